From an optimization exercise on the open Yosys and OpenROAD flow, aimed at small area and a short achievable clock period; shortcuts taken in it are not production practice.
Function was checked by simulation only, so behaviour that the tests miss may differ from the original.
The runs stand in the order in which they began. Some may have run side by side, so a run need not build on the results above it, and the first need not be the original design.
The series may have gaps, and a smaller design here may also do less where the tests do not look.

==> flow/design.v <==
`timescale 1ns/10ps
module alu #(
    parameter WIDTH = 64  
)(
    input [WIDTH-1:0] operand_a,
    input [WIDTH-1:0] operand_b,
    input [4:0] operation,
    input clear_lsb,
    output wire [WIDTH-1:0] result,
    output wire error  
);
    reg [WIDTH-1:0] result_reg;
    reg error_reg;
    assign result = result_reg;
    assign error = error_reg;
    localparam ALU_ADD  = 5'b00000;
    localparam ALU_SUB  = 5'b00001;
    localparam ALU_AND  = 5'b00010;
    localparam ALU_OR   = 5'b00011;
    localparam ALU_XOR  = 5'b00100;
    localparam ALU_SLT  = 5'b00101;
    localparam ALU_SLTU = 5'b00110;
    localparam ALU_SLL  = 5'b00111;
    localparam ALU_SRL  = 5'b01000;
    localparam ALU_SRA  = 5'b01001;
    localparam ALU_MUL  = 5'b01010;
    localparam ALU_MULH = 5'b01011;
    localparam ALU_MULHSU = 5'b01100;
    localparam ALU_MULHU = 5'b01101;
    localparam ALU_DIV  = 5'b01110;
    localparam ALU_DIVU = 5'b01111;
    localparam ALU_REM  = 5'b10000;
    localparam ALU_REMU = 5'b10001;
    function integer clog2;
    	input integer value;
    	integer temp_value;
    	begin
        	clog2 = 0;
        	temp_value = value - 1;
        	while (temp_value > 0) begin
            		clog2 = clog2 + 1;
            		temp_value = temp_value >> 1;
        	end
    	end
    endfunction
    localparam CLOG2_WIDTH = clog2(WIDTH);
    reg [(2*WIDTH)-1:0] temp;
    always @(*) begin
	result_reg = {WIDTH{1'b0}};
    	error_reg = 1'b0;
	temp = {(2*WIDTH){1'b0}};
	case (operation)
            ALU_ADD:    begin
	    		    	result_reg = clear_lsb ? (operand_a + operand_b) & ~1 : (operand_a + operand_b);
			    	error_reg = 1'b0;
			end
            ALU_SUB:    begin
	    		    	result_reg = operand_a - operand_b;
			    	error_reg = 1'b0;
			end
            ALU_AND:    begin
	    		    	result_reg = operand_a & operand_b;
			    	error_reg = 1'b0;
	    		end
            ALU_OR:     begin
	    		    	result_reg = operand_a | operand_b;
				error_reg = 1'b0;
			end
            ALU_XOR:    begin
	    		    	result_reg = operand_a ^ operand_b;
				error_reg = 1'b0;
			end
            ALU_SLT:    begin
	    		    	result_reg = ($signed(operand_a) < $signed(operand_b)) ? {{(WIDTH-1){1'b0}}, 1'b1} : {WIDTH{1'b0}};
				error_reg = 1'b0;
			end
            ALU_SLTU:   begin
	                    	result_reg = (operand_a < operand_b) ? {{(WIDTH-1){1'b0}}, 1'b1} : {WIDTH{1'b0}};
				error_reg = 1'b0;
			end
            ALU_SLL:    begin
	    			result_reg = operand_a << operand_b[CLOG2_WIDTH-1:0];
				error_reg = 1'b0;
			end
            ALU_SRL:    begin
	    			result_reg = operand_a >> operand_b[CLOG2_WIDTH-1:0];
				error_reg = 1'b0;
			end
            ALU_SRA:    begin
	    			result_reg = $signed(operand_a) >>> operand_b[CLOG2_WIDTH-1:0];
				error_reg = 1'b0;
			end
            ALU_MUL:    begin
	    			result_reg = $signed(operand_a) * $signed(operand_b);
				error_reg = 1'b0;
			end
            ALU_MULH:   begin
			    	temp = $signed(operand_a) * $signed(operand_b);
                            	result_reg = temp[(2*WIDTH)-1:WIDTH];
				error_reg = 1'b0;
                        end
            ALU_MULHSU: begin
			    	temp = $signed(operand_a) * operand_b;
                            	result_reg = temp[(2*WIDTH)-1:WIDTH];
				error_reg = 1'b0;
                        end 
            ALU_MULHU:  begin
			    	temp = operand_a * operand_b;
                            	result_reg = temp[(2*WIDTH)-1:WIDTH];
				error_reg = 1'b0;
                        end
            ALU_DIV:    begin
	    			result_reg = (operand_b != {WIDTH{1'b0}}) ? ($signed(operand_a) / $signed(operand_b)) : {WIDTH{1'b0}};
				error_reg = 1'b0;
			end
            ALU_DIVU:   begin
	    			result_reg = (operand_b != {WIDTH{1'b0}}) ? (operand_a / operand_b) : {WIDTH{1'b0}};
				error_reg = 1'b0;
			end
            ALU_REM:    begin
	    			result_reg = (operand_b != {WIDTH{1'b0}}) ? ($signed(operand_a) % $signed(operand_b)) : {WIDTH{1'b0}};
				error_reg = 1'b0;
			end
            ALU_REMU:   begin
	    			result_reg = (operand_b != {WIDTH{1'b0}}) ? (operand_a % operand_b) : {WIDTH{1'b0}};
				error_reg = 1'b0;
			end
            default: 	begin
				result_reg = {WIDTH{1'b0}};
                		error_reg = 1'b1;  
            		end
        endcase
    end
endmodule
`timescale 1ns/10ps
module alu_top (
    input             clk,
    input      [31:0] operand_a,
    input      [31:0] operand_b,
    input      [4:0]  operation,
    input             clear_lsb,
    output reg [31:0] result,
    output reg        error
);
    reg [31:0] a_q;
    reg [31:0] b_q;
    reg [4:0]  op_q;
    reg        cl_q;
    wire [31:0] alu_result;
    wire        alu_error;
    always @(posedge clk) begin
        a_q    <= operand_a;
        b_q    <= operand_b;
        op_q   <= operation;
        cl_q   <= clear_lsb;
        result <= alu_result;
        error  <= alu_error;
    end
    alu #(.WIDTH(32)) alu_0 (
        .operand_a(a_q),
        .operand_b(b_q),
        .operation(op_q),
        .clear_lsb(cl_q),
        .result(alu_result),
        .error(alu_error)
    );
endmodule
==> flow/run.sh <==
#!/bin/bash
# synth_recipe.tcl (not shown) runs the flow's synth.tcl, then flattens the netlist and writes it again
# the make line also repeats each setting of config.mk as NAME=value (left out here)
make -C /OpenROAD-flow-scripts/flow DESIGN_CONFIG=/design/flow/config.mk WORK_HOME=/design/flow/orfs CLKGATE_MAP_FILE= SYNTH_SCRIPT=/design/flow/synth_recipe.tcl finish
==> flow/config.mk <==
export PLATFORM = sky130hd
export DESIGN_NAME = alu_top
export DESIGN_NICKNAME = alu_top
export VERILOG_FILES = /design/flow/design.v
export SDC_FILE = /design/flow/constraint.sdc
export NUM_CORES = 4
export LEC_CHECK = 0
export CAP_MARGIN = 20
export CORE_MARGIN = 2
export CORE_UTILIZATION = 40
export SLEW_MARGIN = 20
==> flow/constraint.sdc <==
create_clock -name core_clock -period 75.0 [get_ports {clk}]
set_input_delay 15.0000 -clock core_clock [delete_from_list [all_inputs] [get_ports {clk}]]
set_output_delay 15.0000 -clock core_clock [all_outputs]
set_load 0.01 [all_outputs]
==> results.py, run 1 <==
metrics = {
    "synth": {
        "synth_top_area_share_pct": 33.0,
        "syn-mean-instance-area_um2": 8.10,
        "netlist_top_cells_area": "fa_1 (33%), ha_1 (14%), inv_1 (7.2%), nand2_1 (5.5%), nor2_1 (4.0%)",
        "async_reset_ff_share_pct": 0,
        "synth_top_cell_by_area": "fa_1",
        "synth_nets": 13606,
        "seq_area_frac_synth_pct": 2.30,
        "ys_ff_latch": 103,
        "synth.distinct_cells": 104,
        "ys_warn_count": 2,
        "synth_ff_type": "dfxtp_1",
        "synth-edff-count": 0,
        "syn-cell-area_um2": 89500,
        "synthCells": 11047,
    },
    "route": {
        "wirelength_mm": 458,
        "drt-initial-drc-count": 10837,
        "dr.pass1.iters": 6,
        "vias_per_cell": 6.12,
        "wl_per_cell_um": 31.2,
        "ant_nets": 0,
        "drc": 0,
        "vias": 90039,
    },
    "finish": {
        "fin_util_pct": 45.6,
        "mostFrequentLayoutCell": "inv_1",
        "area_delta_synth_final_pct": 13.1,
        "mostFrequentLayoutCells": "inv_1 (1697), fa_1 (1473), nand2_1 (1298), ha_1 (1014), buf_4 (976)",
        "finalNonFillerCells": 14701,
        "layout.nets": 14239,
        "fill_cells": 22184,
        "drive_gt1_share_pct": 12.4,
    },
    "sta": {
        "slew_viol_final": 0,
        "relSlewSlack_pct": 17.7,
        "fin_crit_ns": 71.83,
        "finalSetupViolations": 0,
        "min_period_over_period_pct": 95.8,
        "fin_skew_ns": 0.0261,
        "fmax_ghz": 0.0139,
        "holdWs_ns": 0.777,
        "hold_violations": 0,
        "worst_pin_slew_ns": 1.23,
        "rsz0062_at_grt": "true",
    },
    "critical_path": {
        "regToRegSetupSlack_ns": 3.17,
        "worstRegToRegCells": 307,
        "cp-start-kind": "flop",
        "crit_start": "b_q[9]$_DFF_P_",
        "critPathMaxFanout": 20,
        "critPathCapture": "result[30]$_DFF_P_",
        "r2r_end": "result[30]$_DFF_P_",
        "max_stage_delay_ns": 0.52,
        "required_ns": 75.30,
        "cp_num_cells": 307,
        "cp_top_family": "compound AO/OA/AOI/OAI gates",
        "cp_slowest_cell": "nor4_1",
        "path_common_cell": "buf_4",
        "criticalPathCategory": "reg2reg",
        "critical_path_arrival_ns": 72.13,
        "reg2reg_from": "b_q[9]$_DFF_P_",
        "crit_buf_inv": 46,
        "end_kind": "flop",
    },
    "global_route": {
        "grt_start_max_net_pins": 81,
        "gr-total-overflow": 0,
        "grt_pass1_wl_mm": 654,
        "grt_pass1_vias": 91629,
        "grt_use_total_pct": 39.7,
        "grt_antenna_before_repair": 58,
    },
    "placed_design": {
        "hpwl_mm": 373,
        "place.gp.congestion": 1.11,
        "port_buffers": 103,
        "placedCellCount": 14626,
    },
    "floorplanning": {
        "start_util_pct": 40.3,
        "die_w_um": 477,
        "core_region_area_um2": 222000,
        "num_io_pins": 104,
        "die-area_um2": 228000,
        "fp.dieH_um": 477,
        "num_rows": 173,
    },
    "clocking": {
        "clkSinkCount": 103,
        "cts_buffers": 9,
        "clock_latency_ns": 0.48,
        "cts-root-buf": "clkbuf_16",
        "cts_hold_buf": 0,
        "cts_tree": "yes",
        "cts.path.max_buffers": 2,
        "cts_max_level": 3,
        "cts.clk_slew.worst_paths_ns": 0.11,
    },
    "min_path": {
        "hold_path_class": "reg2reg",
    },
    "outcome": {
        "status": "no timing/DRC/antenna violations",
    },
    "run": {
        "maxCapViolCount": 0,
    },
}
## repair_timing
action	in CTS	in global routing
resized for setup	21	132
buffers inserted	1	17
gates cloned	0	0
setup endpoints to repair	32	32
pin swaps	1	9
## cell usage after synthesis (57+ instances only)
| cell | n |
|---|---|
| o21bai_1 | 63 |
| nor2b_1 | 59 |
| a21oi_1 | 603 |
| fa_1 | 1474 |
| nor3_1 | 196 |
| mux2_2 | 61 |
| mux2i_1 | 82 |
| nand3_1 | 167 |
| clkbuf_1 | 351 |
| or2_2 | 60 |
| inv_1 | 1714 |
| a211oi_1 | 96 |
| and3_1 | 75 |
| xor2_1 | 166 |
| o21ai_0 | 403 |
| a31oi_1 | 100 |
| ha_1 | 1014 |
| nand4_1 | 62 |
| xnor2_1 | 293 |
| or3_1 | 85 |
| a21o_1 | 213 |
| o21a_1 | 151 |
| buf_1 | 103 |
| nor2_1 | 952 |
| a221oi_1 | 61 |
| nand2_1 | 1307 |
| o211ai_1 | 95 |
| o31ai_1 | 57 |
| dfxtp_1 | 103 |
| nand2b_1 | 72 |
## metrics by stage
stage	cell area (um^2)	TNS (ns)	setup slack, ns
6_report	101000	0	3.17
5_1_grt	101000	-1.62	-0.200
4_1_cts	100000	0	0.00205
3_5_place_dp	100000	-35.06	-1.62
3_3_place_gp	100000	-21.23	-1.19
2_1_floorplan	89500	0	5.11
## worst reg2reg max path: cells and delay by family (launching register included)
| kind | cells | cell delay (ns) |
|---|---|---|
| buffers and inverters | 46 | 8.12 |
| adder cells (fa/ha/maj) | 31 | 9.66 |
| AND/OR/NAND/NOR | 66 | 14.76 |
| multiplexers | 7 | 2.50 |
| AO/OA/AOI/OAI | 157 | 36.11 |
| flip-flops | 1 | 0.47 |
## how the worst min path moves through the flow
stage | to | from | slack [ns] | cells after the start
2_1_floorplan | error$_DFF_P_ | op_q[4]$_DFF_P_ | 0.65 | 2
3_3_place_gp | error$_DFF_P_ | op_q[4]$_DFF_P_ | 0.75 | 1
3_5_place_dp | error$_DFF_P_ | op_q[4]$_DFF_P_ | 0.74 | 1
4_1_cts | error$_DFF_P_ | op_q[4]$_DFF_P_ | 0.76 | 1
5_1_grt | error$_DFF_P_ | op_q[4]$_DFF_P_ | 0.82 | 1
6_report | error$_DFF_P_ | op_q[4]$_DFF_P_ | 0.78 | 1
## per-layer routing
layer	track usage, %	part of all wire (%)	up-vias
li1	-	-	38276
met1	49.9	39	44805
met2	58.6	41	5432
met3	11.2	11	1476
met4	27.8	8.6	50
met5	0.945	0.16	-
## area by class of cell
cell class | instances | area (um^2) | share of cell area (%)
sequential | 103 | 2130 | 2.10
clock inverter | 7 | 66.3 | 0.0655
tap | 2975 | 3720 | 3.68
antenna | 41 | 103 | 0.101
timing repair buffer | 1091 | 8560 | 8.45
clock buffer | 9 | 225 | 0.222
inverter | 1730 | 6500 | 6.42
multi-input combinational | 8745 | 80000 | 79.0
## cell families after synthesis
logic type / synth area share (%)
DFF: 2.30
buffers and inverters: 9.25
xor gates and xnor gates: 4.49
and+or+nand+nor: 16.0
AOI/OAI and AO/OA: 17.8
muxes: 3.01
adders and majority gates: 47.1
Power of run 1 is left out: the tool's default activity adds up to more than one toggle a clock period on the data nets, which glitch-free logic cannot reach.
==> run 2: too many edits to list; what changed since run 1 <==
flow/design.v: 167 -> 9869 lines; modules unchanged: 1
  alu: edited, 133 -> 160 lines
  alu_mul: new, 2363 lines, not shown
  alu_div: new, 7312 lines, shown in part
==> module alu as of run 2 <==
module alu #(
    parameter WIDTH = 32
)(
    input  [31:0] operand_a,
    input  [31:0] operand_b,
    input  [4:0]  operation,
    input         clear_lsb,
    output [31:0] result,
    output        error
);
    wire [4:0] op = operation;
    wire op_add = (op == 5'd0);
    wire op_sub = (op == 5'd1);
    wire op_and = (op == 5'd2);
    wire op_or = (op == 5'd3);
    wire op_xor = (op == 5'd4);
    wire op_slt = (op == 5'd5);
    wire op_sltu = (op == 5'd6);
    wire op_sll = (op == 5'd7);
    wire op_srl = (op == 5'd8);
    wire op_sra = (op == 5'd9);
    wire op_mul = (op == 5'd10);
    wire op_mulh = (op == 5'd11);
    wire op_mulhsu = (op == 5'd12);
    wire op_mulhu = (op == 5'd13);
    wire op_div = (op == 5'd14);
    wire op_divu = (op == 5'd15);
    wire op_rem = (op == 5'd16);
    wire op_remu = (op == 5'd17);
    assign error = (op > 5'd17);
    wire do_sub = op_sub | op_slt | op_sltu;
    wire bx1 = operand_b[0] ^ do_sub;
    wire bx2 = operand_b[1] ^ do_sub;
    wire bx3 = operand_b[2] ^ do_sub;
    wire bx4 = operand_b[3] ^ do_sub;
    wire bx5 = operand_b[4] ^ do_sub;
    wire bx6 = operand_b[5] ^ do_sub;
    wire bx7 = operand_b[6] ^ do_sub;
    wire bx8 = operand_b[7] ^ do_sub;
    wire bx9 = operand_b[8] ^ do_sub;
    wire bx10 = operand_b[9] ^ do_sub;
    wire bx11 = operand_b[10] ^ do_sub;
    wire bx12 = operand_b[11] ^ do_sub;
    wire bx13 = operand_b[12] ^ do_sub;
    wire bx14 = operand_b[13] ^ do_sub;
    wire bx15 = operand_b[14] ^ do_sub;
    wire bx16 = operand_b[15] ^ do_sub;
    wire bx17 = operand_b[16] ^ do_sub;
    wire bx18 = operand_b[17] ^ do_sub;
    wire bx19 = operand_b[18] ^ do_sub;
    wire bx20 = operand_b[19] ^ do_sub;
    wire bx21 = operand_b[20] ^ do_sub;
    wire bx22 = operand_b[21] ^ do_sub;
    wire bx23 = operand_b[22] ^ do_sub;
    wire bx24 = operand_b[23] ^ do_sub;
    wire bx25 = operand_b[24] ^ do_sub;
    wire bx26 = operand_b[25] ^ do_sub;
    wire bx27 = operand_b[26] ^ do_sub;
    wire bx28 = operand_b[27] ^ do_sub;
    wire bx29 = operand_b[28] ^ do_sub;
    wire bx30 = operand_b[29] ^ do_sub;
    wire bx31 = operand_b[30] ^ do_sub;
    wire bx32 = operand_b[31] ^ do_sub;
    wire s33 = operand_a[0] ^ bx1 ^ do_sub;
    wire c34 = (operand_a[0] & bx1) | (operand_a[0] & do_sub) | (bx1 & do_sub);
    wire s35 = operand_a[1] ^ bx2 ^ c34;
    wire c36 = (operand_a[1] & bx2) | (operand_a[1] & c34) | (bx2 & c34);
    wire s37 = operand_a[2] ^ bx3 ^ c36;
    wire c38 = (operand_a[2] & bx3) | (operand_a[2] & c36) | (bx3 & c36);
    wire s39 = operand_a[3] ^ bx4 ^ c38;
    wire c40 = (operand_a[3] & bx4) | (operand_a[3] & c38) | (bx4 & c38);
    wire s41 = operand_a[4] ^ bx5 ^ c40;
    wire c42 = (operand_a[4] & bx5) | (operand_a[4] & c40) | (bx5 & c40);
    wire s43 = operand_a[5] ^ bx6 ^ c42;
    wire c44 = (operand_a[5] & bx6) | (operand_a[5] & c42) | (bx6 & c42);
    wire s45 = operand_a[6] ^ bx7 ^ c44;
    wire c46 = (operand_a[6] & bx7) | (operand_a[6] & c44) | (bx7 & c44);
    wire s47 = operand_a[7] ^ bx8 ^ c46;
    wire c48 = (operand_a[7] & bx8) | (operand_a[7] & c46) | (bx8 & c46);
    wire s49 = operand_a[8] ^ bx9 ^ c48;
    wire c50 = (operand_a[8] & bx9) | (operand_a[8] & c48) | (bx9 & c48);
    wire s51 = operand_a[9] ^ bx10 ^ c50;
    wire c52 = (operand_a[9] & bx10) | (operand_a[9] & c50) | (bx10 & c50);
    wire s53 = operand_a[10] ^ bx11 ^ c52;
    wire c54 = (operand_a[10] & bx11) | (operand_a[10] & c52) | (bx11 & c52);
    wire s55 = operand_a[11] ^ bx12 ^ c54;
    wire c56 = (operand_a[11] & bx12) | (operand_a[11] & c54) | (bx12 & c54);
    wire s57 = operand_a[12] ^ bx13 ^ c56;
    wire c58 = (operand_a[12] & bx13) | (operand_a[12] & c56) | (bx13 & c56);
    wire s59 = operand_a[13] ^ bx14 ^ c58;
    wire c60 = (operand_a[13] & bx14) | (operand_a[13] & c58) | (bx14 & c58);
    wire s61 = operand_a[14] ^ bx15 ^ c60;
    wire c62 = (operand_a[14] & bx15) | (operand_a[14] & c60) | (bx15 & c60);
    wire s63 = operand_a[15] ^ bx16 ^ c62;
    wire c64 = (operand_a[15] & bx16) | (operand_a[15] & c62) | (bx16 & c62);
    wire s65 = operand_a[16] ^ bx17 ^ c64;
    wire c66 = (operand_a[16] & bx17) | (operand_a[16] & c64) | (bx17 & c64);
    wire s67 = operand_a[17] ^ bx18 ^ c66;
    wire c68 = (operand_a[17] & bx18) | (operand_a[17] & c66) | (bx18 & c66);
    wire s69 = operand_a[18] ^ bx19 ^ c68;
    wire c70 = (operand_a[18] & bx19) | (operand_a[18] & c68) | (bx19 & c68);
    wire s71 = operand_a[19] ^ bx20 ^ c70;
    wire c72 = (operand_a[19] & bx20) | (operand_a[19] & c70) | (bx20 & c70);
    wire s73 = operand_a[20] ^ bx21 ^ c72;
    wire c74 = (operand_a[20] & bx21) | (operand_a[20] & c72) | (bx21 & c72);
    wire s75 = operand_a[21] ^ bx22 ^ c74;
    wire c76 = (operand_a[21] & bx22) | (operand_a[21] & c74) | (bx22 & c74);
    wire s77 = operand_a[22] ^ bx23 ^ c76;
    wire c78 = (operand_a[22] & bx23) | (operand_a[22] & c76) | (bx23 & c76);
    wire s79 = operand_a[23] ^ bx24 ^ c78;
    wire c80 = (operand_a[23] & bx24) | (operand_a[23] & c78) | (bx24 & c78);
    wire s81 = operand_a[24] ^ bx25 ^ c80;
    wire c82 = (operand_a[24] & bx25) | (operand_a[24] & c80) | (bx25 & c80);
    wire s83 = operand_a[25] ^ bx26 ^ c82;
    wire c84 = (operand_a[25] & bx26) | (operand_a[25] & c82) | (bx26 & c82);
    wire s85 = operand_a[26] ^ bx27 ^ c84;
    wire c86 = (operand_a[26] & bx27) | (operand_a[26] & c84) | (bx27 & c84);
    wire s87 = operand_a[27] ^ bx28 ^ c86;
    wire c88 = (operand_a[27] & bx28) | (operand_a[27] & c86) | (bx28 & c86);
    wire s89 = operand_a[28] ^ bx29 ^ c88;
    wire c90 = (operand_a[28] & bx29) | (operand_a[28] & c88) | (bx29 & c88);
    wire s91 = operand_a[29] ^ bx30 ^ c90;
    wire c92 = (operand_a[29] & bx30) | (operand_a[29] & c90) | (bx30 & c90);
    wire s93 = operand_a[30] ^ bx31 ^ c92;
    wire c94 = (operand_a[30] & bx31) | (operand_a[30] & c92) | (bx31 & c92);
    wire s95 = operand_a[31] ^ bx32 ^ c94;
    wire c96 = (operand_a[31] & bx32) | (operand_a[31] & c94) | (bx32 & c94);
    wire [31:0] sum = {s95, s93, s91, s89, s87, s85, s83, s81, s79, s77, s75, s73, s71, s69, s67, s65, s63, s61, s59, s57, s55, s53, s51, s49, s47, s45, s43, s41, s39, s37, s35, s33};
    wire sum_cout = c96;
    wire ltu = ~sum_cout;
    wire lts = (operand_a[31] ^ operand_b[31]) ? operand_a[31] : ~sum_cout;
    wire [4:0] shamt = operand_b[4:0];
    wire is_shift = op_sll | op_srl | op_sra;
    wire [4:0] sexp = op_sll ? shamt : (5'd0 - shamt);
    wire [31:0] sdec = 32'd1 << sexp;
    wire [31:0] mb = is_shift ? sdec : operand_b;
    wire msa = operand_a[31] & (op_mulh | op_sra);
    wire msb = operand_b[31] & op_mulh;
    wire [63:0] prod;
    wire [31:0] quo, rem;
    wire bz;
    alu_mul u_mul (.operand_a(operand_a), .mb(mb), .msa(msa), .msb(msb), .prod(prod));
    alu_div u_div (.operand_a(operand_a), .operand_b(operand_b), .quo(quo), .rem(rem), .bz(bz));
    wire shz = (shamt == 5'd0);
    wire sel_sum = op_add | op_sub;
    wire sel_lo = op_mul | op_sll | ((op_srl | op_sra) & shz);
    wire sel_hi = op_mulh | op_mulhsu | op_mulhu | ((op_srl | op_sra) & ~shz);
    wire sel_q = (op_div | op_divu) & ~bz;
    wire sel_r = (op_rem | op_remu) & ~bz;
    wire [31:0] sumc = {sum[31:1], sum[0] & ~(op_add & clear_lsb)};
    assign result = ({32{sel_sum}} & sumc)
                  | ({32{op_and}} & (operand_a & operand_b))
                  | ({32{op_or}} & (operand_a | operand_b))
                  | ({32{op_xor}} & (operand_a ^ operand_b))
                  | {31'd0, (op_slt & lts) | (op_sltu & ltu)}
                  | ({32{sel_lo}} & prod[31:0])
                  | ({32{sel_hi}} & prod[63:32])
                  | ({32{sel_q}} & quo)
                  | ({32{sel_r}} & rem);
endmodule
==> module alu_div as of run 2, first 54 of 7312 lines <==
module alu_div (
    input  [31:0] operand_a,
    input  [31:0] operand_b,
    output [31:0] quo,
    output [31:0] rem,
    output        bz
);
    assign bz = ~|operand_b;
    wire nb2449 = ~operand_b[0];
    wire nb2450 = ~operand_b[1];
    wire nb2451 = ~operand_b[2];
    wire nb2452 = ~operand_b[3];
    wire nb2453 = ~operand_b[4];
    wire nb2454 = ~operand_b[5];
    wire nb2455 = ~operand_b[6];
    wire nb2456 = ~operand_b[7];
    wire nb2457 = ~operand_b[8];
    wire nb2458 = ~operand_b[9];
    wire nb2459 = ~operand_b[10];
    wire nb2460 = ~operand_b[11];
    wire nb2461 = ~operand_b[12];
    wire nb2462 = ~operand_b[13];
    wire nb2463 = ~operand_b[14];
    wire nb2464 = ~operand_b[15];
    wire nb2465 = ~operand_b[16];
    wire nb2466 = ~operand_b[17];
    wire nb2467 = ~operand_b[18];
    wire nb2468 = ~operand_b[19];
    wire nb2469 = ~operand_b[20];
    wire nb2470 = ~operand_b[21];
    wire nb2471 = ~operand_b[22];
    wire nb2472 = ~operand_b[23];
    wire nb2473 = ~operand_b[24];
    wire nb2474 = ~operand_b[25];
    wire nb2475 = ~operand_b[26];
    wire nb2476 = ~operand_b[27];
    wire nb2477 = ~operand_b[28];
    wire nb2478 = ~operand_b[29];
    wire nb2479 = ~operand_b[30];
    wire nb2480 = ~operand_b[31];
    wire hz2481 = ~|operand_b[31:31];
    wire hz2482 = ~|operand_b[31:30];
    wire hz2483 = ~|operand_b[31:29];
    wire hz2484 = ~|operand_b[31:28];
    wire hz2485 = ~|operand_b[31:27];
    wire hz2486 = ~|operand_b[31:26];
    wire hz2487 = ~|operand_b[31:25];
    wire hz2488 = ~|operand_b[31:24];
    wire hz2489 = ~|operand_b[31:23];
    wire hz2490 = ~|operand_b[31:22];
    wire hz2491 = ~|operand_b[31:21];
    wire hz2492 = ~|operand_b[31:20];
    wire hz2493 = ~|operand_b[31:19];
    wire hz2494 = ~|operand_b[31:18];
--- a/flow/config.mk
+++ b/flow/config.mk
@@ -5,6 +5,7 @@
 export SDC_FILE = /design/flow/constraint.sdc
 export NUM_CORES = 4
 export LEC_CHECK = 0
+export ABC_AREA = 1
 export CAP_MARGIN = 20
 export CORE_MARGIN = 2
 export CORE_UTILIZATION = 40
==> run 2 against run 1 <==
Effect of this change: via count fell by 3.6%; flip-flop and latch count stayed put; still clean on timing, DRC and antenna; synthesized cell count is 14% higher; fmax up 110%; highest routed layer unchanged; utilization down 3.9 points; register-to-register slack gained 37 ns; area after synthesis fell by 9.8%; worst setup slack better by 37 ns.
==> results.py, run 2 <==
metrics = {
    "outcome": {
        "status": "no timing/DRC/antenna violations",
    },
    "global_route": {
        "grt_start_max_net_pins": 47,
        "grt_antenna_before_repair": 13,
        "grt_pass1_wl_mm": 536,
        "grt_use_total_pct": 34.8,
        "gr-total-overflow": 0,
        "grt_pass1_vias": 80428,
    },
    "critical_path": {
        "path_common_cell": "nand2_2",
        "end_kind": "flop",
        "critical_path_arrival_ns": 35.40,
        "cp_slowest_cell": "a21oi_4",
        "criticalPathCategory": "reg2reg",
        "worstRegToRegCells": 232,
        "required_ns": 75.40,
        "cp-start-kind": "flop",
        "critPathMaxFanout": 38,
        "max_stage_delay_ns": 0.92,
    },
    "sta": {
        "finalSetupViolations": 0,
        "hold_violations": 0,
        "worst_pin_slew_ns": 1.16,
        "fin_crit_ns": 35.01,
        "finalSetupTns_ns": 0,
        "relSlewSlack_pct": 22.5,
        "fmax_ghz": 0.0286,
        "rsz0062_at_grt": "false",
        "fin_skew_ns": 0.0246,
        "slew_viol_final": 0,
        "min_period_over_period_pct": 46.7,
    },
    "floorplanning": {
        "num_rows": 164,
        "die-area_um2": 206000,
        "start_util_pct": 40.3,
        "fp.dieH_um": 453,
        "die_w_um": 453,
        "num_io_pins": 104,
        "core_region_area_um2": 200000,
    },
    "synth": {
        "syn-mean-instance-area_um2": 6.39,
        "ys_ff_latch": 103,
        "seq_area_frac_synth_pct": 2.55,
        "synth_ff_type": "dfxtp_1",
        "synth_most_common_cell": "nand2_1",
        "netlist_top_cells_area": "fa_1 (14%), nand2_1 (14%), xor2_1 (8.7%), inv_1 (8.2%), o22ai_1 (4.7%)",
        "syn-cell-area_um2": 80800,
        "synth.distinct_cells": 120,
        "synth_top_cell_by_area": "fa_1",
        "synth_top_area_share_pct": 13.9,
        "ys_warn_count": 1,
        "netlist_top_cells_count": "nand2_1 (2969), inv_1 (1758), xor2_1 (806)",
        "synthCells": 12637,
        "synth-edff-count": 0,
        "synth_nets": 13466,
        "async_reset_ff_share_pct": 0,
    },
    "route": {
        "drc": 0,
        "wirelength_mm": 367,
        "drt-initial-drc-count": 10797,
        "vias": 86842,
        "wl_per_cell_um": 24.3,
        "vias_per_cell": 5.74,
        "ant_nets": 0,
        "dr.pass1.iters": 7,
    },
    "finish": {
        "mostFrequentLayoutCells": "nand2_1 (2967), inv_1 (1742), xor2_1 (805), nor2_1 (795), o22ai_1 (604)",
        "biggestRegsByFlops": "a_q (32), b_q (32), result (32)",
        "design_area_um2": 83500,
        "area_delta_synth_final_pct": 3.33,
        "drive_gt1_share_pct": 16.2,
        "finalNonFillerCells": 15142,
        "mostFrequentLayoutCell": "nand2_1",
        "layout.nets": 13301,
    },
    "clocking": {
        "cts.path.max_buffers": 2,
        "cts_resized": 0,
        "postCtsSetupBuffers": 0,
        "cts_tree": "yes",
        "cts_buffers": 9,
        "cts-root-buf": "clkbuf_16",
        "cts_max_level": 3,
        "cts_hold_buf": 0,
        "cts.clk_slew.worst_paths_ns": 0.09,
        "clkSinkCount": 103,
        "clock_latency_ns": 0.46,
    },
    "placed_design": {
        "hpwl_mm": 278,
        "place.gp.congestion": 1.03,
        "port_buffers": 103,
        "placedCellCount": 15116,
        "placed_cell_area_um2": 83100,
    },
    "min_path": {
        "hold_path_class": "reg2reg",
        "whs_path_depth": 5,
    },
    "run": {
        "maxCapViolCount": 0,
    },
}
==> run 2: cell types whose count changed in the layout (fill, tap and decap cells not counted), moves of 130 or more <==
cell	delta
inv_2	+268
nor2_1	-143
o22ai_1	+567
fa_1	-918
nor3_1	-130
nand2_1	+1669
a21o_1	-212
nand3_2	+221
ha_1	-819
xor2_1	+639
nand3_1	+382
nand2_2	+549
buf_4	-748
==> run 2: per-layer routing <==
layer | up-vias | wire [um] | track usage [%]
li1 | 40154 | - | -
met1 | 40519 | 146000 | 45.1
met2 | 5014 | 150000 | 51.6
met3 | 1141 | 40800 | 7.36
met4 | 14 | 30600 | 23.8
met5 | - | 92 | 0
==> run 2: through the flow <==
stage / setup WS [ns] / utilization, % / hold slack (ns)
2_1_floorplan: 48.53 / - / 0.523
3_3_place_gp: 41.08 / 41.5 / 0.996
3_5_place_dp: 40.81 / 41.5 / 1.00
4_1_cts: 40.72 / 41.7 / 1.01
5_1_grt: 37.47 / 41.7 / 1.05
6_report: 39.99 / 41.7 / 1.09
==> run 2: worst max-delay path: cells and delay by family, from the launching register on <==
kind | cells | cell delay [ns]
compound gates | 44 | 8.85
xor+xnor | 3 | 0.52
fa+ha+maj | 3 | 1.28
buf+inv | 25 | 5.46
flops | 1 | 0.32
simple gates | 157 | 18.24
==> run 2: worst paths after layout <==
kind	slack [ns]	startpoint	to
hold reg to reg	1.09	a_q[0]$_DFF_P_	result[0]$_DFF_P_
setup reg to reg	39.99	b_q[1]$_DFF_P_	result[24]$_DFF_P_
hold / removal	1.09	a_q[0]$_DFF_P_	result[0]$_DFF_P_
setup / recovery	39.99	b_q[1]$_DFF_P_	result[24]$_DFF_P_
==> run 2: kinds of logic (layout without fill, tap and decap cells) <==
kind of cell	Yosys count	count (layout)	synth area share (%)
compound gates	2170	2170	17.2
xor+xnor	1085	1085	11.8
fa+ha+maj	769	769	17.1
buf+inv	2685	2525	15.4
flops	103	103	2.55
mux	4	4	0.0496
other cells	0	9	0
simple gates	5821	5821	35.9
==> run 2: cell type report <==
type | instances | area (um^2)
well taps | 2656 | 3320
diodes | 9 | 22.5
inverters | 2176 | 8430
clock inverters | 7 | 97.6
multi-input cells | 9849 | 66500
flip-flops and latches | 103 | 2070
fillers | 21873 | 117000
clock buffers | 9 | 225
repair buffers | 333 | 2760
Power of run 2 is not shown: the default activity estimate is doubtful for this run.
--- run 3: outline of the changes from run 2 ---
flow/design.v: 9869 -> 9968 lines; modules unchanged: 2
  alu_mul: edited, 2363 -> 2422 lines
  alu_div: edited, 7312 -> 7352 lines, shown in part
==> module alu_mul, changes in run 3 <==
@@ -2139,225 +2139,284 @@
     wire g2226 = g2191 | (p2192 & g2164);
     wire g2227 = g2193 | (p2194 & g2164);
     wire g2228 = g2195 | (p2196 & g2164);
-    wire gq2229 = g1846 | (t1782 & g1845);
-    wire tq2230 = t1782 & t1781;
-    wire gx2231 = gq2229 | (tq2230 & g1844);
-    wire gq2232 = g1848 | (t1784 & g1847);
-    wire tq2233 = t1784 & t1783;
-    wire gx2234 = gq2232 | (tq2233 & gx2231);
-    wire gq2235 = g1850 | (t1786 & g1849);
-    wire tq2236 = t1786 & t1785;
-    wire gx2237 = gq2235 | (tq2236 & gx2234);
-    wire gq2238 = g1852 | (t1788 & g1851);
-    wire tq2239 = t1788 & t1787;
-    wire gx2240 = gq2238 | (tq2239 & gx2237);
-    wire gq2241 = g1854 | (t1790 & g1853);
-    wire tq2242 = t1790 & t1789;
-    wire gx2243 = gq2241 | (tq2242 & gx2240);
-    wire gq2244 = g1856 | (t1792 & g1855);
-    wire tq2245 = t1792 & t1791;
-    wire gx2246 = gq2244 | (tq2245 & gx2243);
-    wire gq2247 = g1858 | (t1794 & g1857);
-    wire tq2248 = t1794 & t1793;
-    wire gx2249 = gq2247 | (tq2248 & gx2246);
-    wire gq2250 = g1860 | (t1796 & g1859);
-    wire tq2251 = t1796 & t1795;
-    wire gx2252 = gq2250 | (tq2251 & gx2249);
-    wire gq2253 = g1862 | (t1798 & g1861);
-    wire tq2254 = t1798 & t1797;
-    wire gx2255 = gq2253 | (tq2254 & gx2252);
-    wire gq2256 = g1864 | (t1800 & g1863);
-    wire tq2257 = t1800 & t1799;
-    wire gx2258 = gq2256 | (tq2257 & gx2255);
-    wire gq2259 = g1866 | (t1802 & g1865);
-    wire tq2260 = t1802 & t1801;
-    wire gx2261 = gq2259 | (tq2260 & gx2258);
-    wire gq2262 = g1868 | (t1804 & g1867);
-    wire tq2263 = t1804 & t1803;
-    wire gx2264 = gq2262 | (tq2263 & gx2261);
-    wire gq2265 = g1870 | (t1806 & g1869);
-    wire tq2266 = t1806 & t1805;
-    wire gx2267 = gq2265 | (tq2266 & gx2264);
-    wire gq2268 = g1872 | (t1808 & g1871);
-    wire tq2269 = t1808 & t1807;
-    wire gx2270 = gq2268 | (tq2269 & gx2267);
-    wire gq2271 = g1874 | (t1810 & g1873);
-    wire tq2272 = t1810 & t1809;
-    wire gx2273 = gq2271 | (tq2272 & gx2270);
-    wire gq2274 = g1876 | (t1812 & g1875);
-    wire tq2275 = t1812 & t1811;
-    wire gx2276 = gq2274 | (tq2275 & gx2273);
-    wire gq2277 = g1878 | (t1814 & g1877);
-    wire tq2278 = t1814 & t1813;
-    wire gx2279 = gq2277 | (tq2278 & gx2276);
-    wire gq2280 = g1880 | (t1816 & g1879);
-    wire tq2281 = t1816 & t1815;
-    wire gx2282 = gq2280 | (tq2281 & gx2279);
-    wire gq2283 = g1882 | (t1818 & g1881);
-    wire tq2284 = t1818 & t1817;
-    wire gx2285 = gq2283 | (tq2284 & gx2282);
-    wire gq2286 = g1884 | (t1820 & g1883);
-    wire tq2287 = t1820 & t1819;
-    wire gx2288 = gq2286 | (tq2287 & gx2285);
-    wire gq2289 = g1886 | (t1822 & g1885);
-    wire tq2290 = t1822 & t1821;
-    wire gx2291 = gq2289 | (tq2290 & gx2288);
-    wire gq2292 = g1888 | (t1824 & g1887);
-    wire tq2293 = t1824 & t1823;
-    wire gx2294 = gq2292 | (tq2293 & gx2291);
-    wire gq2295 = g1890 | (t1826 & g1889);
-    wire tq2296 = t1826 & t1825;
-    wire gx2297 = gq2295 | (tq2296 & gx2294);
-    wire gq2298 = g1892 | (t1828 & g1891);
-    wire tq2299 = t1828 & t1827;
-    wire gx2300 = gq2298 | (tq2299 & gx2297);
-    wire gq2301 = g1894 | (t1830 & g1893);
-    wire tq2302 = t1830 & t1829;
-    wire gx2303 = gq2301 | (tq2302 & gx2300);
-    wire gq2304 = g1896 | (t1832 & g1895);
-    wire tq2305 = t1832 & t1831;
-    wire gx2306 = gq2304 | (tq2305 & gx2303);
-    wire gq2307 = g1898 | (t1834 & g1897);
-    wire tq2308 = t1834 & t1833;
-    wire gx2309 = gq2307 | (tq2308 & gx2306);
-    wire gq2310 = g1900 | (t1836 & g1899);
-    wire tq2311 = t1836 & t1835;
-    wire gx2312 = gq2310 | (tq2311 & gx2309);
-    wire gq2313 = g1902 | (t1838 & g1901);
-    wire tq2314 = t1838 & t1837;
-    wire gx2315 = gq2313 | (tq2314 & gx2312);
-    wire gq2316 = g1904 | (t1840 & g1903);
-    wire tq2317 = t1840 & t1839;
-    wire gx2318 = gq2316 | (tq2317 & gx2315);
-    wire gq2319 = g1906 | (t1842 & g1905);
-    wire tq2320 = t1842 & t1841;
-    wire gx2321 = gq2319 | (tq2320 & gx2318);
-    wire sx2322 = mra[0] ^ mrb[0];
-    wire sx2323 = mra[1] ^ g1844;
-    wire sx2324 = sx2323 ^ mrb[1];
-    wire sx2325 = mra[2] ^ g1908;
-    wire sx2326 = sx2325 ^ mrb[2];
-    wire sx2327 = mra[3] ^ gx2231;
-    wire sx2328 = sx2327 ^ mrb[3];
-    wire sx2329 = mra[4] ^ g1972;
-    wire sx2330 = sx2329 ^ mrb[4];
-    wire sx2331 = mra[5] ^ gx2234;
-    wire sx2332 = sx2331 ^ mrb[5];
-    wire sx2333 = mra[6] ^ g2034;
-    wire sx2334 = sx2333 ^ mrb[6];
-    wire sx2335 = mra[7] ^ gx2237;
-    wire sx2336 = sx2335 ^ mrb[7];
-    wire sx2337 = mra[8] ^ g2036;
-    wire sx2338 = sx2337 ^ mrb[8];
-    wire sx2339 = mra[9] ^ gx2240;
-    wire sx2340 = sx2339 ^ mrb[9];
-    wire sx2341 = mra[10] ^ g2094;
-    wire sx2342 = sx2341 ^ mrb[10];
-    wire sx2343 = mra[11] ^ gx2243;
-    wire sx2344 = sx2343 ^ mrb[11];
-    wire sx2345 = mra[12] ^ g2096;
-    wire sx2346 = sx2345 ^ mrb[12];
-    wire sx2347 = mra[13] ^ gx2246;
-    wire sx2348 = sx2347 ^ mrb[13];
-    wire sx2349 = mra[14] ^ g2098;
-    wire sx2350 = sx2349 ^ mrb[14];
-    wire sx2351 = mra[15] ^ gx2249;
-    wire sx2352 = sx2351 ^ mrb[15];
-    wire sx2353 = mra[16] ^ g2100;
-    wire sx2354 = sx2353 ^ mrb[16];
-    wire sx2355 = mra[17] ^ gx2252;
-    wire sx2356 = sx2355 ^ mrb[17];
-    wire sx2357 = mra[18] ^ g2150;
-    wire sx2358 = sx2357 ^ mrb[18];
-    wire sx2359 = mra[19] ^ gx2255;
-    wire sx2360 = sx2359 ^ mrb[19];
-    wire sx2361 = mra[20] ^ g2152;
-    wire sx2362 = sx2361 ^ mrb[20];
-    wire sx2363 = mra[21] ^ gx2258;
-    wire sx2364 = sx2363 ^ mrb[21];
-    wire sx2365 = mra[22] ^ g2154;
-    wire sx2366 = sx2365 ^ mrb[22];
-    wire sx2367 = mra[23] ^ gx2261;
-    wire sx2368 = sx2367 ^ mrb[23];
-    wire sx2369 = mra[24] ^ g2156;
-    wire sx2370 = sx2369 ^ mrb[24];
-    wire sx2371 = mra[25] ^ gx2264;
-    wire sx2372 = sx2371 ^ mrb[25];
-    wire sx2373 = mra[26] ^ g2158;
-    wire sx2374 = sx2373 ^ mrb[26];
-    wire sx2375 = mra[27] ^ gx2267;
-    wire sx2376 = sx2375 ^ mrb[27];
-    wire sx2377 = mra[28] ^ g2160;
-    wire sx2378 = sx2377 ^ mrb[28];
-    wire sx2379 = mra[29] ^ gx2270;
-    wire sx2380 = sx2379 ^ mrb[29];
-    wire sx2381 = mra[30] ^ g2162;
-    wire sx2382 = sx2381 ^ mrb[30];
-    wire sx2383 = mra[31] ^ gx2273;
-    wire sx2384 = sx2383 ^ mrb[31];
-    wire sx2385 = mra[32] ^ g2164;
-    wire sx2386 = sx2385 ^ mrb[32];
-    wire sx2387 = mra[33] ^ gx2276;
-    wire sx2388 = sx2387 ^ mrb[33];
-    wire sx2389 = mra[34] ^ g2198;
-    wire sx2390 = sx2389 ^ mrb[34];
-    wire sx2391 = mra[35] ^ gx2279;
-    wire sx2392 = sx2391 ^ mrb[35];
-    wire sx2393 = mra[36] ^ g2200;
-    wire sx2394 = sx2393 ^ mrb[36];
-    wire sx2395 = mra[37] ^ gx2282;
-    wire sx2396 = sx2395 ^ mrb[37];
-    wire sx2397 = mra[38] ^ g2202;
-    wire sx2398 = sx2397 ^ mrb[38];
-    wire sx2399 = mra[39] ^ gx2285;
-    wire sx2400 = sx2399 ^ mrb[39];
-    wire sx2401 = mra[40] ^ g2204;
-    wire sx2402 = sx2401 ^ mrb[40];
-    wire sx2403 = mra[41] ^ gx2288;
-    wire sx2404 = sx2403 ^ mrb[41];
-    wire sx2405 = mra[42] ^ g2206;
-    wire sx2406 = sx2405 ^ mrb[42];
-    wire sx2407 = mra[43] ^ gx2291;
-    wire sx2408 = sx2407 ^ mrb[43];
-    wire sx2409 = mra[44] ^ g2208;
-    wire sx2410 = sx2409 ^ mrb[44];
-    wire sx2411 = mra[45] ^ gx2294;
-    wire sx2412 = sx2411 ^ mrb[45];
-    wire sx2413 = mra[46] ^ g2210;
-    wire sx2414 = sx2413 ^ mrb[46];
-    wire sx2415 = mra[47] ^ gx2297;
-    wire sx2416 = sx2415 ^ mrb[47];
-    wire sx2417 = mra[48] ^ g2212;
-    wire sx2418 = sx2417 ^ mrb[48];
-    wire sx2419 = mra[49] ^ gx2300;
-    wire sx2420 = sx2419 ^ mrb[49];
-    wire sx2421 = mra[50] ^ g2214;
-    wire sx2422 = sx2421 ^ mrb[50];
-    wire sx2423 = mra[51] ^ gx2303;
-    wire sx2424 = sx2423 ^ mrb[51];
-    wire sx2425 = mra[52] ^ g2216;
-    wire sx2426 = sx2425 ^ mrb[52];
-    wire sx2427 = mra[53] ^ gx2306;
-    wire sx2428 = sx2427 ^ mrb[53];
-    wire sx2429 = mra[54] ^ g2218;
-    wire sx2430 = sx2429 ^ mrb[54];
-    wire sx2431 = mra[55] ^ gx2309;
-    wire sx2432 = sx2431 ^ mrb[55];
-    wire sx2433 = mra[56] ^ g2220;
-    wire sx2434 = sx2433 ^ mrb[56];
-    wire sx2435 = mra[57] ^ gx2312;
-    wire sx2436 = sx2435 ^ mrb[57];
-    wire sx2437 = mra[58] ^ g2222;
-    wire sx2438 = sx2437 ^ mrb[58];
-    wire sx2439 = mra[59] ^ gx2315;
-    wire sx2440 = sx2439 ^ mrb[59];
-    wire sx2441 = mra[60] ^ g2224;
-    wire sx2442 = sx2441 ^ mrb[60];
-    wire sx2443 = mra[61] ^ gx2318;
-    wire sx2444 = sx2443 ^ mrb[61];
-    wire sx2445 = mra[62] ^ g2226;
-    wire sx2446 = sx2445 ^ mrb[62];
-    wire sx2447 = mra[63] ^ gx2321;
-    wire sx2448 = sx2447 ^ mrb[63];
-    assign prod = {sx2448, sx2446, sx2444, sx2442, sx2440, sx2438, sx2436, sx2434, sx2432, sx2430, sx2428, sx2426, sx2424, sx2422, sx2420, sx2418, sx2416, sx2414, sx2412, sx2410, sx2408, sx2406, sx2404, sx2402, sx2400, sx2398, sx2396, sx2394, sx2392, sx2390, sx2388, sx2386, sx2384, sx2382, sx2380, sx2378, sx2376, sx2374, sx2372, sx2370, sx2368, sx2366, sx2364, sx2362, sx2360, sx2358, sx2356, sx2354, sx2352, sx2350, sx2348, sx2346, sx2344, sx2342, sx2340, sx2338, sx2336, sx2334, sx2332, sx2330, sx2328, sx2326, sx2324, sx2322};
+    wire gx2229 = g1845 | (t1781 & mra[0] & mrb[0]);
+    wire gx2230 = g1846 | (t1782 & g1845) | (t1782 & t1781 & mra[0] & mrb[0]);
+    wire gq2231 = g1847 | (t1783 & g1846);
+    wire tq2232 = t1783 & t1782;
+    wire gq2233 = g1848 | (t1784 & gq2231);
+    wire tq2234 = t1784 & tq2232;
+    wire gx2235 = gq2233 | (tq2234 & gx2229);
+    wire gq2236 = g1849 | (t1785 & g1848);
+    wire tq2237 = t1785 & t1784;
+    wire gq2238 = g1850 | (t1786 & gq2236);
+    wire tq2239 = t1786 & tq2237;
+    wire gx2240 = gq2238 | (tq2239 & g1972);
+    wire gq2241 = g1851 | (t1787 & g1850);
+    wire tq2242 = t1787 & t1786;
+    wire gq2243 = g1852 | (t1788 & gq2241);
+    wire tq2244 = t1788 & tq2242;
+    wire gx2245 = gq2243 | (tq2244 & g2034);
+    wire gq2246 = g1853 | (t1789 & g1852);
+    wire tq2247 = t1789 & t1788;
+    wire gq2248 = g1854 | (t1790 & gq2246);
+    wire tq2249 = t1790 & tq2247;
+    wire gx2250 = gq2248 | (tq2249 & g2036);
+    wire gq2251 = g1855 | (t1791 & g1854);
+    wire tq2252 = t1791 & t1790;
+    wire gq2253 = g1856 | (t1792 & gq2251);
+    wire tq2254 = t1792 & tq2252;
+    wire gx2255 = gq2253 | (tq2254 & g2094);
+    wire gq2256 = g1857 | (t1793 & g1856);
+    wire tq2257 = t1793 & t1792;
+    wire gq2258 = g1858 | (t1794 & gq2256);
+    wire tq2259 = t1794 & tq2257;
+    wire gx2260 = gq2258 | (tq2259 & g2096);
+    wire gq2261 = g1859 | (t1795 & g1858);
+    wire tq2262 = t1795 & t1794;
+    wire gq2263 = g1860 | (t1796 & gq2261);
+    wire tq2264 = t1796 & tq2262;
+    wire gx2265 = gq2263 | (tq2264 & g2098);
+    wire gq2266 = g1861 | (t1797 & g1860);
+    wire tq2267 = t1797 & t1796;
+    wire gq2268 = g1862 | (t1798 & gq2266);
+    wire tq2269 = t1798 & tq2267;
+    wire gx2270 = gq2268 | (tq2269 & g2100);
+    wire gq2271 = g1863 | (t1799 & g1862);
+    wire tq2272 = t1799 & t1798;
+    wire gq2273 = g1864 | (t1800 & gq2271);
+    wire tq2274 = t1800 & tq2272;
+    wire gx2275 = gq2273 | (tq2274 & g2150);
+    wire gq2276 = g1865 | (t1801 & g1864);
+    wire tq2277 = t1801 & t1800;
+    wire gq2278 = g1866 | (t1802 & gq2276);
+    wire tq2279 = t1802 & tq2277;
+    wire gx2280 = gq2278 | (tq2279 & g2152);
+    wire gq2281 = g1867 | (t1803 & g1866);
+    wire tq2282 = t1803 & t1802;
+    wire gq2283 = g1868 | (t1804 & gq2281);
+    wire tq2284 = t1804 & tq2282;
+    wire gx2285 = gq2283 | (tq2284 & g2154);
+    wire gq2286 = g1869 | (t1805 & g1868);
+    wire tq2287 = t1805 & t1804;
+    wire gq2288 = g1870 | (t1806 & gq2286);
+    wire tq2289 = t1806 & tq2287;
+    wire gx2290 = gq2288 | (tq2289 & g2156);
+    wire gq2291 = g1871 | (t1807 & g1870);
+    wire tq2292 = t1807 & t1806;
+    wire gq2293 = g1872 | (t1808 & gq2291);
+    wire tq2294 = t1808 & tq2292;
+    wire gx2295 = gq2293 | (tq2294 & g2158);
+    wire gq2296 = g1873 | (t1809 & g1872);
+    wire tq2297 = t1809 & t1808;
+    wire gq2298 = g1874 | (t1810 & gq2296);
+    wire tq2299 = t1810 & tq2297;
+    wire gx2300 = gq2298 | (tq2299 & g2160);
+    wire gq2301 = g1875 | (t1811 & g1874);
+    wire tq2302 = t1811 & t1810;
+    wire gq2303 = g1876 | (t1812 & gq2301);
+    wire tq2304 = t1812 & tq2302;
+    wire gx2305 = gq2303 | (tq2304 & g2162);
+    wire gq2306 = g1877 | (t1813 & g1876);
+    wire tq2307 = t1813 & t1812;
+    wire gq2308 = g1878 | (t1814 & gq2306);
+    wire tq2309 = t1814 & tq2307;
+    wire gx2310 = gq2308 | (tq2309 & g2164);
+    wire gq2311 = g1879 | (t1815 & g1878);
+    wire tq2312 = t1815 & t1814;
+    wire gq2313 = g1880 | (t1816 & gq2311);
+    wire tq2314 = t1816 & tq2312;
+    wire gx2315 = gq2313 | (tq2314 & g2198);
+    wire gq2316 = g1881 | (t1817 & g1880);
+    wire tq2317 = t1817 & t1816;
+    wire gq2318 = g1882 | (t1818 & gq2316);
+    wire tq2319 = t1818 & tq2317;
+    wire gx2320 = gq2318 | (tq2319 & g2200);
+    wire gq2321 = g1883 | (t1819 & g1882);
+    wire tq2322 = t1819 & t1818;
+    wire gq2323 = g1884 | (t1820 & gq2321);
+    wire tq2324 = t1820 & tq2322;
+    wire gx2325 = gq2323 | (tq2324 & g2202);
+    wire gq2326 = g1885 | (t1821 & g1884);
+    wire tq2327 = t1821 & t1820;
+    wire gq2328 = g1886 | (t1822 & gq2326);
+    wire tq2329 = t1822 & tq2327;
+    wire gx2330 = gq2328 | (tq2329 & g2204);
+    wire gq2331 = g1887 | (t1823 & g1886);
+    wire tq2332 = t1823 & t1822;
+    wire gq2333 = g1888 | (t1824 & gq2331);
+    wire tq2334 = t1824 & tq2332;
+    wire gx2335 = gq2333 | (tq2334 & g2206);
+    wire gq2336 = g1889 | (t1825 & g1888);
+    wire tq2337 = t1825 & t1824;
+    wire gq2338 = g1890 | (t1826 & gq2336);
+    wire tq2339 = t1826 & tq2337;
+    wire gx2340 = gq2338 | (tq2339 & g2208);
+    wire gq2341 = g1891 | (t1827 & g1890);
+    wire tq2342 = t1827 & t1826;
+    wire gq2343 = g1892 | (t1828 & gq2341);
+    wire tq2344 = t1828 & tq2342;
+    wire gx2345 = gq2343 | (tq2344 & g2210);
+    wire gq2346 = g1893 | (t1829 & g1892);
+    wire tq2347 = t1829 & t1828;
+    wire gq2348 = g1894 | (t1830 & gq2346);
+    wire tq2349 = t1830 & tq2347;
+    wire gx2350 = gq2348 | (tq2349 & g2212);
+    wire gq2351 = g1895 | (t1831 & g1894);
+    wire tq2352 = t1831 & t1830;
+    wire gq2353 = g1896 | (t1832 & gq2351);
+    wire tq2354 = t1832 & tq2352;
+    wire gx2355 = gq2353 | (tq2354 & g2214);
+    wire gq2356 = g1897 | (t1833 & g1896);
+    wire tq2357 = t1833 & t1832;
+    wire gq2358 = g1898 | (t1834 & gq2356);
+    wire tq2359 = t1834 & tq2357;
+    wire gx2360 = gq2358 | (tq2359 & g2216);
+    wire gq2361 = g1899 | (t1835 & g1898);
+    wire tq2362 = t1835 & t1834;
+    wire gq2363 = g1900 | (t1836 & gq2361);
+    wire tq2364 = t1836 & tq2362;
+    wire gx2365 = gq2363 | (tq2364 & g2218);
+    wire gq2366 = g1901 | (t1837 & g1900);
+    wire tq2367 = t1837 & t1836;
+    wire gq2368 = g1902 | (t1838 & gq2366);
+    wire tq2369 = t1838 & tq2367;
+    wire gx2370 = gq2368 | (tq2369 & g2220);
+    wire gq2371 = g1903 | (t1839 & g1902);
+    wire tq2372 = t1839 & t1838;
+    wire gq2373 = g1904 | (t1840 & gq2371);
+    wire tq2374 = t1840 & tq2372;
+    wire gx2375 = gq2373 | (tq2374 & g2222);
+    wire gq2376 = g1905 | (t1841 & g1904);
+    wire tq2377 = t1841 & t1840;
+    wire gq2378 = g1906 | (t1842 & gq2376);
+    wire tq2379 = t1842 & tq2377;
+    wire gx2380 = gq2378 | (tq2379 & g2224);
+    wire sx2381 = mra[0] ^ mrb[0];
+    wire sx2382 = mra[1] ^ g1844;
+    wire sx2383 = sx2382 ^ mrb[1];
+    wire sx2384 = mra[2] ^ gx2229;
+    wire sx2385 = sx2384 ^ mrb[2];
+    wire sx2386 = mra[3] ^ gx2230;
+    wire sx2387 = sx2386 ^ mrb[3];
+    wire sx2388 = mra[4] ^ g1972;
+    wire sx2389 = sx2388 ^ mrb[4];
+    wire sx2390 = mra[5] ^ gx2235;
+    wire sx2391 = sx2390 ^ mrb[5];
+    wire sx2392 = mra[6] ^ g2034;
+    wire sx2393 = sx2392 ^ mrb[6];
+    wire sx2394 = mra[7] ^ gx2240;
+    wire sx2395 = sx2394 ^ mrb[7];
+    wire sx2396 = mra[8] ^ g2036;
+    wire sx2397 = sx2396 ^ mrb[8];
+    wire sx2398 = mra[9] ^ gx2245;
+    wire sx2399 = sx2398 ^ mrb[9];
+    wire sx2400 = mra[10] ^ g2094;
+    wire sx2401 = sx2400 ^ mrb[10];
+    wire sx2402 = mra[11] ^ gx2250;
+    wire sx2403 = sx2402 ^ mrb[11];
+    wire sx2404 = mra[12] ^ g2096;
+    wire sx2405 = sx2404 ^ mrb[12];
+    wire sx2406 = mra[13] ^ gx2255;
+    wire sx2407 = sx2406 ^ mrb[13];
+    wire sx2408 = mra[14] ^ g2098;
+    wire sx2409 = sx2408 ^ mrb[14];
+    wire sx2410 = mra[15] ^ gx2260;
+    wire sx2411 = sx2410 ^ mrb[15];
+    wire sx2412 = mra[16] ^ g2100;
+    wire sx2413 = sx2412 ^ mrb[16];
+    wire sx2414 = mra[17] ^ gx2265;
+    wire sx2415 = sx2414 ^ mrb[17];
+    wire sx2416 = mra[18] ^ g2150;
+    wire sx2417 = sx2416 ^ mrb[18];
+    wire sx2418 = mra[19] ^ gx2270;
+    wire sx2419 = sx2418 ^ mrb[19];
+    wire sx2420 = mra[20] ^ g2152;
+    wire sx2421 = sx2420 ^ mrb[20];
+    wire sx2422 = mra[21] ^ gx2275;
+    wire sx2423 = sx2422 ^ mrb[21];
+    wire sx2424 = mra[22] ^ g2154;
+    wire sx2425 = sx2424 ^ mrb[22];
+    wire sx2426 = mra[23] ^ gx2280;
+    wire sx2427 = sx2426 ^ mrb[23];
+    wire sx2428 = mra[24] ^ g2156;
+    wire sx2429 = sx2428 ^ mrb[24];
+    wire sx2430 = mra[25] ^ gx2285;
+    wire sx2431 = sx2430 ^ mrb[25];
+    wire sx2432 = mra[26] ^ g2158;
+    wire sx2433 = sx2432 ^ mrb[26];
+    wire sx2434 = mra[27] ^ gx2290;
+    wire sx2435 = sx2434 ^ mrb[27];
+    wire sx2436 = mra[28] ^ g2160;
+    wire sx2437 = sx2436 ^ mrb[28];
+    wire sx2438 = mra[29] ^ gx2295;
+    wire sx2439 = sx2438 ^ mrb[29];
+    wire sx2440 = mra[30] ^ g2162;
+    wire sx2441 = sx2440 ^ mrb[30];
+    wire sx2442 = mra[31] ^ gx2300;
+    wire sx2443 = sx2442 ^ mrb[31];
+    wire sx2444 = mra[32] ^ g2164;
+    wire sx2445 = sx2444 ^ mrb[32];
+    wire sx2446 = mra[33] ^ gx2305;
+    wire sx2447 = sx2446 ^ mrb[33];
+    wire sx2448 = mra[34] ^ g2198;
+    wire sx2449 = sx2448 ^ mrb[34];
+    wire sx2450 = mra[35] ^ gx2310;
+    wire sx2451 = sx2450 ^ mrb[35];
+    wire sx2452 = mra[36] ^ g2200;
+    wire sx2453 = sx2452 ^ mrb[36];
+    wire sx2454 = mra[37] ^ gx2315;
+    wire sx2455 = sx2454 ^ mrb[37];
+    wire sx2456 = mra[38] ^ g2202;
+    wire sx2457 = sx2456 ^ mrb[38];
+    wire sx2458 = mra[39] ^ gx2320;
+    wire sx2459 = sx2458 ^ mrb[39];
+    wire sx2460 = mra[40] ^ g2204;
+    wire sx2461 = sx2460 ^ mrb[40];
+    wire sx2462 = mra[41] ^ gx2325;
+    wire sx2463 = sx2462 ^ mrb[41];
+    wire sx2464 = mra[42] ^ g2206;
+    wire sx2465 = sx2464 ^ mrb[42];
+    wire sx2466 = mra[43] ^ gx2330;
+    wire sx2467 = sx2466 ^ mrb[43];
+    wire sx2468 = mra[44] ^ g2208;
+    wire sx2469 = sx2468 ^ mrb[44];
+    wire sx2470 = mra[45] ^ gx2335;
+    wire sx2471 = sx2470 ^ mrb[45];
+    wire sx2472 = mra[46] ^ g2210;
+    wire sx2473 = sx2472 ^ mrb[46];
+    wire sx2474 = mra[47] ^ gx2340;
+    wire sx2475 = sx2474 ^ mrb[47];
+    wire sx2476 = mra[48] ^ g2212;
+    wire sx2477 = sx2476 ^ mrb[48];
+    wire sx2478 = mra[49] ^ gx2345;
+    wire sx2479 = sx2478 ^ mrb[49];
+    wire sx2480 = mra[50] ^ g2214;
+    wire sx2481 = sx2480 ^ mrb[50];
+    wire sx2482 = mra[51] ^ gx2350;
+    wire sx2483 = sx2482 ^ mrb[51];
+    wire sx2484 = mra[52] ^ g2216;
+    wire sx2485 = sx2484 ^ mrb[52];
+    wire sx2486 = mra[53] ^ gx2355;
+    wire sx2487 = sx2486 ^ mrb[53];
+    wire sx2488 = mra[54] ^ g2218;
+    wire sx2489 = sx2488 ^ mrb[54];
+    wire sx2490 = mra[55] ^ gx2360;
+    wire sx2491 = sx2490 ^ mrb[55];
+    wire sx2492 = mra[56] ^ g2220;
+    wire sx2493 = sx2492 ^ mrb[56];
+    wire sx2494 = mra[57] ^ gx2365;
+    wire sx2495 = sx2494 ^ mrb[57];
+    wire sx2496 = mra[58] ^ g2222;
+    wire sx2497 = sx2496 ^ mrb[58];
+    wire sx2498 = mra[59] ^ gx2370;
+    wire sx2499 = sx2498 ^ mrb[59];
+    wire sx2500 = mra[60] ^ g2224;
+    wire sx2501 = sx2500 ^ mrb[60];
+    wire sx2502 = mra[61] ^ gx2375;
+    wire sx2503 = sx2502 ^ mrb[61];
+    wire sx2504 = mra[62] ^ g2226;
+    wire sx2505 = sx2504 ^ mrb[62];
+    wire sx2506 = mra[63] ^ gx2380;
+    wire sx2507 = sx2506 ^ mrb[63];
+    assign prod = {sx2507, sx2505, sx2503, sx2501, sx2499, sx2497, sx2495, sx2493, sx2491, sx2489, sx2487, sx2485, sx2483, sx2481, sx2479, sx2477, sx2475, sx2473, sx2471, sx2469, sx2467, sx2465, sx2463, sx2461, sx2459, sx2457, sx2455, sx2453, sx2451, sx2449, sx2447, sx2445, sx2443, sx2441, sx2439, sx2437, sx2435, sx2433, sx2431, sx2429, sx2427, sx2425, sx2423, sx2421, sx2419, sx2417, sx2415, sx2413, sx2411, sx2409, sx2407, sx2405, sx2403, sx2401, sx2399, sx2397, sx2395, sx2393, sx2391, sx2389, sx2387, sx2385, sx2383, sx2381};
 endmodule
==> module alu_div as of run 3, first 54 of 7352 lines <==
module alu_div (
    input  [31:0] operand_a,
    input  [31:0] operand_b,
    output [31:0] quo,
    output [31:0] rem,
    output        bz
);
    assign bz = ~|operand_b;
    wire nb2508 = ~operand_b[0];
    wire nb2509 = ~operand_b[1];
    wire nb2510 = ~operand_b[2];
    wire nb2511 = ~operand_b[3];
    wire nb2512 = ~operand_b[4];
    wire nb2513 = ~operand_b[5];
    wire nb2514 = ~operand_b[6];
    wire nb2515 = ~operand_b[7];
    wire nb2516 = ~operand_b[8];
    wire nb2517 = ~operand_b[9];
    wire nb2518 = ~operand_b[10];
    wire nb2519 = ~operand_b[11];
    wire nb2520 = ~operand_b[12];
    wire nb2521 = ~operand_b[13];
    wire nb2522 = ~operand_b[14];
    wire nb2523 = ~operand_b[15];
    wire nb2524 = ~operand_b[16];
    wire nb2525 = ~operand_b[17];
    wire nb2526 = ~operand_b[18];
    wire nb2527 = ~operand_b[19];
    wire nb2528 = ~operand_b[20];
    wire nb2529 = ~operand_b[21];
    wire nb2530 = ~operand_b[22];
    wire nb2531 = ~operand_b[23];
    wire nb2532 = ~operand_b[24];
    wire nb2533 = ~operand_b[25];
    wire nb2534 = ~operand_b[26];
    wire nb2535 = ~operand_b[27];
    wire nb2536 = ~operand_b[28];
    wire nb2537 = ~operand_b[29];
    wire nb2538 = ~operand_b[30];
    wire nb2539 = ~operand_b[31];
    wire hz2540 = ~|operand_b[31:31];
    wire hz2541 = ~|operand_b[31:30];
    wire hz2542 = ~|operand_b[31:29];
    wire hz2543 = ~|operand_b[31:28];
    wire hz2544 = ~|operand_b[31:27];
    wire hz2545 = ~|operand_b[31:26];
    wire hz2546 = ~|operand_b[31:25];
    wire hz2547 = ~|operand_b[31:24];
    wire hz2548 = ~|operand_b[31:23];
    wire hz2549 = ~|operand_b[31:22];
    wire hz2550 = ~|operand_b[31:21];
    wire hz2551 = ~|operand_b[31:20];
    wire hz2552 = ~|operand_b[31:19];
    wire hz2553 = ~|operand_b[31:18];
removed: flow/run.sh
==> flow/flow/run.sh (new file) <==
#!/bin/bash
# Layout flow: the standard flow (standard.sh: same synthesis, same settings,
# same clock and constraints), except that the resizer's repair_timing is asked
# for a setup slack margin of 48 ns, so that it sizes up and buffers the long
# divider paths instead of stopping at zero slack. Its moves are limited to
# sizing gates up and inserting buffers (no pin swaps, no gate cloning), so the
# layout's netlist keeps the synthesized netlist's structure.
# make's output goes to standard.log; ORFS's own logs are under orfs/logs/.
set -euo pipefail
export SETUP_SLACK_MARGIN=48
export SETUP_MOVE_SEQUENCE=sizeup,buffer
export SKIP_GATE_CLONING=1
export SKIP_PIN_SWAP=1
bash standard.sh > standard.log 2>&1
==> flow/standard.sh (new file) <==
#!/bin/bash
# synth_recipe.tcl (not shown) runs the flow's synth.tcl, then flattens the netlist and writes it again
# the make line also repeats each setting of config.mk as NAME=value (left out here)
make -C /OpenROAD-flow-scripts/flow DESIGN_CONFIG=/design/flow/config.mk WORK_HOME=/design/flow/orfs CLKGATE_MAP_FILE= SYNTH_SCRIPT=/design/flow/synth_recipe.tcl "${@:-finish}"
--- a/flow/config.mk
+++ b/flow/config.mk
@@ -9,4 +9,6 @@
 export CAP_MARGIN = 20
 export CORE_MARGIN = 2
 export CORE_UTILIZATION = 40
+export CTS_CLUSTER_DIAMETER = 50
+export CTS_CLUSTER_SIZE = 10
 export SLEW_MARGIN = 20
==> run 3 against run 2 <==
Effect of this change: non-clock buffer count is 542 higher; wire length rose by 2.7%; largest cell class unchanged; via count up 6.2%; clock skew increased by 0.015 ns; critical path depth decreased by 45; die area down 5.7%; flip-flop and latch count unchanged; highest routed layer unchanged.
==> results.py, run 3 <==
metrics = {
    "outcome": {
        "status": "no timing/DRC/antenna violations",
    },
    "synth": {
        "synthCells": 12939,
        "ys_ff_latch": 103,
        "synth_top_area_share_pct": 18.4,
        "synth.distinct_cells": 84,
        "netlist_top_cells_area": "nand2_1 (18%), fa_1 (13%), xor2_1 (11%), nand3_1 (8.8%), inv_1 (7.9%)",
        "async_reset_ff_share_pct": 0,
        "synth_ff_type": "dfxtp_1",
        "synth_most_common_cell": "nand2_1",
        "netlist_top_cells_count": "nand2_1 (3732), inv_1 (1611), nand3_1 (1331)",
        "synth_top_cell_by_area": "nand2_1",
        "syn-mean-instance-area_um2": 5.88,
        "seq_area_frac_synth_pct": 2.71,
        "ys_warn_count": 1,
        "synth-edff-count": 0,
        "syn-cell-area_um2": 76100,
        "synth_nets": 13630,
    },
    "sta": {
        "holdWs_ns": 0.748,
        "min_period_over_period_pct": 35.2,
        "hold_violations": 0,
        "finalSetupTns_ns": 0,
        "worst_pin_slew_ns": 1.25,
        "finalSetupViolations": 0,
        "slew_viol_final": 0,
        "rsz0062_at_grt": "false",
        "relSlewSlack_pct": 16.1,
        "fin_crit_ns": 26.42,
        "fmax_ghz": 0.0378,
        "fin_skew_ns": 0.0392,
    },
    "critical_path": {
        "worstRegToRegCells": 187,
        "r2r_end": "result[0]$_DFF_P_",
        "max_stage_delay_ns": 0.94,
        "required_ns": 75.40,
        "cp_slowest_cell": "a21oi_4",
        "end_kind": "flop",
        "critPathMaxFanout": 36,
        "critical_path_arrival_ns": 26.82,
        "cp-start-kind": "flop",
        "critPathCapture": "result[0]$_DFF_P_",
        "reg2reg_from": "b_q[16]$_DFF_P_",
        "criticalPathCategory": "reg2reg",
        "regToRegSetupSlack_ns": 48.58,
        "crit_start": "b_q[16]$_DFF_P_",
        "path_common_cell": "nand2_2",
    },
    "clocking": {
        "cts.path.max_buffers": 2,
        "cts_tree": "yes",
        "cts-root-buf": "clkbuf_16",
        "cts.clk_slew.worst_paths_ns": 0.12,
        "clkSinkCount": 103,
        "clock_latency_ns": 0.52,
        "cts_hold_buf": 0,
        "cts_buffers": 9,
        "cts_max_level": 3,
    },
    "placed_design": {
        "hpwl_mm": 272,
        "port_buffers": 103,
        "placedCellCount": 15179,
        "place.gp.congestion": 1.09,
    },
    "finish": {
        "register_area_um2": 2100,
        "area_delta_synth_final_pct": 15.7,
        "layout.nets": 13886,
        "mostFrequentLayoutCell": "nand2_1",
        "biggestRegsByFlops": "a_q (32), b_q (32), result (32)",
        "finalNonFillerCells": 15718,
        "drive_gt1_share_pct": 20.5,
        "fin_util_pct": 46.5,
        "multiInputGateArea_um2": 68000,
        "mostFrequentLayoutCells": "nand2_1 (3291), inv_1 (1576), nand3_1 (1109), xor2_1 (947), buf_4 (709)",
        "fill_cells": 20110,
    },
    "route": {
        "vias": 92258,
        "ant_nets": 0,
        "drc": 0,
        "dr.pass1.iters": 9,
        "drt-initial-drc-count": 10668,
        "wirelength_mm": 377,
        "wl_per_cell_um": 24.0,
        "vias_per_cell": 5.87,
    },
    "floorplanning": {
        "die-area_um2": 194000,
        "num_io_pins": 104,
        "die_w_um": 440,
        "num_rows": 160,
        "fp.dieH_um": 440,
        "start_util_pct": 40.1,
        "core_region_area_um2": 190000,
    },
    "global_route": {
        "grt_pass1_vias": 82924,
        "grt_use_total_pct": 37.0,
        "grt_pass1_wl_mm": 539,
        "grt_start_max_net_pins": 55,
        "grt_antenna_before_repair": 24,
        "gr-total-overflow": 0,
    },
    "min_path": {
        "hold_path_class": "reg2reg",
        "whs_path_depth": 4,
        "hold_start": "a_q[1]$_DFF_P_",
    },
    "run": {
        "maxCapViolCount": 0,
    },
}
==> run 3: repair_timing <==
action,CTS,global route
setup endpoints to repair,32,32
gates cloned,0,0
gates resized for setup,151,1191
setup buffers,90,425
==> run 3: area by class of cell <==
cell class	count	area share, %
multi-input combinational	10378	77.2
antenna	7	0.0199
clock buffer	9	0.256
timing repair buffer	875	8.34
inverter	1828	8.08
sequential	103	2.39
clock inverter	7	0.112
tap	2511	3.57
==> run 3: cells by family after synthesis <==
group	synth area share, %
AO/OA/AOI/OAI	12.3
XOR/XNOR	11.3
adder cells (fa/ha/maj)	15.0
buffers and inverters	14.8
flip-flops	2.71
multiplexers	0.0526
AND/OR/NAND/NOR	43.8
==> run 3: worst min-delay path by stage <==
stage	end	slack (ns)
2_1_floorplan	error$_DFF_P_	0.52
3_3_place_gp	result[1]$_DFF_P_	0.72
3_5_place_dp	result[1]$_DFF_P_	0.72
4_1_cts	result[1]$_DFF_P_	0.74
5_1_grt	result[1]$_DFF_P_	0.78
6_report	result[1]$_DFF_P_	0.75
==> run 3: worst max-delay path, delay by kind of cell (launching register included) <==
kind            cells  cell delay [ns]
simple gates      145            18.26
compound gates     16             3.90
buf+inv            26             3.57
flops               1             0.33
==> run 3: through the flow <==
stage          area, um^2  setup slack [ns]
6_report            88100             48.58
5_1_grt             88100             47.41
4_1_cts             80100             48.02
3_5_place_dp        78200             42.54
3_3_place_gp        78200             42.78
2_1_floorplan       76100             53.97
==> run 3: routing by layer <==
metal  vias up  GRT usage [%]  share of wire, %
li1      42319              -                 -
met1     42913           45.9                38
met2      5627           55.3                42
met3      1377           10.5                12
met4        22           25.1               8.4
met5         -          0.149             0.036
Power of run 3 is not shown: the default activity estimate is doubtful for this run.
==> inputs of run 4 (changes only) <==
==> flow/flow/run.sh (replaced) <==
#!/bin/bash
# Layout flow: the standard flow (standard.sh: same synthesis, same settings,
# same clock and constraints), except that the resizer's repair_timing is asked
# for a setup slack margin of 50 ns, so that it sizes up and buffers the long
# divider paths instead of stopping at zero slack. Its moves are limited to
# sizing gates up and inserting buffers (no pin swaps, no gate cloning), so the
# layout's netlist keeps the synthesized netlist's structure.
# make's output goes to standard.log; ORFS's own logs are under orfs/logs/.
set -euo pipefail
export SETUP_SLACK_MARGIN=50
export SETUP_MOVE_SEQUENCE=sizeup,buffer
export SKIP_GATE_CLONING=1
export SKIP_PIN_SWAP=1
bash standard.sh > standard.log 2>&1
==> run 4 against run 3 <==
Effect of this change: count of clock-buffer cells in the layout stayed put; utilization is 0.81 points lower; hold slack better by 0.0042 ns; wire length is 0.16% lower.
==> results.py, run 4 <==
metrics = {
    "outcome": {
        "status": "no timing/DRC/antenna violations",
    },
    "min_path": {
        "whs_endpoint": "result[1]$_DFF_P_",
        "whs_path_depth": 4,
        "hold_path_class": "reg2reg",
        "hold_start": "a_q[1]$_DFF_P_",
    },
    "critical_path": {
        "end_kind": "flop",
        "reg2reg_from": "b_q[16]$_DFF_P_",
        "max_stage_delay_ns": 0.94,
        "criticalPathCategory": "reg2reg",
        "cp_slowest_cell": "a21oi_4",
        "required_ns": 75.39,
        "path_common_cell": "nand2_2",
        "cp-start-kind": "flop",
        "regToRegSetupSlack_ns": 48.75,
        "r2r_end": "result[22]$_DFF_P_",
        "critPathMaxFanout": 36,
        "worstRegToRegCells": 189,
        "critical_path_arrival_ns": 26.64,
    },
    "synth": {
        "synth_mux_area_share_pct": 0.0526,
        "synth_top_family_by_area": "simple AND/OR/NAND/NOR gates",
        "syn-cell-area_um2": 76100,
        "netlist_top_cells_area": "nand2_1 (18%), fa_1 (13%), xor2_1 (11%), nand3_1 (8.8%), inv_1 (7.9%)",
        "synth.distinct_cells": 84,
        "synth_top_cell_by_area": "nand2_1",
        "synth_top_area_share_pct": 18.4,
        "synthAdderAreaFrac_pct": 15.0,
        "ys_ff_latch": 103,
        "synth_ff_type": "dfxtp_1",
        "synth-edff-count": 0,
        "ys_warn_count": 1,
        "synthCells": 12939,
        "seq_area_frac_synth_pct": 2.71,
        "synth_nets": 13630,
        "synth_compound_gate_area_share_pct": 12.3,
        "synth_xor_area_share_pct": 11.3,
        "async_reset_ff_share_pct": 0,
        "synth_most_common_cell": "nand2_1",
        "netlist_top_cells_count": "nand2_1 (3732), inv_1 (1611), nand3_1 (1331)",
        "synth-simple-area-share_pct": 43.8,
        "syn-mean-instance-area_um2": 5.88,
    },
    "clocking": {
        "cts.path.max_buffers": 2,
        "clkSinkCount": 103,
        "cts-root-buf": "clkbuf_16",
        "clock_latency_ns": 0.52,
        "cts.clk_slew.worst_paths_ns": 0.12,
        "cts_hold_buf": 0,
        "cts_tree": "yes",
        "cts_max_level": 3,
        "cts_buffers": 9,
    },
    "sta": {
        "finalSetupTns_ns": 0,
        "worst_pin_slew_ns": 1.22,
        "slew_viol_final": 0,
        "finalSetupViolations": 0,
        "hold_violations": 0,
        "min_period_over_period_pct": 35.0,
        "fmax_ghz": 0.0381,
        "finalWorstSetupSlack_ns": 48.75,
        "fin_crit_ns": 26.25,
        "fin_skew_ns": 0.0327,
        "relSlewSlack_pct": 18.5,
        "rsz0062_at_grt": "true",
    },
    "finish": {
        "layout.nets": 13868,
        "mostFrequentLayoutCells": "nand2_1 (3419), inv_1 (1584), nand3_1 (1179), xor2_1 (947), buf_4 (691)",
        "design_area_um2": 86600,
        "biggestRegsByFlops": "a_q (32), b_q (32), result (32)",
        "area_delta_synth_final_pct": 13.7,
        "drive_gt1_share_pct": 18.6,
        "mostFrequentLayoutCell": "nand2_1",
        "fill_cells": 20244,
    },
    "route": {
        "wl_per_cell_um": 24.0,
        "drt-initial-drc-count": 10532,
        "dr.pass1.iters": 9,
        "vias_per_cell": 5.88,
        "vias": 92314,
        "ant_nets": 0,
        "drc": 0,
        "wirelength_mm": 376,
    },
    "floorplanning": {
        "die-area_um2": 194000,
        "start_util_pct": 40.1,
        "die_w_um": 440,
        "num_io_pins": 104,
        "core_region_area_um2": 190000,
        "fp.dieH_um": 440,
        "num_rows": 160,
    },
    "global_route": {
        "gr-total-overflow": 0,
        "grt_use_total_pct": 37.6,
        "grt_pass1_vias": 85216,
        "grt_start_max_net_pins": 55,
        "grt_pass1_wl_mm": 548,
        "grt_antenna_before_repair": 26,
    },
    "run": {
        "maxCapViolCount": 0,
    },
    "placed_design": {
        "place.gp.congestion": 1.09,
        "post-place-ws_ns": 42.54,
        "hpwl_mm": 272,
        "port_buffers": 103,
        "placed_cell_area_um2": 78200,
    },
}
[run 4: kinds of logic (layout without fill, tap and decap cells)]
| family | count (synthesis) | after routing |
|---|---|---|
| AND/OR/NAND/NOR | 7193 | 7193 |
| buffers and inverters | 2458 | 2701 |
| AO/OA/AOI/OAI | 1578 | 1578 |
| XOR/XNOR | 983 | 983 |
| adder cells (fa/ha/maj) | 620 | 620 |
| flip-flops | 103 | 103 |
| multiplexers | 4 | 4 |
| other | 0 | 7 |
[run 4: worst max path at each step]
stage          depth (start not counted)                  to  slack [ns]            start
6_report                             189  result[22]$_DFF_P_       48.75  b_q[16]$_DFF_P_
3_3_place_gp                         193  result[27]$_DFF_P_       42.78   b_q[1]$_DFF_P_
5_1_grt                              202  result[19]$_DFF_P_       47.21   b_q[1]$_DFF_P_
2_1_floorplan                        220  result[24]$_DFF_P_       53.97   b_q[0]$_DFF_P_
3_5_place_dp                         193  result[27]$_DFF_P_       42.54   b_q[1]$_DFF_P_
4_1_cts                              205   result[6]$_DFF_P_       50.00   b_q[1]$_DFF_P_
[run 4: cell type report]
cell class                      instances  area, um^2  share of cell area [%]
Timing Repair Buffer                  857        7160                    8.27
Clock buffer                            9         225                   0.260
Tap cell                             2511        3140                    3.63
Multi-Input combinational cell      10378       66700                    77.1
Inverter                             1828        7090                    8.19
Clock inverter                          7        98.8                   0.114
Sequential cell                       103        2100                    2.43
Antenna cell                            7        17.5                  0.0202
[run 4: repair_timing]
item                                    in CTS  in global routing
buffers inserted                           360                137
endpoints found under the setup margin      32                 32
pin swaps                                    0                  0
resized for setup                          604                396
[run 4: worst max-delay path: cells and delay by family (launching register included)]
family,cells,cell delay [ns]
buffers and inverters,26,3.43
AO/OA/AOI/OAI,16,3.98
AND/OR/NAND/NOR,147,18.20
flip-flops,1,0.33
[run 4: through the flow]
| stage | util [%] | hold slack [ns] | instances |
|---|---|---|---|
| after floorplan | - | 0.523 | 12939 |
| after global placement | 41.3 | 0.718 | 15178 |
| after detailed placement | 41.3 | 0.715 | 15179 |
| after CTS | 44.3 | 0.742 | 15555 |
| after global routing | 45.7 | 0.778 | 15693 |
| final | 45.7 | 0.752 | 15700 |
[run 4: layer usage]
layer	up-vias	part of all wire [%]	global-route usage, %
li1	42280	-	-
met1	42949	38	46.3
met2	5675	41	56.0
met3	1392	12	10.7
met4	18	8.7	26.7
met5	-	0.026	0.149
Power of run 4 is not shown: the default activity estimate is doubtful for this run.

## re-timing with driven ports
No port has a modelled driver above. Below, the same layouts with a new extraction and two added sets of constraints. Step 1: set_driving_cell puts a clkbuf_16 on clk and a buf_2 on each other input, an assumption about the parent block. Step 2, shift: input delay + t, output delay - t, t = (earliest + latest rising clock arrival at the registers) / 2. This alone moves slack from input paths to output paths. a / b / c = no drivers / after step 1 / after step 2; a / b = the first two.
run | shift t [ns] | setup slack, ns | worst setup path at the end | slew at the worst register clock pin (ns) | pins driven straight from the clock port
run 1 | 0.548 | 3.169 / 3.169 / 3.169 | register to register | 0.11 / 0.11 | 1
run 2 | 0.526 | 39.992 / 39.992 / 39.992 | register to register | 0.11 / 0.11 | 1
run 3 | 0.593 | 48.578 / 48.578 / 48.578 | register to register | 0.12 / 0.12 | 1
run 4 | 0.589 | 48.751 / 48.751 / 48.751 | register to register | 0.12 / 0.12 | 1
After both steps setup and hold are still met in every run listed.
